What follows belongs to an exercise in optimizing a design on an open flow for small area; a production flow would make more cautious choices. Only simulation tests tie the RTL to the original design; equivalence was not proved. Runs are listed by start time; runs that overlapped did not see each other's results, and the first one shown may already differ from the original design. Not every run is shown, and edits may drop behaviour that the tests do not exercise. No driver is modelled on the clock port, so clocking that relies on it looks cheaper here than on a real chip. Power is estimated from default activity; no workload was simulated.

`design/flow/constraint.sdc`:
```
create_clock -name core_clock -period 8.0 [get_ports {CLOCK_50}]
set_input_delay 1.6000 -clock core_clock [delete_from_list [all_inputs] [get_ports {CLOCK_50}]]
set_output_delay 1.6000 -clock core_clock [all_outputs]
set_load 0.01 [all_outputs]
```
`design/flow/design.v`:
```
module hex_decoder(hex_digit, segments);
    input [3:0] hex_digit;
    output reg [6:0] segments;
    always @(*)
        case (hex_digit)
            4'h0: segments = 7'b100_0000;
            4'h1: segments = 7'b111_1001;
            4'h2: segments = 7'b010_0100;
            4'h3: segments = 7'b011_0000;
            4'h4: segments = 7'b001_1001;
            4'h5: segments = 7'b001_0010;
            4'h6: segments = 7'b000_0010;
            4'h7: segments = 7'b111_1000;
            4'h8: segments = 7'b000_0000;
            4'h9: segments = 7'b001_1000;
            4'hA: segments = 7'b000_1000;
            4'hB: segments = 7'b000_0011;
            4'hC: segments = 7'b100_0110;
            4'hD: segments = 7'b010_0001;
            4'hE: segments = 7'b000_0110;
            4'hF: segments = 7'b000_1110;
            default: segments = 7'h7f;
        endcase
endmodule
module rate_divider_fast(rst, enable, clkin, tick, fast);
	parameter FAST_DIV = 1500000;
	parameter SLOW_DIV = 3000000;
	input rst;
	input [0:0] enable;
	input clkin;
	input fast;
	output tick;
	reg [0:0]clkout;
	reg [24:0] count;
	assign tick = enable & ~clkout & (fast ? (count >= FAST_DIV) : (count >= SLOW_DIV));
	always @(posedge clkin) begin
		if (rst) begin
			count <= 0;
			clkout <= 0;
		end
		else if (enable == 1'b1) begin
			if (fast) begin
				if (count < FAST_DIV)
					count <= count + 1;
				else begin
					count <= 0;
					clkout <= ~clkout;
				end
			end
			else begin
				if (count < SLOW_DIV)
					count <= count + 1;
				else begin
					count <= 0;
					clkout <= ~clkout;
				end
			end
		end
	end
endmodule
module rate_divider_slow(rst, enable, clkin, tick);
	parameter SECOND_DIV = 24999999;
	input rst;
	input [0:0] enable;
	input clkin;
	output tick;
	reg [0:0]clkout;
	reg [24:0] count;
	assign tick = enable & ~clkout & (count >= SECOND_DIV);
	always @(posedge clkin) begin
		if (rst) begin
			count <= 0;
			clkout <= 0;
		end
		else if (enable == 1'b1) begin
			if (count < SECOND_DIV)
				count <= count + 1;
			else begin
				count <= 0;
				clkout <= ~clkout;
			end
		end
	end
endmodule
module timeCount (rst, SW ,CLOCK_50, HEX0, HEX1, HEX2, HEX3, fast_slow);
	parameter SECOND_DIV = 24999999;
	input rst;
	input [0:0] SW;
	input CLOCK_50;
	output [6:0] HEX0, HEX1, HEX2, HEX3;
	output fast_slow;
	wire tick;
	reg [3:0] counter0, counter1, counter2, counter3;
	rate_divider_slow myDivider (rst, SW, CLOCK_50, tick);
	defparam myDivider.SECOND_DIV = SECOND_DIV;
	always @(posedge CLOCK_50) begin
		if (rst) begin
			counter0 <= 0;
			counter1 <= 0;
			counter2 <= 0;
			counter3 <= 0;
		end
		else if (tick) begin
		if (counter0 < 4'b1001)begin
			counter0 <= counter0 + 1;
		end
		else begin
			counter0 <= 0;
			counter1 <= counter1 + 1;
		end
		if (counter1 == 4'b1001) begin
			counter1 <= 0;
			counter2 <= counter2 + 1;
		end
		if (counter2 == 4'b1001) begin
			counter2 <= 0;
			counter3 <= counter3 + 1;
		end
		end
	end
	assign fast_slow = (counter1) % 2;
	hex_decoder myHEX0(counter0, HEX0);
	hex_decoder myHEX1(counter1, HEX1);
	hex_decoder myHEX2(counter2, HEX2);
	hex_decoder myHEX3(counter3, HEX3);
endmodule
module ps2_keyboard (
    input clk,                
    input rst,                
    input ps2_clk,            
    input ps2_data,           
    output reg w, a, s, d,    
    output reg up, left, down, right   
);
    reg [10:0] shift_reg;   
    reg [3:0] bit_count;    
    reg [7:0] last_key;
    reg key_released;       
    reg [2:0] ps2_clk_s;    
    reg [1:0] ps2_data_s;   
    wire ps2_fall = ps2_clk_s[2] & ~ps2_clk_s[1];
    always @(posedge clk) begin
        if (rst) begin
            ps2_clk_s <= 3'b111;
            ps2_data_s <= 2'b11;
        end else begin
            ps2_clk_s <= {ps2_clk_s[1:0], ps2_clk};
            ps2_data_s <= {ps2_data_s[0], ps2_data};
        end
    end
    always @(posedge clk) begin
        if (rst) begin
            shift_reg <= 0;
            bit_count <= 0;
            last_key <= 0;
        end else if (ps2_fall) begin
        if (bit_count < 11) begin
            shift_reg <= {ps2_data_s[1], shift_reg[10:1]};  
            bit_count <= bit_count + 1;
        end 
        if (bit_count == 10) begin
            last_key <= shift_reg[8:1];  
            bit_count <= 0;              
        end
        end
    end
    always @(posedge clk) begin
        if (rst) begin
            key_released <= 0;
            w <= 0; a <= 0; s <= 0; d <= 0;
            up <= 0; left <= 0; down <= 0; right <= 0;
        end else
        if (last_key == 8'b11110000) begin  
            key_released <= 1;
        end else if (key_released) begin
            case (last_key)
                8'b00011101: w <= 0;   
                8'b00011011: s <= 0;   
                8'b00011100: a <= 0;   
                8'b00100011: d <= 0;   
                8'b01110101: up <= 0;   
                8'b01110010: down <= 0;  
                8'b01101011: left <= 0;  
                8'b01110100: right <= 0;  
            endcase
            key_released <= 0;
        end else begin
            case (last_key)
                8'b00011101: w <= 1;    
                8'b00011011: s <= 1;    
                8'b00011100: a <= 1;    
                8'b00100011: d <= 1;    
                8'b01110101: up <= 1;   
                8'b01110010: down <= 1;  
                8'b01101011: left <= 1;  
                8'b01110100: right <= 1;  
            endcase
        end
    end
endmodule
module vga_address_translator(x, y, mem_address);
	parameter RESOLUTION = "320x240";
	input [((RESOLUTION == "320x240") ? (8) : (7)):0] x; 
	input [((RESOLUTION == "320x240") ? (7) : (6)):0] y;	
	output reg [((RESOLUTION == "320x240") ? (16) : (14)):0] mem_address;
	wire [16:0] res_320x240 = ({1'b0, y, 8'd0} + {1'b0, y, 6'd0} + {1'b0, x});
	wire [15:0] res_160x120 = ({1'b0, y, 7'd0} + {1'b0, y, 5'd0} + {1'b0, x});
	always @(*)
	begin
		if (RESOLUTION == "320x240")
			mem_address = res_320x240;
		else
			mem_address = res_160x120[14:0];
	end
endmodule
module vga_controller(	vga_clock, resetn, rst, pixel_colour, memory_address, 
		VGA_R, VGA_G, VGA_B,
		VGA_HS, VGA_VS, VGA_BLANK,
		VGA_SYNC);
	parameter BITS_PER_COLOUR_CHANNEL = 1;
	parameter MONOCHROME = "FALSE";
	parameter RESOLUTION = "320x240";
	parameter C_VERT_NUM_PIXELS  = 10'd480;
	parameter C_VERT_SYNC_START  = 10'd493;
	parameter C_VERT_SYNC_END    = 10'd494;  
	parameter C_VERT_TOTAL_COUNT = 10'd525;
	parameter C_HORZ_NUM_PIXELS  = 10'd640;
	parameter C_HORZ_SYNC_START  = 10'd659;
	parameter C_HORZ_SYNC_END    = 10'd754;  
	parameter C_HORZ_TOTAL_COUNT = 10'd800;	
	input vga_clock, resetn;
	input rst;  
	input [((MONOCHROME == "TRUE") ? (0) : (BITS_PER_COLOUR_CHANNEL*3-1)):0] pixel_colour;
	output [((RESOLUTION == "320x240") ? (16) : (14)):0] memory_address;
	output reg [9:0] VGA_R;
	output reg [9:0] VGA_G;
	output reg [9:0] VGA_B;
	output reg VGA_HS;
	output reg VGA_VS;
	output reg VGA_BLANK;
	output VGA_SYNC;
	reg VGA_HS1;
	reg VGA_VS1;
	reg VGA_BLANK1; 
	reg [9:0] xCounter, yCounter;
	wire xCounter_clear;
	wire yCounter_clear;
	wire vcc;
	reg [((RESOLUTION == "320x240") ? (8) : (7)):0] x; 
	reg [((RESOLUTION == "320x240") ? (7) : (6)):0] y;	
	assign vcc =1'b1;
	always @(posedge vga_clock)
	begin
		if (!resetn || rst)
			xCounter <= 10'd0;
		else if (xCounter_clear)
			xCounter <= 10'd0;
		else
		begin
			xCounter <= xCounter + 1'b1;
		end
	end
	assign xCounter_clear = (xCounter == (C_HORZ_TOTAL_COUNT-1));
	always @(posedge vga_clock)
	begin
		if (!resetn || rst)
			yCounter <= 10'd0;
		else if (xCounter_clear && yCounter_clear)
			yCounter <= 10'd0;
		else if (xCounter_clear)		 
			yCounter <= yCounter + 1'b1;
	end
	assign yCounter_clear = (yCounter == (C_VERT_TOTAL_COUNT-1)); 
	always @(*)
	begin
		if (RESOLUTION == "320x240")
		begin
			x = xCounter[9:1];
			y = yCounter[8:1];
		end
		else
		begin
			x = xCounter[9:2];
			y = yCounter[8:2];
		end
	end
	vga_address_translator controller_translator(
					.x(x), .y(y), .mem_address(memory_address) );
		defparam controller_translator.RESOLUTION = RESOLUTION;
	always @(posedge vga_clock)
	if (rst)
	begin
		VGA_HS1 <= 1'b1;
		VGA_VS1 <= 1'b1;
		VGA_BLANK1 <= 1'b0;
		VGA_HS <= 1'b1;
		VGA_VS <= 1'b1;
		VGA_BLANK <= 1'b0;
	end
	else
	begin
		VGA_HS1 <= ~((xCounter >= C_HORZ_SYNC_START) && (xCounter <= C_HORZ_SYNC_END));
		VGA_VS1 <= ~((yCounter >= C_VERT_SYNC_START) && (yCounter <= C_VERT_SYNC_END));
		VGA_BLANK1 <= ((xCounter < C_HORZ_NUM_PIXELS) && (yCounter < C_VERT_NUM_PIXELS));	
		VGA_HS <= VGA_HS1;
		VGA_VS <= VGA_VS1;
		VGA_BLANK <= VGA_BLANK1;	
	end
	assign VGA_SYNC = vcc;
	integer index;
	integer sub_index;
	always @(*)
	begin		
		VGA_R = 'b0;
		VGA_G = 'b0;
		VGA_B = 'b0;
		if (MONOCHROME == "FALSE")
		begin
			for (index = 10-BITS_PER_COLOUR_CHANNEL; index >= 0; index = index - BITS_PER_COLOUR_CHANNEL)
			begin
				for (sub_index = BITS_PER_COLOUR_CHANNEL - 1; sub_index >= 0; sub_index = sub_index - 1)
				begin
					VGA_R[sub_index+index] = pixel_colour[sub_index + BITS_PER_COLOUR_CHANNEL*2];
					VGA_G[sub_index+index] = pixel_colour[sub_index + BITS_PER_COLOUR_CHANNEL];
					VGA_B[sub_index+index] = pixel_colour[sub_index];
				end
			end	
		end
		else
		begin
			for (index = 0; index < 10; index = index + 1)
			begin
				VGA_R[index] = pixel_colour[0:0];
				VGA_G[index] = pixel_colour[0:0];
				VGA_B[index] = pixel_colour[0:0];
			end	
		end
	end
endmodule
module vga_adapter(
			resetn,
			clock,
			colour,
			x, y, plot,
			VGA_R,
			VGA_G,
			VGA_B,
			VGA_HS,
			VGA_VS,
			VGA_BLANK,
			VGA_SYNC,
			mem_we, mem_waddr, mem_wdata, mem_raddr, mem_rdata,
			rst);
	parameter BITS_PER_COLOUR_CHANNEL = 1;
	parameter MONOCHROME = "FALSE";
	parameter RESOLUTION = "320x240";
	parameter BACKGROUND_IMAGE = "background.mif";
	input resetn;
	input clock;
	input [((MONOCHROME == "TRUE") ? (0) : (BITS_PER_COLOUR_CHANNEL*3-1)):0] colour;
	input [((RESOLUTION == "320x240") ? (8) : (7)):0] x; 
	input [((RESOLUTION == "320x240") ? (7) : (6)):0] y;
	input plot;
	output [9:0] VGA_R;
	output [9:0] VGA_G;
	output [9:0] VGA_B;
	output VGA_HS;
	output VGA_VS;
	output VGA_BLANK;
	output VGA_SYNC;
	output mem_we;
	output [((RESOLUTION == "320x240") ? (16) : (14)):0] mem_waddr;
	output [((MONOCHROME == "TRUE") ? (0) : (BITS_PER_COLOUR_CHANNEL*3-1)):0] mem_wdata;
	output [((RESOLUTION == "320x240") ? (16) : (14)):0] mem_raddr;
	input [((MONOCHROME == "TRUE") ? (0) : (BITS_PER_COLOUR_CHANNEL*3-1)):0] mem_rdata;
	input rst;
	wire valid_160x120;
	wire valid_320x240;
	wire writeEn;
	wire [((MONOCHROME == "TRUE") ? (0) : (BITS_PER_COLOUR_CHANNEL*3-1)):0] to_ctrl_colour;
	wire [((RESOLUTION == "320x240") ? (16) : (14)):0] user_to_video_memory_addr;
	wire [((RESOLUTION == "320x240") ? (16) : (14)):0] controller_to_video_memory_addr;
	wire vcc, gnd;
	assign vcc = 1'b1;
	assign gnd = 1'b0;
	vga_address_translator user_input_translator(
					.x(x), .y(y), .mem_address(user_to_video_memory_addr) );
		defparam user_input_translator.RESOLUTION = RESOLUTION;
	assign valid_160x120 = (({1'b0, x} >= 0) & ({1'b0, x} < 160) & ({1'b0, y} >= 0) & ({1'b0, y} < 120)) & (RESOLUTION == "160x120");
	assign valid_320x240 = (({1'b0, x} >= 0) & ({1'b0, x} < 320) & ({1'b0, y} >= 0) & ({1'b0, y} < 240)) & (RESOLUTION == "320x240");
	assign writeEn = (plot) & (valid_160x120 | valid_320x240);
	assign mem_we = writeEn;
	assign mem_waddr = user_to_video_memory_addr;
	assign mem_wdata = colour;
	assign mem_raddr = controller_to_video_memory_addr;
	assign to_ctrl_colour = mem_rdata;
	vga_controller controller(
			.vga_clock(clock),
			.resetn(resetn),
			.rst(rst),
			.pixel_colour(to_ctrl_colour),
			.memory_address(controller_to_video_memory_addr), 
			.VGA_R(VGA_R),
			.VGA_G(VGA_G),
			.VGA_B(VGA_B),
			.VGA_HS(VGA_HS),
			.VGA_VS(VGA_VS),
			.VGA_BLANK(VGA_BLANK),
			.VGA_SYNC(VGA_SYNC)
		);
		defparam controller.BITS_PER_COLOUR_CHANNEL  = BITS_PER_COLOUR_CHANNEL ;
		defparam controller.MONOCHROME = MONOCHROME;
		defparam controller.RESOLUTION = RESOLUTION;
endmodule
module game (
    CLOCK_50,                            
    rst,                                 
    KEY,
    SW,
    VGA_HS,                              
    VGA_VS,                              
    VGA_BLANK_N,                         
    VGA_SYNC_N,                          
    VGA_R,                               
    VGA_G,                               
    VGA_B,                               
    ps2_clk,        
    ps2_data,       
    HEX0,
    HEX1,
    HEX2,
    HEX3,
    HEX4,
    HEX5,
    HEX6,
    HEX7,
    LEDR,
    fb_we,
    fb_waddr,
    fb_wdata,
    fb_raddr,
    fb_rdata
    );
    parameter FAST_DIV   = 15;         
    parameter SLOW_DIV   = 30;         
    parameter SECOND_DIV = 249;        
    input       CLOCK_50;
    input       rst;
    input       [17:0] SW;
    input       [3:0] KEY;
    input ps2_clk;        
    input ps2_data;       
    output [6:0] HEX0, HEX1, HEX2, HEX3, HEX4, HEX6, HEX5, HEX7;
    output [0:0] LEDR;
    output      VGA_HS;                  
    output      VGA_VS;                  
    output      VGA_BLANK_N;             
    output      VGA_SYNC_N;              
    output      [9:0] VGA_R;             
    output      [9:0] VGA_G;             
    output      [9:0] VGA_B;             
    output      fb_we;
    output      [14:0] fb_waddr;
    output      [2:0] fb_wdata;
    output      [14:0] fb_raddr;
    input       [2:0] fb_rdata;
    wire w, a, s, d, up, left, down, right;
    wire resetn;
    assign resetn = KEY[0];
    wire [7:0] t1x, t2x;
	reg [7:0] x;
	reg [6:0] y;
	reg [2:0] colour;
    wire [6:0] t1y, t2y;
    wire [1:0] xposoff1, yposoff1, xposoff2, yposoff2;
    reg [1:0] switch;
	reg writeEn;
    wire clk_out_fast;
    reg [24:0] counter;
	reg p1Dead, p2Dead;
	wire fast;
	reg [31:0] i, j;
    rate_divider_fast fast_clk(
        .rst(rst),
        .enable(SW[17]),
        .clkin(CLOCK_50),
        .fast(fast),
        .tick(clk_out_fast));
    defparam fast_clk.FAST_DIV = FAST_DIV;
    defparam fast_clk.SLOW_DIV = SLOW_DIV;
    ps2_keyboard teclado (
        .clk(CLOCK_50),
        .rst(rst),
        .ps2_clk(ps2_clk),
        .ps2_data(ps2_data),
        .w(w), .a(a), .s(s), .d(d),
        .up(up), .left(left), .down(down), .right(right)
    );
    vga_adapter VGA(
        .resetn(1'b1),
        .rst(rst),
        .clock(CLOCK_50),
        .colour(colour),
        .x(x),
        .y(y),
        .plot(writeEn),
        .VGA_R(VGA_R),
        .VGA_G(VGA_G),
        .VGA_B(VGA_B),
        .VGA_HS(VGA_HS),
        .VGA_VS(VGA_VS),
        .VGA_BLANK(VGA_BLANK_N),
        .VGA_SYNC(VGA_SYNC_N),
        .mem_we(fb_we),
        .mem_waddr(fb_waddr),
        .mem_wdata(fb_wdata),
        .mem_raddr(fb_raddr),
        .mem_rdata(fb_rdata));
    defparam VGA.RESOLUTION = "160x120";
    defparam VGA.MONOCHROME = "FALSE";
    defparam VGA.BITS_PER_COLOUR_CHANNEL = 1;
    wire reposition;
    wire p1_left, p1_right, p1_up, p1_down;
    wire p2_left, p2_right, p2_up, p2_down;
    assign p1_left  = a | SW[12];
    assign p1_down  = s | SW[11];
    assign p1_up    = w | SW[10];
    assign p1_right = d | SW[9];
    assign p2_left  = left  | SW[3];
    assign p2_down  = down  | SW[2];
    assign p2_up    = up    | SW[1];
    assign p2_right = right | SW[0];
    tron_datapath_1 d1(
        .clk(CLOCK_50),
        .rst(rst),
        .en(clk_out_fast),
        .coordsX(t1x),
        .coordsY(t1y),
        .xOffset(xposoff1),
        .yOffset(yposoff1),
        .resetn(reposition));
	assign reposition = ~KEY[0] || p1Dead || p2Dead;
    tron_datapath_2 d2(
        .clk(CLOCK_50),
        .rst(rst),
        .en(clk_out_fast),
        .coordsX(t2x),
        .coordsY(t2y),
        .xOffset(xposoff2),
		  .yOffset(yposoff2),
        .resetn(reposition));
     tron_control c1 (
        .clk(CLOCK_50),
        .rst(rst),
        .SW({p1_left, p1_down, p1_up, p1_right}),
        .resetn(KEY[3] || p1Dead || p2Dead),
        .xOffset(xposoff1),
        .yOffset(yposoff1)
    );
     tron_control c2 (
        .clk(CLOCK_50),
        .rst(rst),
        .SW({p2_left, p2_down, p2_up, p2_right}),
        .resetn(KEY[3] || p1Dead || p2Dead),
        .xOffset(xposoff2),
        .yOffset(yposoff2)
    );
    timeCount count(
       .rst(rst),
       .SW(SW[17]),
       .CLOCK_50(CLOCK_50),
       .HEX0(HEX0),
       .HEX1(HEX1),
       .HEX2(HEX2),
       .HEX3(HEX3),
		 .fast_slow(fast));
    defparam count.SECOND_DIV = SECOND_DIV;
    always @(posedge CLOCK_50) begin
	   if (rst) begin
		p1Dead <= 0;
		p2Dead <= 0;
		i <= 11;
		j <= 18;
		x <= 0;
		y <= 0;
		colour <= 0;
		writeEn <= 0;
		switch <= 0;
		counter <= 0;
	   end
	   else begin
		 if (reposition) begin
		    writeEn <= 1;
			colour <= 3'b000;
			if (i == 148 && j == 107) begin
				p1Dead <= 0;
				p2Dead <= 0;
			    i <= 11;
				j <= 18;
				writeEn <= 0;
			end
			else if (i < 148 && j == 107) begin
				i <= i + 1;
				j <= 18;
			end
			else if (j < 107) begin
				j <= j + 1;
			end
			x <= i[7:0];
			y <= j[6:0];
		 end
		 if (~reposition) begin
			if (switch == 2'b00) begin
				if((t1x == t2x && t1y ==t2y) || t1x == 8'd10 || t1x == 8'd149 || t1y == 7'd17 || t1y == 7'd108) begin
				    p1Dead <= 1;
				end
			    else begin
					x <= t1x;
					y <= t1y;
					colour <= 3'b001;
					writeEn <= 1;
					switch <= switch + 1;
				end
			end
			else if (switch == 2'b01) begin
				if((t1x == t2x && t1y ==t2y) || t2x == 8'd10 || t2x == 8'd149 || t2y == 7'd17 || t2y == 7'd108) begin
					p2Dead <= 1;
				end
				else begin
					x <= t2x;
					y <= t2y;
					colour <= 3'b100;
					writeEn <= 1;
					switch <= switch + 1;
				end
			end
		else
			writeEn <= 0;
			 if (fast) begin
			   if (counter < FAST_DIV - 1)
			    counter <= counter + 1;
				else begin
					counter <= 0;
					switch <= 0;
			end
			 end
			 else begin
		    if (counter < SLOW_DIV - 1)
			    counter <= counter + 1;
	        else begin
				counter <= 0;
				switch <= 0;
			end
			end
	  end
	  end
    end
	assign LEDR[0] = p1Dead || p2Dead;
	scoreKeep player1Score(CLOCK_50, rst, p2Dead, HEX6);
	scoreKeep player2Score(CLOCK_50, rst, p1Dead, HEX4);
	scoreKeep player1ScoreH(CLOCK_50, rst, ~KEY[2], HEX7);  
	scoreKeep player2ScoreH(CLOCK_50, rst, ~KEY[1], HEX5);  
endmodule
module scoreKeep(
		input clk,
		input rst,
		input givePoint,
		output [6:0] hex0,
		output [6:0] hex1);
	reg [3:0] ones, tens;
	reg givePoint_q;
	always@(posedge clk) begin
		if (rst) begin
			ones <= 0;
			tens <= 0;
			givePoint_q <= 0;
		end
		else begin
			givePoint_q <= givePoint;
			if (givePoint && !givePoint_q) begin
				if (ones < 9) begin
					ones <= ones + 1;
				end
				else begin
					ones <= 0;
					tens <= tens + 1;
				end
			end
		end
	end
	hex_decoder hex6(ones, hex0);
	hex_decoder hex7(tens, hex1);
endmodule
module tron_datapath_1(
    input clk,
    input rst,
    input en,
    input [1:0] xOffset,
    input  [1:0] yOffset,
    input resetn,
    output [7:0] coordsX,
    output [6:0] coordsY);
    reg [7:0] y_coordinate;
	reg [7:0] x_coordinate;
    always @(posedge clk) begin
		if (rst) begin
			x_coordinate <= 8'd25;
			y_coordinate <= 7'd100;
		end
		else if (en) begin
		if (resetn != 1) begin
		    if (xOffset == 2'b01)begin
				x_coordinate <= x_coordinate + 1'b1;
		     end
		    else if (xOffset == 2'b10) begin
			    x_coordinate <= x_coordinate - 1'b1;
		    end
		    if (yOffset == 2'b01)begin
			    y_coordinate <= y_coordinate + 1'b1;
		    end
		    else if (yOffset == 2'b10) begin
			    y_coordinate <= y_coordinate - 1'b1;
		    end
		end
	   else begin
		    x_coordinate <= 8'd25;
		    y_coordinate <= 7'd100;
	   end
		end
	end
	assign coordsY = y_coordinate[6:0];
    assign coordsX = x_coordinate;
endmodule
module tron_datapath_2(
    input clk,
    input rst,
    input en,
    output [7:0] coordsX,
	output [6:0] coordsY,
    input [1:0] xOffset,
    input  [1:0] yOffset,
    input resetn);
    reg [7:0] y_coordinate;
	reg [7:0] x_coordinate;
    always @(posedge clk) begin
		if (rst) begin
			x_coordinate <= 8'd135;
			y_coordinate <= 7'd100;
		end
		else if (en) begin
		if (resetn != 1) begin
		if (xOffset == 2'b01)begin
			x_coordinate <= x_coordinate + 1'b1;
		end
		else if (xOffset == 2'b10) begin
			x_coordinate <= x_coordinate - 1'b1;
		end
		if (yOffset == 2'b01)begin
			y_coordinate <= y_coordinate + 1'b1;
		end
		else if (yOffset == 2'b10) begin
			y_coordinate <= y_coordinate - 1'b1;
		end
		end
		else begin
			x_coordinate <= 8'd135;
			y_coordinate <= 7'd100;
		end
		end
	end
    assign coordsY = y_coordinate[6:0];
    assign coordsX = x_coordinate;
endmodule
module tron_control(
    input clk,
    input rst,
    input resetn,
	input [3:0] SW,
    output reg [1:0] xOffset,
    output reg [1:0] yOffset);
    reg [2:0] current_state, next_state;
    localparam  down = 2'b00,
                right = 2'b01,
                up = 2'b10,
                left = 2'b11;
    always@(posedge clk)
    begin: state_table
      if (rst)
        next_state <= 3'd0;
      else
      case (current_state)
        up: begin: turn_table_1
			       case (SW[3:0])
				         4'b0001: next_state <= right;
				         4'b1000: next_state <= left;
				         default: next_state <= up;
			       endcase
			end
		right: begin: turn_table_2
				    case (SW[3:0])
					     4'b0010: next_state <= up;
					     4'b0100: next_state <= down;
					     default: next_state <= right;
				     endcase
			 end
		down: begin: turn_table_3
				      case (SW[3:0])
					     4'b0001: next_state <= right;
					     4'b1000: next_state <= left;
					     default: next_state <= down;
			         endcase
            end
		left: begin: turn_table_4
				      case (SW[3:0])
					     4'b0100: next_state <= down;
					     4'b0010: next_state <= up;
					     default: next_state <= left;
				     endcase
            end
      default: next_state <= up;
      endcase
  end
  always@(*)
  begin: make_output
      case(current_state)
       up: begin
				        xOffset = 2'b00;
				        yOffset = 2'b01;
			        end
	   right: begin
				        xOffset = 2'b01;
				        yOffset = 2'b00;
		         end
       down: begin
                xOffset = 2'b00;
                yOffset = 2'b10;
		         end
       left: begin
				        yOffset = 2'b00;
				        xOffset = 2'b10;
			       end
      default: begin
			        	xOffset = 2'b00;
				        yOffset = 2'b00;
			         end
      endcase
    end
    always@(posedge clk)
    begin: state_FFs
        if (rst)
            current_state <= 3'd0;
        else if(!resetn)  
            current_state <= down;
		else
            current_state <= next_state;
    end
endmodule
```
`design/flow/config.mk`:
```
export PLATFORM = sky130hd
export DESIGN_NAME = game
export DESIGN_NICKNAME = game
export VERILOG_FILES = /design/flow/design.v
export SDC_FILE = /design/flow/constraint.sdc
export NUM_CORES = 4
export LEC_CHECK = 0
export CAP_MARGIN = 20
export CORE_MARGIN = 2
export CORE_UTILIZATION = 40
export PLACE_DENSITY = 0.6
export SLEW_MARGIN = 20
```
`design/flow/run.sh`:
```
#!/bin/bash
# synth_recipe.tcl (not shown) runs the flow's synth.tcl, then flattens the netlist and writes it again
# the make line also repeats each setting of config.mk as NAME=value (left out here)
make -C /OpenROAD-flow-scripts/flow DESIGN_CONFIG=/design/flow/config.mk WORK_HOME=/design/flow/orfs CLKGATE_MAP_FILE= SYNTH_SCRIPT=/design/flow/synth_recipe.tcl finish
```
==> results_dict.tcl, run 1 <==
set metrics [dict create \
    status "finished clean" \
    regToRegSetupSlack_ns 4.64 \
    drtPass1Iterations 5 \
    holdWs_ns 0.406 \
    viasPerCell 5.30 \
    htreeDepth 2 \
    drt-total-wl_um 40800 \
    rows 78 \
    start_kind "register" \
    cp_max_fo 8 \
    ys_ff_latch 356 \
    grt_pass1_wl_um 68400 \
    nets 2329 \
    hpwl_um 28700 \
    final_antenna_net_count 0 \
    regArea_sq_um 7130 \
    clockBufferDepth 3 \
    ys_seq_area_share_pct 38.7 \
    p_total_mw 3.94 \
    reg2reg_to "HEX3[3]$_DFF_P_" \
    initial_core_util_pct 40.5 \
    avgSynthCellArea_sq_um 8.72 \
    grt-ovfl-total 0 \
    netlist_area_sq_um 18400 \
    syn2layout_area_growth_pct 14.7 \
    slowest_stage "clkdlybuf4s50_1" \
    powerDensity_nw_per_um2 187 \
    die_y_um 218 \
    rsz0062_at_grt "no" \
    vias 14800 \
    yosys-top-cells-area "dfxtp_1, ha_1, nor2_1, xnor2_1, a21oi_1" \
    fin_crit_sh_pct 63.3 \
    synth.most_common_cell "dfxtp_1" \
    hp-start "teclado.ps2_clk_s[0]$_SDFF_PP1_" \
    startpoint "VGA.controller.yCounter[4]$_SDFFE_PP0P_" \
    fp.dieW_um 218 \
    track_usage_pct 17.0 \
    post_drt_wl_per_cell_um 14.6 \
    place_ws_ns 2.68 \
    endpoint "fb_raddr[13]" \
    reg_top3 "i (32), j (32)" \
    synth_fp_nets 2276 \
    synth_area_leader_cell "dfxtp_1" \
    worstRegToRegCells 11 \
    antenna_found_initial 0 \
    cts-root-buf "clkbuf_16" \
    final-hold-violation-count 0 \
    post_cts_buffers 0 \
    cts_resized 0 \
    final_util_pct 46.5 \
    grt_max_degree 60 \
    clk_latency_ns 0.56 \
    tightest_slew_ns 0.968 \
    slew_headroom_pct 34.9 \
    grt_pass1_vias 14200 \
    crit_type "reg -> out" \
    numClockSinks 356 \
    ios 154 \
    yosysUniqueCellTypes 91 \
    nFillCells 4345 \
    finalSetupTns_ns 0 \
    synth_warnings 12 \
    maxCapViolCount 0 \
    clk_pin_slew_ns 0.06 \
    critPathCaptureType "output port" \
    hold_path_class "reg -> reg" \
    fin_ws_ns 2.93 \
    leakagePower_nw 8.35 \
    drc 0 \
    setup_viol 0 \
    crit_chain "fa_1, ha_1, a21o_1, a21oi_1, o21bai_1, a21oi_1, o21ai_0, xor2_1, clkdlybuf4s50_1" \
    skew_ns 0.0241 \
    maxSlewViolCount 0 \
    synth_top_flop_cell "dfxtp_1" \
    synth_edf_count 0 \
    place_congestion 0.850 \
    dr.first_iter.drc_count 893 \
    dieArea_sq_um 47700 \
    postCtsHoldBufs 0 \
    max_stage_delay_ns 0.55 \
    irDropWorstVdd_mv 0.167 \
    yosys-top-cells-count "dfxtp_1, nor2_1, nand2_1" \
    ys_async_sr_fraction_pct 0 \
    cts_tree "done" \
    synth_top_area_share_pct 38.7 \
    num_antenna_cells 0 \
    cts_buffers 41 \
    port_buffers 110 \
    crit_required_ns 6.40 \
    multiInputGateArea_sq_um 10300 \
    core_sq_um 45400 \
    synthCells 2110 \
    r2r-start "count.myDivider.count[0]$_SDFFE_PP0P_" \
    worst_path_most_repeated_cell "a21oi_1" \
    drive_above_1_share_pct 5.47 \
    arrival_ns 3.47 \
    fin_crit_ns 5.07 \
    fmax_mhz 197 \
]
per-stage QoR:
stage | area, sq um | instances
6_report | 21100 | 2793
2_1_floorplan | 18400 | 2110
3_3_place_gp | 19700 | 2720
5_1_grt | 21100 | 2793
4_1_cts | 21100 | 2793
3_5_place_dp | 19700 | 2720
worst min path at each step:
| stage | endpoint | slack (ns) | cells past startpoint |
|---|---|---|---|
| 2_1_floorplan | VGA.controller.VGA_HS$_SDFF_PP1_ | 0.39 | 1 |
| 3_3_place_gp | VGA.controller.VGA_HS$_SDFF_PP1_ | 0.39 | 1 |
| 3_5_place_dp | VGA.controller.VGA_HS$_SDFF_PP1_ | 0.40 | 1 |
| 4_1_cts | VGA.controller.VGA_HS$_SDFF_PP1_ | 0.41 | 1 |
| 5_1_grt | teclado.ps2_data_s[1]$_SDFF_PP1_ | 0.42 | 1 |
| 6_report | teclado.ps2_clk_s[1]$_SDFF_PP1_ | 0.41 | 1 |
critical path: cells and delay by family (launching register included):
kind | cells | cell delay [ns]
compound gates | 5 | 0.88
fa+ha+maj | 2 | 0.84
buf+inv | 1 | 0.55
flops | 1 | 0.48
xor+xnor | 1 | 0.17
layer usage:
metal | vias to the layer above | wire [um] | GRT usage [%]
met5 | - | 0 | 0
met4 | 0 | 958 | 5.26
met3 | 67 | 1690 | 3.30
met2 | 269 | 19500 | 29.1
met1 | 6942 | 18600 | 21.7
li1 | 7513 | - | -
power by group:
part | internal, mW | total (mW) | leakage [nW] | switching (mW)
clock network | 1.14 | 1.88 | 0.667 | 0.736
registers | 1.80 | 1.82 | 2.88 | 0.0211
logic | 0.101 | 0.243 | 4.80 | 0.141
logic make-up (layout without fill, tap and decap cells):
group | Yosys count | count (layout) | synth area share, %
and+or+nand+nor | 811 | 811 | 22.3
AOI/OAI and AO/OA | 401 | 401 | 14.4
DFF | 356 | 356 | 38.7
buffers and inverters | 210 | 293 | 5.26
xor gates and xnor gates | 148 | 148 | 7.13
adders and majority gates | 137 | 137 | 9.64
muxes | 46 | 46 | 2.54
other | 1 | 1 | 0.0204
area by class of cell:
class / instances / share of cell area [%]
Multi-Input combinational cell: 1544 / 48.9
Sequential cell: 356 / 33.8
Clock buffer: 60 / 5.73
Timing Repair Buffer: 120 / 5.56
Tap cell: 600 / 3.56
Inverter: 100 / 1.78
Clock inverter: 13 / 0.705
cell usage in the layout (no fill, tap or decap), types with 7 or more instances in the layout:
master | Yosys | final
and3_1 | 46 | 46
nor3_1 | 38 | 38
clkbuf_8 | 0 | 7
ha_1 | 129 | 129
nor2b_1 | 26 | 26
o21a_1 | 11 | 11
or2_2 | 8 | 8
and2_1 | 36 | 36
mux2i_1 | 44 | 44
a21o_1 | 15 | 15
clkbuf_16 | 0 | 43
o31ai_1 | 7 | 7
xnor2_1 | 86 | 86
clkinv_2 | 0 | 7
nand2_1 | 134 | 134
nand4_1 | 38 | 38
inv_1 | 98 | 97
clkbuf_1 | 43 | 10
and4_1 | 8 | 8
o21bai_1 | 8 | 8
nor4bb_1 | 9 | 9
o22ai_1 | 17 | 17
a221oi_1 | 18 | 18
nor2_1 | 283 | 283
nand3_1 | 73 | 73
xor2_1 | 60 | 60
nor4_1 | 40 | 40
dfxtp_1 | 356 | 356
nand2b_1 | 21 | 21
o21ai_0 | 72 | 72
or3_1 | 9 | 9
fa_1 | 8 | 8
buf_4 | 44 | 11
a21oi_1 | 125 | 125
a211oi_1 | 16 | 16
clkdlybuf4s50_1 | 0 | 109
a31oi_1 | 30 | 30
==> run 2: changes to the inputs <==
==> design/flow/design.v (replaced) <==
module hex_decoder(hex_digit, segments);
    input [3:0] hex_digit;
    output reg [6:0] segments;
    always @(*)
        case (hex_digit)
            4'h0: segments = 7'b100_0000;
            4'h1: segments = 7'b111_1001;
            4'h2: segments = 7'b010_0100;
            4'h3: segments = 7'b011_0000;
            4'h4: segments = 7'b001_1001;
            4'h5: segments = 7'b001_0010;
            4'h6: segments = 7'b000_0010;
            4'h7: segments = 7'b111_1000;
            4'h8: segments = 7'b000_0000;
            4'h9: segments = 7'b001_1000;
            4'hA: segments = 7'b000_1000;
            4'hB: segments = 7'b000_0011;
            4'hC: segments = 7'b100_0110;
            4'hD: segments = 7'b010_0001;
            4'hE: segments = 7'b000_0110;
            default: segments = 7'b000_1110;
        endcase
endmodule
module bcd_decoder(d, seg);
    input [3:0] d;
    output [6:0] seg;
    wire A = d[3], B = d[2], C = d[1], D = d[0];
    wire a = A | C | (B & D) | (~B & ~D);
    wire b = ~B | (~C & ~D) | (C & D);
    wire c = B | ~C | D;
    wire dd = (~B & ~D) | (C & ~D) | (B & ~C & D) | (~B & C);
    wire e = (~B & ~D) | (C & ~D);
    wire f = A | (~C & ~D) | (B & ~C) | (B & ~D);
    wire g = A | (B & ~C) | (~B & C) | (C & ~D);
    assign seg = ~{g, f, e, dd, c, b, a};
endmodule
module game (
    CLOCK_50, rst, KEY, SW,
    VGA_HS, VGA_VS, VGA_BLANK_N, VGA_SYNC_N, VGA_R, VGA_G, VGA_B,
    ps2_clk, ps2_data,
    HEX0, HEX1, HEX2, HEX3, HEX4, HEX5, HEX6, HEX7,
    LEDR,
    fb_we, fb_waddr, fb_wdata, fb_raddr, fb_rdata
    );
    parameter FAST_DIV   = 15;
    parameter SLOW_DIV   = 30;
    parameter SECOND_DIV = 249;
    input       CLOCK_50;
    input       rst;
    input       [17:0] SW;
    input       [3:0] KEY;
    input       ps2_clk;
    input       ps2_data;
    output [6:0] HEX0, HEX1, HEX2, HEX3, HEX4, HEX6, HEX5, HEX7;
    output [0:0] LEDR;
    output      VGA_HS;
    output      VGA_VS;
    output      VGA_BLANK_N;
    output      VGA_SYNC_N;
    output      [9:0] VGA_R;
    output      [9:0] VGA_G;
    output      [9:0] VGA_B;
    output      fb_we;
    output      [14:0] fb_waddr;
    output      [2:0] fb_wdata;
    output      [14:0] fb_raddr;
    input       [2:0] fb_rdata;
    wire clk = CLOCK_50;
    wire run = SW[17];
    reg [2:0] ps2_clk_s;
    reg [1:0] ps2_data_s;       
    reg [7:0] kb_shift;         
    reg [3:0] bit_count;
    reg [3:0] last_key;         
    reg key_released;
    reg w, a, s, d, up, left, down, right;
    wire ps2_fall = ps2_clk_s[2] & ~ps2_clk_s[1];
    always @(posedge clk) begin
        ps2_data_s <= {ps2_data_s[0], ps2_data};
        if (ps2_fall && !bit_count[3])
            kb_shift <= {ps2_data_s[1], kb_shift[7:1]};
    end
    reg [3:0] key_class;
    always @(*) begin
        case (kb_shift)
            8'h1D: key_class = 4'd1;    
            8'h1B: key_class = 4'd2;    
            8'h1C: key_class = 4'd3;    
            8'h23: key_class = 4'd4;    
            8'h75: key_class = 4'd5;    
            8'h72: key_class = 4'd6;    
            8'h6B: key_class = 4'd7;    
            8'h74: key_class = 4'd8;    
            8'hF0: key_class = 4'd9;
            default: key_class = 4'd0;
        endcase
    end
    always @(posedge clk) begin
        if (rst) begin
            ps2_clk_s <= 3'b111;
            bit_count <= 0;
            last_key <= 0;
            key_released <= 0;
            w <= 0; a <= 0; s <= 0; d <= 0;
            up <= 0; left <= 0; down <= 0; right <= 0;
        end else begin
            ps2_clk_s <= {ps2_clk_s[1:0], ps2_clk};
            if (ps2_fall) begin
                if (bit_count == 4'd10) begin
                    last_key <= key_class;
                    bit_count <= 0;
                end else
                    bit_count <= bit_count + 1'b1;
            end
            key_released <= (last_key == 4'd9);
            if (last_key == 4'd1) w <= ~key_released;
            if (last_key == 4'd2) s <= ~key_released;
            if (last_key == 4'd3) a <= ~key_released;
            if (last_key == 4'd4) d <= ~key_released;
            if (last_key == 4'd5) up <= ~key_released;
            if (last_key == 4'd6) down <= ~key_released;
            if (last_key == 4'd7) left <= ~key_released;
            if (last_key == 4'd8) right <= ~key_released;
        end
    end
    reg [7:0] sec_count;
    reg sec_clkout;
    reg [3:0] counter0, counter1, counter2, counter3;
    wire sec_tick = run & ~sec_clkout & (sec_count == SECOND_DIV);
    always @(posedge clk) begin
        if (rst) begin
            sec_count <= 0;
            sec_clkout <= 0;
        end else if (run) begin
            if (sec_count == SECOND_DIV) begin
                sec_count <= 0;
                sec_clkout <= ~sec_clkout;
            end else
                sec_count <= sec_count + 1'b1;
        end
    end
    always @(posedge clk) begin
        if (rst) begin
            counter0 <= 0;
            counter1 <= 0;
            counter2 <= 0;
            counter3 <= 0;
        end else if (sec_tick) begin
            if (counter0 != 4'd9)
                counter0 <= counter0 + 1'b1;
            else begin
                counter0 <= 0;
                counter1 <= counter1 + 1'b1;
            end
            if (counter1 == 4'd9) begin
                counter1 <= 0;
                counter2 <= counter2 + 1'b1;
            end
            if (counter2 == 4'd9) begin
                counter2 <= 0;
                counter3 <= counter3 + 1'b1;
            end
        end
    end
    wire fast = counter1[0];
    bcd_decoder hx0(counter0, HEX0);
    bcd_decoder hx1(counter1, HEX1);
    bcd_decoder hx2(counter2, HEX2);
    hex_decoder hx3(counter3, HEX3);
    reg [4:0] mv_count;
    reg mv_clkout;
    wire mv_wrap = fast ? (mv_count >= FAST_DIV) : (mv_count >= SLOW_DIV);
    wire mv_tick = run & ~mv_clkout & mv_wrap;
    always @(posedge clk) begin
        if (rst) begin
            mv_count <= 0;
            mv_clkout <= 0;
        end else if (run) begin
            if (mv_wrap) begin
                mv_count <= 0;
                mv_clkout <= ~mv_clkout;
            end else
                mv_count <= mv_count + 1'b1;
        end
    end
    reg p1Dead, p2Dead;
    wire dead = p1Dead | p2Dead;
    wire reposition = ~KEY[0] | dead;
    wire dir_keep = KEY[3] | dead;
    wire [3:0] p1_sw = {a | SW[12], s | SW[11], w | SW[10], d | SW[9]};
    wire [3:0] p2_sw = {left | SW[3], down | SW[2], up | SW[1], right | SW[0]};
    function [1:0] turn;
        input [1:0] cs;
        input [3:0] sw;
        begin
            turn = cs;
            if (cs[0] == 1'b0) begin
                if (sw == 4'b0001) turn = 2'd1;
                else if (sw == 4'b1000) turn = 2'd3;
            end else begin
                if (sw == 4'b0010) turn = 2'd2;
                else if (sw == 4'b0100) turn = 2'd0;
            end
        end
    endfunction
    reg [1:0] cs1, ns1, cs2, ns2;
    always @(posedge clk) begin
        if (rst) begin
            cs1 <= 0; ns1 <= 0; cs2 <= 0; ns2 <= 0;
        end else begin
            ns1 <= turn(cs1, p1_sw);
            ns2 <= turn(cs2, p2_sw);
            cs1 <= dir_keep ? ns1 : 2'd0;
            cs2 <= dir_keep ? ns2 : 2'd0;
        end
    end
    reg [7:0] t1x, t2x;
    reg [6:0] t1y, t2y;
    always @(posedge clk) begin
        if (rst) begin
            t1x <= 8'd25;  t1y <= 7'd100;
            t2x <= 8'd135; t2y <= 7'd100;
        end else if (mv_tick) begin
            if (reposition) begin
                t1x <= 8'd25;  t1y <= 7'd100;
                t2x <= 8'd135; t2y <= 7'd100;
            end else begin
                if (cs1 == 2'd1) t1x <= t1x + 1'b1;
                if (cs1 == 2'd3) t1x <= t1x - 1'b1;
                if (cs1 == 2'd2) t1y <= t1y + 1'b1;
                if (cs1 == 2'd0) t1y <= t1y - 1'b1;
                if (cs2 == 2'd1) t2x <= t2x + 1'b1;
                if (cs2 == 2'd3) t2x <= t2x - 1'b1;
                if (cs2 == 2'd2) t2y <= t2y + 1'b1;
                if (cs2 == 2'd0) t2y <= t2y - 1'b1;
            end
        end
    end
    reg [7:0] i;
    reg [6:0] j;
    reg [7:0] x;            
    reg [6:0] y;            
    reg col_p1, col_p2;
    reg writeEn;
    reg [1:0] switch;
    reg [4:0] counter;
    wire heads = (t1x == t2x) && (t1y == t2y);
    wire die1 = heads || t1x == 8'd10 || t1x == 8'd149 || t1y == 7'd17 || t1y == 7'd108;
    wire die2 = heads || t2x == 8'd10 || t2x == 8'd149 || t2y == 7'd17 || t2y == 7'd108;
    wire clear_done = (i == 8'd148) && (j == 7'd107);
    wire cnt_wrap = fast ? (counter >= FAST_DIV - 1) : (counter >= SLOW_DIV - 1);
    always @(posedge clk) begin
        if (rst) begin
            p1Dead <= 0;
            p2Dead <= 0;
            i <= 8'd11;
            j <= 7'd18;
            writeEn <= 0;
            switch <= 0;
            counter <= 0;
        end else if (reposition) begin
            writeEn <= 1;
            if (j == 7'd107) begin
                if (i == 8'd148) begin
                    p1Dead <= 0;
                    p2Dead <= 0;
                    i <= 8'd11;
                    writeEn <= 0;
                end else
                    i <= i + 1'b1;
                j <= 7'd18;
            end else
                j <= j + 1'b1;
        end else begin
            if (switch == 2'd0) begin
                if (die1) p1Dead <= 1;
                else begin
                    writeEn <= 1;
                    switch <= 2'd1;
                end
            end else if (switch == 2'd1) begin
                if (die2) p2Dead <= 1;
                else begin
                    writeEn <= 1;
                    switch <= 2'd2;
                end
            end else
                writeEn <= 0;
            if (cnt_wrap) begin
                counter <= 0;
                switch <= 0;
            end else
                counter <= counter + 1'b1;
        end
    end
    always @(posedge clk) begin
        if (reposition) begin
            x <= i;
            y <= j;
            col_p1 <= 0;
            col_p2 <= 0;
        end else if (switch == 2'd0) begin
            if (!die1) begin
                x <= t1x;
                y <= t1y;
                col_p1 <= 1;
                col_p2 <= 0;
            end
        end else if (switch == 2'd1) begin
            if (!die2) begin
                x <= t2x;
                y <= t2y;
                col_p1 <= 0;
                col_p2 <= 1;
            end
        end
    end
    assign fb_we = writeEn & (x < 8'd160) & (y < 7'd120);
    assign fb_waddr = {({1'b0, y, 2'b00} + {3'b000, y} + {7'b0, x[7:5]}), x[4:0]};
    assign fb_wdata = {col_p2, 1'b0, col_p1};
    assign LEDR[0] = dead;
    reg repos_q;            
    reg key2_q, key1_q;
    reg [3:0] sc_p1, sc_p2, hn_p1, hn_p2;
    always @(posedge clk)
        repos_q <= reposition;
    always @(posedge clk) begin
        if (rst) begin
            key2_q <= 0; key1_q <= 0;
            sc_p1 <= 0; sc_p2 <= 0; hn_p1 <= 0; hn_p2 <= 0;
        end else begin
            key2_q <= ~KEY[2];
            key1_q <= ~KEY[1];
            if (p2Dead && !repos_q) sc_p1 <= (sc_p1 == 4'd9) ? 4'd0 : sc_p1 + 1'b1;
            if (p1Dead && !repos_q) sc_p2 <= (sc_p2 == 4'd9) ? 4'd0 : sc_p2 + 1'b1;
            if (~KEY[2] && !key2_q) hn_p1 <= (hn_p1 == 4'd9) ? 4'd0 : hn_p1 + 1'b1;
            if (~KEY[1] && !key1_q) hn_p2 <= (hn_p2 == 4'd9) ? 4'd0 : hn_p2 + 1'b1;
        end
    end
    bcd_decoder hx6(sc_p1, HEX6);
    bcd_decoder hx4(sc_p2, HEX4);
    bcd_decoder hx7(hn_p1, HEX7);
    bcd_decoder hx5(hn_p2, HEX5);
    reg [9:0] xCounter, yCounter;
    wire x_end = (xCounter == 10'd799);
    wire y_end = (yCounter == 10'd524);
    always @(posedge clk) begin
        if (rst) begin
            xCounter <= 0;
            yCounter <= 0;
        end else begin
            xCounter <= x_end ? 10'd0 : xCounter + 1'b1;
            if (x_end)
                yCounter <= y_end ? 10'd0 : yCounter + 1'b1;
        end
    end
    wire [7:0] sx = xCounter[9:2];
    wire [6:0] sy = yCounter[8:2];
    assign fb_raddr = {({1'b0, sy, 2'b00} + {3'b000, sy} + {7'b0, sx[7:5]}), sx[4:0]};
    wire x_lt2 = (xCounter < 10'd2);
    assign VGA_HS = ~((xCounter >= 10'd661) && (xCounter <= 10'd756));
    assign VGA_VS = ~(x_lt2 ? (yCounter == 10'd494 || yCounter == 10'd495)
                            : (yCounter == 10'd493 || yCounter == 10'd494));
    assign VGA_BLANK_N = (xCounter >= 10'd2) && (xCounter <= 10'd641) && (yCounter < 10'd480);
    assign VGA_SYNC_N = 1'b1;
    assign VGA_R = {10{fb_rdata[2]}};
    assign VGA_G = {10{fb_rdata[1]}};
    assign VGA_B = {10{fb_rdata[0]}};
endmodule
==> run 2 against run 1 <==
  * Still clean on timing, DRC and antenna
  * Setup slack worse by 0.067 ns
  * Cell count is 35% lower
  * Flip-flop and latch count is 169 lower
  * Global-route usage is 0.39 points lower
  * Design area is 37% lower
  * Register-to-register slack better by 0.10 ns
  * Routed wire length is 39% lower
  * Count of clock-buffer cells in the layout is 41 lower
  * Sequential share of layout area is 3.7 points lower
  * Utilization is 0.27 points lower
  * Die area is 36% lower
  * Critical path type unchanged
  * Largest cell class unchanged
==> results_dict.tcl, run 2 <==
set metrics [dict create \
    status "finished clean" \
    clockPowerShare_pct 40.1 \
    fin_ws_ns 2.87 \
    internal-power_mw 1.56 \
    ys_seq_area_share_pct 34.3 \
    dieArea_sq_um 30400 \
    maxSlewViolCount 0 \
    powerDensity_nw_per_um2 163 \
    cts-root-buf "clkbuf_16" \
    p_comb_share_pct 13.2 \
    crit_chain "inv_1, fa_1, inv_1, ha_1, a21o_1, a21oi_1, nor2b_1, o21a_1, o41a_1, xor2_1, clkdlybuf4s50_1" \
    critical_path_buf_inv_count 3 \
    finalSetupTns_ns 0 \
    final_util_pct 46.2 \
    clk_pin_slew_ns 0.08 \
    fin_crit_sh_pct 64.1 \
    multiInputGateArea_sq_um 6850 \
    arrival_ns 3.53 \
    drt-total-wl_um 24700 \
    cts_resized 0 \
    synth_warnings 2 \
    synth_area_leader_cell "dfxtp_1" \
    netlist_area_sq_um 11600 \
    port_buffers 109 \
    holdWs_ns 0.333 \
    final_antenna_net_count 0 \
    place_congestion 0.804 \
    hpwl_um 17800 \
    p_total_mw 2.15 \
    place_ws_ns 3.10 \
    final-hold-violation-count 0 \
    tightest_slew_ns 0.890 \
    worst_path_most_repeated_cell "inv_1" \
    ios 154 \
    nFillCells 2788 \
    fin_crit_ns 5.13 \
    crit_cells 11 \
    synth_fp_nets 1498 \
    max_stage_delay_ns 0.56 \
    clockBufferDepth 2 \
    fmax_mhz 195 \
    final_common_cell "nor2_1" \
    cts_buffers 17 \
    final_area_sq_um 13200 \
    cts_tree "done" \
    regToRegSetupSlack_ns 4.74 \
    nets 1527 \
    leakagePower_nw 5.17 \
    critPathCaptureType "output port" \
    drive_above_1_share_pct 4.40 \
    startpoint "xCounter[9]$_SDFF_PP0_" \
    postCtsHoldBufs 0 \
    syn2layout_area_growth_pct 14.1 \
    track_usage_pct 16.7 \
    r2r-start "cs1[0]$_SDFF_PP0_" \
    crit_type "reg -> out" \
    worstRegToRegCells 8 \
    viasPerCell 5.20 \
    ys_ff_latch 187 \
    ys_async_sr_fraction_pct 0 \
    dr.first_iter.drc_count 604 \
    post_drt_wl_per_cell_um 13.6 \
    setup_viol 0 \
    hold_path_class "reg -> reg" \
    core_sq_um 28600 \
    final_cell_mix "nor2_1, dfxtp_1, clkdlybuf4s50_1, a21oi_1, nand2_1" \
    drtPass1Iterations 5 \
    seq_power_share_pct 46.7 \
    synth.most_common_cell "nor2_1" \
    slowest_stage "clkdlybuf4s50_1" \
    start_kind "register" \
    fp.dieW_um 174 \
    endpoint "fb_raddr[13]" \
    synth_edf_count 23 \
    regArea_sq_um 3970 \
    grt-ovfl-total 0 \
    yosys-top-cells-area "dfxtp_1, ha_1, edfxtp_1, nor2_1, xnor2_1" \
    cp_max_fo 6 \
    clk_latency_ns 0.45 \
    drc 0 \
    switching_share_pct 27.6 \
    p_sw_uw 594 \
    avgSynthCellArea_sq_um 8.35 \
    vias 9445 \
    synth_top_flop_cell "dfxtp_1" \
    dpl.cell_count 1783 \
    num_antenna_cells 0 \
    reg2reg_to "t1x[7]$_SDFFE_PP0P_" \
    die_y_um 174 \
    grt_max_degree 69 \
    irDropWorstVdd_mv 0.0960 \
    yosys-top-cells-count "nor2_1, dfxtp_1, a21oi_1" \
    instances_no_fill 1815 \
    yosysUniqueCellTypes 78 \
    maxCapViolCount 0 \
    skew_ns 0.0130 \
    numClockSinks 187 \
    post_cts_buffers 0 \
    cp_top_family "compound AO/OA/AOI/OAI gates" \
    grt_pass1_vias 8629 \
    crit_required_ns 6.40 \
    reg_top3 "xCounter (10), yCounter (10)" \
    htreeDepth 4 \
    slew_headroom_pct 39.1 \
    antenna_found_initial 0 \
    rsz0062_at_grt "no" \
    initial_core_util_pct 40.5 \
    synthCells 1389 \
    postPlaceCellArea_sq_um 12600 \
    grt_pass1_wl_um 42300 \
    rows 62 \
    synth_top_area_share_pct 28.3 \
]
==> run 2: kinds of logic after synthesis <==
group	share of synthesized area [%]
adder cells (fa/ha/maj)	9.15
XOR/XNOR	8.08
multiplexers	2.11
buffers and inverters	6.70
AND/OR/NAND/NOR	23.6
AO/OA/AOI/OAI	16.0
flip-flops	34.3
other	0.0648
==> run 2: power by group through the flow <==
| stage | clock network (mW) | registers [mW] | logic, mW |
|---|---|---|---|
| final | 0.864 | 1.01 | 0.284 |
| after global routing | 0.932 | 1.01 | 0.320 |
| after CTS | 0.890 | 1.01 | 0.288 |
| after detailed placement | 0 | 1.03 | 0.287 |
| after global placement | 0 | 1.03 | 0.283 |
| after floorplan | 0 | 1.02 | 0.211 |
==> run 2: layer usage <==
| metal | track usage [%] | part of all wire [%] | vias to the layer above |
|---|---|---|---|
| met5 | 0 | 0 | - |
| met1 | 23.2 | 50 | 4382 |
| met2 | 26.5 | 46 | 137 |
| met3 | 2.91 | 3.3 | 27 |
| li1 | - | - | 4899 |
| met4 | 4.69 | 1.2 | 0 |
==> run 2: layout make-up <==
class                      instances  share of cell area, %
multi-input combinational       1040                   51.8
sequential                       187                   30.0
timing repair buffer             113                   8.45
tap                              384                   3.63
clock buffer                      19                   3.43
inverter                          59                   1.67
clock inverter                    13                   1.02
==> run 2: worst min path at each step <==
stage / startpoint / endpoint / cells past startpoint
after global placement: ps2_data_s[0]$_DFF_P_ / ps2_data_s[1]$_DFF_P_ / 0
after CTS: ps2_data_s[0]$_DFF_P_ / ps2_data_s[1]$_DFF_P_ / 0
after detailed placement: ps2_data_s[0]$_DFF_P_ / ps2_data_s[1]$_DFF_P_ / 0
after floorplan: ps2_data_s[0]$_DFF_P_ / ps2_data_s[1]$_DFF_P_ / 0
after global routing: ps2_data_s[0]$_DFF_P_ / ps2_data_s[1]$_DFF_P_ / 0
final: ps2_data_s[0]$_DFF_P_ / ps2_data_s[1]$_DFF_P_ / 0
==> run 3: changes to the inputs <==
==> design/flow/design.v (replaced) <==
module hex_decoder(hex_digit, segments);
    input [3:0] hex_digit;
    output [6:0] segments;
    wire [15:0] s0 = 16'b0010_1000_0001_0010;
    wire [15:0] s1 = 16'b1101_1000_0110_0000;
    wire [15:0] s2 = 16'b1101_0000_0000_0100;
    wire [15:0] s3 = 16'b1000_0110_1001_0010;
    wire [15:0] s4 = 16'b0000_0010_1011_1010;
    wire [15:0] s5 = 16'b0010_0000_1000_1110;
    wire [15:0] s6 = 16'b0001_0000_1000_0011;
    assign segments = {s6[hex_digit], s5[hex_digit], s4[hex_digit], s3[hex_digit],
                       s2[hex_digit], s1[hex_digit], s0[hex_digit]};
endmodule
module bcd_decoder(d, seg);
    input [3:0] d;
    output [6:0] seg;
    wire A = d[3], B = d[2], C = d[1], D = d[0];
    wire a = A | C | (B & D) | (~B & ~D);
    wire b = ~B | (~C & ~D) | (C & D);
    wire c = B | ~C | D;
    wire dd = (~B & ~D) | (C & ~D) | (B & ~C & D) | (~B & C);
    wire e = (~B & ~D) | (C & ~D);
    wire f = A | (~C & ~D) | (B & ~C) | (B & ~D);
    wire g = A | (B & ~C) | (~B & C) | (C & ~D);
    assign seg = ~{g, f, e, dd, c, b, a};
endmodule
module game (
    CLOCK_50, rst, KEY, SW,
    VGA_HS, VGA_VS, VGA_BLANK_N, VGA_SYNC_N, VGA_R, VGA_G, VGA_B,
    ps2_clk, ps2_data,
    HEX0, HEX1, HEX2, HEX3, HEX4, HEX5, HEX6, HEX7,
    LEDR,
    fb_we, fb_waddr, fb_wdata, fb_raddr, fb_rdata
    );
    parameter FAST_DIV   = 15;
    parameter SLOW_DIV   = 30;
    parameter SECOND_DIV = 249;
    input       CLOCK_50;
    input       rst;
    input       [17:0] SW;
    input       [3:0] KEY;
    input       ps2_clk;
    input       ps2_data;
    output [6:0] HEX0, HEX1, HEX2, HEX3, HEX4, HEX6, HEX5, HEX7;
    output [0:0] LEDR;
    output      VGA_HS;
    output      VGA_VS;
    output      VGA_BLANK_N;
    output      VGA_SYNC_N;
    output      [9:0] VGA_R;
    output      [9:0] VGA_G;
    output      [9:0] VGA_B;
    output      fb_we;
    output      [14:0] fb_waddr;
    output      [2:0] fb_wdata;
    output      [14:0] fb_raddr;
    input       [2:0] fb_rdata;
    wire w, a, s, d, up, left, down, right;
    wire [3:0] counter0, counter1, counter2, counter3;
    wire fast = counter1[0];
    wire mv_tick;
    wire p1Dead, p2Dead;
    wire dead = p1Dead | p2Dead;
    wire reposition = ~KEY[0] | dead;
    wire [7:0] t1x, t2x;
    wire [6:0] t1y, t2y;
    ps2_keyboard_min kbd (
        .clk(CLOCK_50), .rst(rst), .ps2_clk(ps2_clk), .ps2_data(ps2_data),
        .w(w), .a(a), .s(s), .d(d), .up(up), .left(left), .down(down), .right(right));
    game_timer timer (
        .clk(CLOCK_50), .rst(rst), .run(SW[17]),
        .counter0(counter0), .counter1(counter1), .counter2(counter2), .counter3(counter3));
    bcd_decoder hx0(counter0, HEX0);
    bcd_decoder hx1(counter1, HEX1);
    bcd_decoder hx2(counter2, HEX2);
    hex_decoder hx3(counter3, HEX3);
    move_divider mdiv (
        .clk(CLOCK_50), .rst(rst), .run(SW[17]), .fast(fast), .tick(mv_tick));
    player #(.X0(8'd25)) pl1 (
        .clk(CLOCK_50), .rst(rst), .tick(mv_tick), .reposition(reposition),
        .dir_keep(KEY[3] | dead),
        .keys({a | SW[12], s | SW[11], w | SW[10], d | SW[9]}),
        .x(t1x), .y(t1y));
    player #(.X0(8'd135)) pl2 (
        .clk(CLOCK_50), .rst(rst), .tick(mv_tick), .reposition(reposition),
        .dir_keep(KEY[3] | dead),
        .keys({left | SW[3], down | SW[2], up | SW[1], right | SW[0]}),
        .x(t2x), .y(t2y));
    draw_control drw (
        .clk(CLOCK_50), .rst(rst), .reposition(reposition), .fast(fast),
        .t1x(t1x), .t1y(t1y), .t2x(t2x), .t2y(t2y),
        .p1Dead(p1Dead), .p2Dead(p2Dead),
        .fb_we(fb_we), .fb_waddr(fb_waddr), .fb_wdata(fb_wdata));
    assign LEDR[0] = dead;
    scores sc (
        .clk(CLOCK_50), .rst(rst), .reposition(reposition),
        .p1Dead(p1Dead), .p2Dead(p2Dead), .KEY(KEY[2:1]),
        .HEX4(HEX4), .HEX5(HEX5), .HEX6(HEX6), .HEX7(HEX7));
    vga_scan vga (
        .clk(CLOCK_50), .rst(rst),
        .fb_raddr(fb_raddr), .VGA_HS(VGA_HS), .VGA_VS(VGA_VS), .VGA_BLANK_N(VGA_BLANK_N));
    assign VGA_SYNC_N = 1'b1;
    assign VGA_R = {10{fb_rdata[2]}};
    assign VGA_G = {10{fb_rdata[1]}};
    assign VGA_B = {10{fb_rdata[0]}};
endmodule
module ps2_keyboard_min (
    input clk, input rst, input ps2_clk, input ps2_data,
    output reg w, a, s, d, up, left, down, right);
    reg [2:0] ps2_clk_s;
    reg [1:0] ps2_data_s;       
    reg [7:0] kb_shift;         
    reg [3:0] bit_count;        
    reg [3:0] last_key;         
    reg key_released;
    wire ps2_fall = ps2_clk_s[2] & ~ps2_clk_s[1];
    always @(posedge clk) begin
        ps2_data_s <= {ps2_data_s[0], ps2_data};
        if (ps2_fall && !bit_count[3])
            kb_shift <= {ps2_data_s[1], kb_shift[7:1]};
    end
    reg [3:0] key_class;
    always @(*) begin
        case (kb_shift)
            8'h1D: key_class = 4'd1;    
            8'h1B: key_class = 4'd2;    
            8'h1C: key_class = 4'd3;    
            8'h23: key_class = 4'd4;    
            8'h75: key_class = 4'd5;    
            8'h72: key_class = 4'd6;    
            8'h6B: key_class = 4'd7;    
            8'h74: key_class = 4'd8;    
            8'hF0: key_class = 4'd9;    
            default: key_class = 4'd0;
        endcase
    end
    always @(posedge clk) begin
        if (rst) begin
            ps2_clk_s <= 3'b111;
            bit_count <= 0;
            last_key <= 0;
            key_released <= 0;
            w <= 0; a <= 0; s <= 0; d <= 0;
            up <= 0; left <= 0; down <= 0; right <= 0;
        end else begin
            ps2_clk_s <= {ps2_clk_s[1:0], ps2_clk};
            if (ps2_fall) begin
                if (bit_count[3] & bit_count[1]) begin    
                    last_key <= key_class;
                    bit_count <= 0;
                end else
                    bit_count <= bit_count + 1'b1;
            end
            key_released <= (last_key == 4'd9);
            if (last_key == 4'd1) w <= ~key_released;
            if (last_key == 4'd2) s <= ~key_released;
            if (last_key == 4'd3) a <= ~key_released;
            if (last_key == 4'd4) d <= ~key_released;
            if (last_key == 4'd5) up <= ~key_released;
            if (last_key == 4'd6) down <= ~key_released;
            if (last_key == 4'd7) left <= ~key_released;
            if (last_key == 4'd8) right <= ~key_released;
        end
    end
endmodule
module game_timer (
    input clk, input rst, input run,
    output reg [3:0] counter0, counter1, counter2, counter3);
    reg [7:0] sec_count;    
    reg sec_clkout;
    wire sec_end = &{sec_count[7:3], sec_count[0]};    
    wire sec_tick = run & ~sec_clkout & sec_end;
    always @(posedge clk) begin
        if (rst) begin
            sec_count <= 0;
            sec_clkout <= 0;
        end else if (run) begin
            if (sec_end) begin
                sec_count <= 0;
                sec_clkout <= ~sec_clkout;
            end else
                sec_count <= sec_count + 1'b1;
        end
    end
    always @(posedge clk) begin
        if (rst) begin
            counter0 <= 0;
            counter1 <= 0;
            counter2 <= 0;
            counter3 <= 0;
        end else if (sec_tick) begin
            if (!(counter0[3] & counter0[0]))
                counter0 <= counter0 + 1'b1;
            else begin
                counter0 <= 0;
                counter1 <= counter1 + 1'b1;
            end
            if (counter1[3] & counter1[0]) begin
                counter1 <= 0;
                counter2 <= counter2 + 1'b1;
            end
            if (counter2[3] & counter2[0]) begin
                counter2 <= 0;
                counter3 <= counter3 + 1'b1;
            end
        end
    end
endmodule
module move_divider (
    input clk, input rst, input run, input fast, output tick);
    reg [4:0] mv_count;     
    reg mv_clkout;
    wire ge15 = mv_count[4] | (&mv_count[3:0]);
    wire ge30 = &mv_count[4:1];
    wire mv_wrap = fast ? ge15 : ge30;
    assign tick = run & ~mv_clkout & mv_wrap;
    always @(posedge clk) begin
        if (rst) begin
            mv_count <= 0;
            mv_clkout <= 0;
        end else if (run) begin
            if (mv_wrap) begin
                mv_count <= 0;
                mv_clkout <= ~mv_clkout;
            end else
                mv_count <= mv_count + 1'b1;
        end
    end
endmodule
module player #(parameter [7:0] X0 = 8'd25) (
    input clk, input rst, input tick, input reposition, input dir_keep,
    input [3:0] keys,
    output reg [7:0] x, output reg [6:0] y);
    reg [1:0] cs, ns;
    reg [1:0] turn;
    always @(*) begin
        turn = cs;
        if (cs[0] == 1'b0) begin
            if (keys == 4'b0001) turn = 2'd1;
            else if (keys == 4'b1000) turn = 2'd3;
        end else begin
            if (keys == 4'b0010) turn = 2'd2;
            else if (keys == 4'b0100) turn = 2'd0;
        end
    end
    always @(posedge clk) begin
        if (rst) begin
            cs <= 0; ns <= 0;
        end else begin
            ns <= turn;
            cs <= dir_keep ? ns : 2'd0;
        end
    end
    wire xdn = cs[1];           
    wire ydn = ~cs[1];          
    wire [7:0] xc, xn;
    wire [6:0] yc, yn;
    assign xc[0] = 1'b1;
    assign yc[0] = 1'b1;
    genvar k;
    generate
        for (k = 1; k < 8; k = k + 1) begin : gx
            assign xc[k] = xc[k-1] & (x[k-1] ^ xdn);
        end
        for (k = 1; k < 7; k = k + 1) begin : gy
            assign yc[k] = yc[k-1] & (y[k-1] ^ ydn);
        end
    endgenerate
    assign xn = x ^ xc;
    assign yn = y ^ yc;
    always @(posedge clk) begin
        if (rst) begin
            x <= X0;
            y <= 7'd100;
        end else if (tick) begin
            if (reposition) begin
                x <= X0;
                y <= 7'd100;
            end else if (cs[0])
                x <= xn;
            else
                y <= yn;
        end
    end
endmodule
module draw_control (
    input clk, input rst, input reposition, input fast,
    input [7:0] t1x, input [6:0] t1y, input [7:0] t2x, input [6:0] t2y,
    output reg p1Dead, output reg p2Dead,
    output fb_we, output [14:0] fb_waddr, output [2:0] fb_wdata);
    reg [7:0] i;            
    reg [6:0] j;            
    reg [7:0] x;            
    reg [6:0] y;            
    reg col_p1, col_p2;
    reg writeEn;
    reg [1:0] switch;       
    reg [4:0] counter;      
    wire heads = (t1x == t2x) && (t1y == t2y);
    wire die1 = heads || t1x == 8'd10 || t1x == 8'd149 || t1y == 7'd17 || t1y == 7'd108;
    wire die2 = heads || t2x == 8'd10 || t2x == 8'd149 || t2y == 7'd17 || t2y == 7'd108;
    wire j_end = j[6] & j[5] & j[3] & j[1] & j[0];     
    wire i_end = i[7] & i[4] & i[2];                   
    wire ge14 = counter[4] | (&counter[3:1]);
    wire ge29 = counter[4] & counter[3] & counter[2] & counter[0];
    wire cnt_wrap = fast ? ge14 : ge29;
    always @(posedge clk) begin
        if (rst) begin
            p1Dead <= 0;
            p2Dead <= 0;
            i <= 8'd11;
            j <= 7'd18;
            writeEn <= 0;
            switch <= 0;
            counter <= 0;
        end else if (reposition) begin
            writeEn <= 1;
            if (j_end) begin
                if (i_end) begin
                    p1Dead <= 0;
                    p2Dead <= 0;
                    i <= 8'd11;
                    writeEn <= 0;
                end else
                    i <= i + 1'b1;
                j <= 7'd18;
            end else
                j <= j + 1'b1;
        end else begin
            if (switch == 2'd0) begin
                if (die1) p1Dead <= 1;
                else begin
                    writeEn <= 1;
                    switch <= 2'd1;
                end
            end else if (switch == 2'd1) begin
                if (die2) p2Dead <= 1;
                else begin
                    writeEn <= 1;
                    switch <= 2'd2;
                end
            end else
                writeEn <= 0;
            if (cnt_wrap) begin
                counter <= 0;
                switch <= 0;
            end else
                counter <= counter + 1'b1;
        end
    end
    always @(posedge clk) begin
        if (reposition) begin
            x <= i;
            y <= j;
            col_p1 <= 0;
            col_p2 <= 0;
        end else if (switch == 2'd0) begin
            if (!die1) begin
                x <= t1x;
                y <= t1y;
                col_p1 <= 1;
                col_p2 <= 0;
            end
        end else if (switch == 2'd1) begin
            if (!die2) begin
                x <= t2x;
                y <= t2y;
                col_p1 <= 0;
                col_p2 <= 1;
            end
        end
    end
    assign fb_we = writeEn & (x < 8'd160) & (y < 7'd120);
    assign fb_waddr = {({1'b0, y, 2'b00} + {3'b000, y} + {7'b0, x[7:5]}), x[4:0]};
    assign fb_wdata = {col_p2, 1'b0, col_p1};
endmodule
module scores (
    input clk, input rst, input reposition, input p1Dead, input p2Dead,
    input [2:1] KEY,
    output [6:0] HEX4, HEX5, HEX6, HEX7);
    reg repos_q;            
    reg key2_q, key1_q;
    reg [3:0] sc_p1, sc_p2, hn_p1, hn_p2;    
    always @(posedge clk)
        repos_q <= reposition;
    function [3:0] bcd_inc;
        input [3:0] v;
        bcd_inc = (v[3] & v[0]) ? 4'd0 : v + 1'b1;
    endfunction
    always @(posedge clk) begin
        if (rst) begin
            key2_q <= 0; key1_q <= 0;
            sc_p1 <= 0; sc_p2 <= 0; hn_p1 <= 0; hn_p2 <= 0;
        end else begin
            key2_q <= ~KEY[2];
            key1_q <= ~KEY[1];
            if (p2Dead && !repos_q) sc_p1 <= bcd_inc(sc_p1);
            if (p1Dead && !repos_q) sc_p2 <= bcd_inc(sc_p2);
            if (~KEY[2] && !key2_q) hn_p1 <= bcd_inc(hn_p1);
            if (~KEY[1] && !key1_q) hn_p2 <= bcd_inc(hn_p2);
        end
    end
    bcd_decoder hx6(sc_p1, HEX6);
    bcd_decoder hx4(sc_p2, HEX4);
    bcd_decoder hx7(hn_p1, HEX7);
    bcd_decoder hx5(hn_p2, HEX5);
endmodule
module vga_scan (
    input clk, input rst,
    output [14:0] fb_raddr, output VGA_HS, output VGA_VS, output VGA_BLANK_N);
    reg [9:0] xCounter;     
    reg [9:0] yCounter;     
    wire x_end = xCounter[9] & xCounter[8] & (&xCounter[4:0]);    
    wire y_end = yCounter[9] & yCounter[3] & yCounter[2];           
    always @(posedge clk) begin
        if (rst) begin
            xCounter <= 0;
            yCounter <= 0;
        end else begin
            xCounter <= x_end ? 10'd0 : xCounter + 1'b1;
            if (x_end)
                yCounter <= y_end ? 10'd0 : yCounter + 1'b1;
        end
    end
    wire [7:0] sx = xCounter[9:2];
    wire [6:0] sy = yCounter[8:2];
    assign fb_raddr = {({1'b0, sy, 2'b00} + {3'b000, sy} + {7'b0, sx[7:5]}), sx[4:0]};
    wire x_lt2 = ~|xCounter[9:1];
    assign VGA_HS = ~((xCounter >= 10'd661) && (xCounter <= 10'd756));
    assign VGA_VS = ~(x_lt2 ? (yCounter == 10'd494 || yCounter == 10'd495)
                            : (yCounter == 10'd493 || yCounter == 10'd494));
    assign VGA_BLANK_N = ~x_lt2 && (xCounter <= 10'd641) && (yCounter < 10'd480);
endmodule
==> run 3 against run 2 <==
  * Design area shrank 6.3%
  * Critical path type unchanged
  * Still clean
  * Setup slack better by 0.079 ns
  * Highest routed layer unchanged
  * Fmax rose by 1.6%
  * Synthesized cell count is 4.8% lower
==> results_dict.tcl, run 3 <==
set metrics [dict create \
    status "finished clean" \
    maxSlewViolCount 0 \
    vias 8753 \
    grt-ovfl-total 0 \
    clk_latency_ns 0.44 \
    final_antenna_net_count 0 \
    rsz0062_at_grt "no" \
    start_kind "register" \
    fmax_mhz 198 \
    synth_fp_nets 1421 \
    postCtsHoldBufs 0 \
    regArea_sq_um 3830 \
    antenna_found_initial 0 \
    rows 60 \
    crit_type "reg -> out" \
    fin_crit_ns 5.05 \
    drtPass1Iterations 5 \
    final_common_cell "nor2_1" \
    grt_max_degree 61 \
    p_total_mw 2.03 \
    yosys-top-cells-count "nor2_1, dfxtp_1, nand2_1" \
    setup_viol 0 \
    synth_edf_count 23 \
    ys_seq_area_share_pct 35.2 \
    arrival_ns 3.45 \
    cts_tree "done" \
    final-hold-violation-count 0 \
    synth_top_flop_cell "dfxtp_1" \
    synth_top_area_share_pct 28.9 \
    multiInputGateArea_sq_um 6230 \
    irDropWorstVdd_mv 0.117 \
    grt_pass1_vias 7982 \
    drive_above_1_share_pct 4.09 \
    ios 154 \
    drt-total-wl_um 22500 \
    numClockSinks 180 \
    fp.dieW_um 169 \
    crit_chain "inv_1, fa_1, inv_1, fa_1, a21o_1, a21oi_1, o21bai_1, a21oi_1, xnor2_1, clkdlybuf4s50_1" \
    critPathCaptureType "output port" \
    hp-start "kbd.ps2_data_s[0]$_DFF_P_" \
    htreeDepth 4 \
    max_stage_delay_ns 0.56 \
    ys_async_sr_fraction_pct 0 \
    cts-root-buf "clkbuf_16" \
    synth_warnings 8 \
    maxCapViolCount 0 \
    dieArea_sq_um 28500 \
    slowest_stage "clkdlybuf4s50_1" \
    crit_required_ns 6.40 \
    synth.most_common_cell "nor2_1" \
    post_drt_wl_per_cell_um 13.4 \
    hpwl_um 16100 \
    cts_resized 0 \
    post_cts_buffers 0 \
    skew_ns 0.0133 \
    synthCells 1322 \
    clockBufferDepth 2 \
    ys_ff_latch 180 \
    slew_headroom_pct 43.4 \
    avgSynthCellArea_sq_um 8.23 \
    yosysUniqueCellTypes 71 \
    die_y_um 169 \
    drc 0 \
    yosys-top-cells-area "dfxtp_1, ha_1, edfxtp_1, nor2_1, xnor2_1" \
    cp_max_fo 5 \
    startpoint "vga.yCounter[2]$_SDFFE_PP0P_" \
    netlist_area_sq_um 10900 \
    final_cell_mix "nor2_1, dfxtp_1, nand2_1, clkdlybuf4s50_1, o21ai_0" \
    fin_crit_sh_pct 63.2 \
    place_congestion 0.804 \
    dr.first_iter.drc_count 437 \
    regToRegSetupSlack_ns 5.41 \
    num_antenna_cells 0 \
    grt_pass1_wl_um 38800 \
    finalSetupTns_ns 0 \
    initial_core_util_pct 40.6 \
    nets 1430 \
    nFillCells 2583 \
    viasPerCell 5.19 \
    clk_pin_slew_ns 0.08 \
    leakagePower_nw 4.58 \
    reg_top3 "vga.xCounter (10), vga.yCounter (10)" \
    track_usage_pct 16.2 \
    syn2layout_area_growth_pct 13.9 \
    r2r-start "timer.counter1[0]$_SDFFE_PP0P_" \
    synth_area_leader_cell "dfxtp_1" \
    hold_path_class "reg -> reg" \
    tightest_slew_ns 0.849 \
    core_sq_um 26800 \
    powerDensity_nw_per_um2 164 \
    cts_buffers 17 \
    port_buffers 109 \
]
==> run 3: changes by cell type after synthesis, moves of 11 or more <==
cell / before / now
nand2_1: 86 / 124
a21oi_1: 103 / 66
clkbuf_1: 41 / 61
nand2b_1: 32 / 17
nor3_1: 35 / 50
inv_1: 57 / 43
nand3_1: 46 / 32
o21a_1: 16 / 2
xor2_1: 42 / 56
a22oi_1: 16 / 3
and2_1: 18 / 7
nor2_1: 169 / 158
==> run 3: path summary, 6_finish.rpt <==
path / endpoint / depth (start not counted)
setup reg to reg: pl2.y[1]$_SDFFE_PP0P_ / 6
hold / removal: kbd.ps2_data_s[1]$_DFF_P_ / 0
hold reg to reg: kbd.ps2_data_s[1]$_DFF_P_ / 0
setup / recovery: fb_raddr[12] / 10
==> run 3: routing by layer <==
layer	routed length, um	GRT usage [%]
met1	11000	21.9
met2	10500	26.7
met3	778	3.11
met4	209	4.16
met5	0	0
==> run 3: report_power, final <==
part	internal, mW	switching, mW	leakage [nW]
Clock	0.463	0.393	0.294
Sequential	0.936	0.0262	1.51
Combinational	0.107	0.102	2.77
==> run 3: cell families after synthesis <==
kind of cell    synth area share, %
compound gates                 13.0
other cells                  0.0690
mux                            2.02
fa+ha+maj                      8.32
buf+inv                        7.53
xor+xnor                       9.82
flops                          35.2
simple gates                   24.1
==> run 3: critical path, delay by kind of cell, from the launching register on <==
family	cells	cell delay, ns
DFF	1	0.41
xor gates and xnor gates	1	0.15
adders and majority gates	2	0.99
buffers and inverters	3	0.74
AOI/OAI and AO/OA	4	0.73
==> run 3: area by class of cell <==
type / instances / area share, %
repair buffers: 115 / 9.12
flip-flops and latches: 180 / 30.9
inverters: 44 / 1.33
well taps: 341 / 3.44
multi-input cells: 973 / 50.3
clock buffers: 18 / 3.63
clock inverters: 14 / 1.29
==> run 3: metrics by stage <==
step / worst slack (ns) / util, % / hold WS, ns / area, sq um / cells
after CTS: 2.91 / 46.3 / 0.343 / 12400 / 1685
after floorplan: 4.09 / - / 0.310 / 10900 / 1322
final: 2.95 / 46.3 / 0.336 / 12400 / 1685
after global placement: 3.42 / 44.0 / 0.311 / 11800 / 1653
after global routing: 2.72 / 46.3 / 0.345 / 12400 / 1685
after detailed placement: 3.40 / 44.0 / 0.316 / 11800 / 1653
==> run 4: changes to the inputs <==
==> design/flow/flow/run.sh (new file) <==
#!/bin/bash
# Standard synthesis, then the combinational logic between the registers is
# mapped again for area (registers untouched), then the standard layout with
# the smallest port buffers and a clock tree of small clock buffers without
# dummy loads. Each tool's output goes to a log file in this folder.
set -euo pipefail
HERE=$(pwd)
R=$HERE/orfs/results/sky130hd/game/base
LIB=$FLOW_HOME/platforms/sky130hd/lib/sky130_fd_sc_hd__tt_025C_1v80.lib

# 1. standard synthesis
bash standard.sh synth > synth.log 2>&1

# 2. area re-mapping of the combinational logic
cp $R/1_2_yosys.v $HERE/std_synth.v
DU=""
for c in $(sed -n '/^export DONT_USE_CELLS/,/^#/p' $FLOW_HOME/platforms/sky130hd/config.mk | grep -oE 'sky130_fd_sc_hd__[a-z0-9_]+'); do
  DU="$DU -dont_use $c"
done
SEQ=$(grep -oE '^\s*sky130_fd_sc_hd__[a-z0-9_]+' std_synth.v | sort -u | grep -E '__(e?dfx|dfr|dfs|dfb|sdf|dl|conb)' | tr '\n' ' ')
cat > remap.ys <<YS
read_liberty -ignore_miss_func $LIB
read_verilog $HERE/std_synth.v
hierarchy -top game
blackbox $SEQ
flatten
opt_clean
read_liberty -lib -overwrite $LIB
abc -liberty $LIB $DU -script $HERE/flow/remap.abc
opt_clean -purge
splitnets
opt_clean -purge
hilomap -singleton -hicell sky130_fd_sc_hd__conb_1 HI -locell sky130_fd_sc_hd__conb_1 LO
insbuf -buf sky130_fd_sc_hd__buf_1 A X
opt_clean -purge
check -assert
stat -liberty $LIB
write_verilog -noattr -nohex -nodec $HERE/remap.v
YS
yosys -s remap.ys > remap.log 2>&1
if grep -qE '^\s*assign\s+\S+\s*=.*>>' remap.v; then echo "unmapped logic left" >&2; exit 1; fi
cp remap.v $R/1_2_yosys.v
rm -f $R/1_synth.odb $R/1_synth.sdc

# 3. layout
export BUFFER_PORTS_ARGS="-buffer_cell sky130_fd_sc_hd__buf_1"
export CTS_ARGS="-sink_clustering_enable -repair_clock_nets -buf_list sky130_fd_sc_hd__clkbuf_8 -dont_use_dummy_load"
bash standard.sh > layout.log 2>&1
==> design/flow/flow/remap.abc (new file) <==
strash
&get -n
&deepsyn -T 60
&put
dch -f
amap
topo
==> design/flow/standard.sh (new file) <==
#!/bin/bash
# synth_recipe.tcl (not shown) runs the flow's synth.tcl, then flattens the netlist and writes it again
# the make line also repeats each setting of config.mk as NAME=value (left out here)
make -C /OpenROAD-flow-scripts/flow DESIGN_CONFIG=/design/flow/config.mk WORK_HOME=/design/flow/orfs CLKGATE_MAP_FILE= SYNTH_SCRIPT=/design/flow/synth_recipe.tcl "${@:-finish}"
--- a/design/flow/config.mk
+++ b/design/flow/config.mk
@@ -5,8 +5,9 @@
 export SDC_FILE = /design/flow/constraint.sdc
 export NUM_CORES = 4
 export LEC_CHECK = 0
+export ABC_AREA = 1
 export CAP_MARGIN = 20
 export CORE_MARGIN = 2
-export CORE_UTILIZATION = 40
+export CORE_UTILIZATION = 60
 export PLACE_DENSITY = 0.6
 export SLEW_MARGIN = 20
removed: design/flow/run.sh
==> run 4 against run 3 <==
  * Non-clock buffer count down 2
  * Cell count is 15% lower
  * Critical path type unchanged
  * Utilization increased by 18 points
  * Global-route usage increased by 8.1 points
  * Synthesized cell count decreased by 6.3%
  * Worst hold slack improved by 0.012 ns
  * Fmax fell by 1.2%
  * Area after synthesis fell by 18%
==> results_dict.tcl, run 4 <==
set metrics [dict create \
    port_buffers 109 \
    top_layer "met4" \
    wl_met1_um 8830 \
    setup_viol 0 \
    seq_power_share_pct 61.1 \
    p_sw_uw 390 \
    antenna_found_initial 0 \
    fp.dieW_um 126 \
    wl_met2_um 8780 \
    leakagePower_nw 3.18 \
    synth_warnings 8 \
    hpwl_um 14300 \
    tightest_slew_ns 0.833 \
    cts_resized 0 \
    fin_crit_ns 5.11 \
    post_cts_buffers 0 \
    netlist_area_sq_um 8880 \
    finalSetupTns_ns 0 \
    arrival_ns 3.51 \
    fmax_mhz 196 \
    die_y_um 126 \
    clockBufferDepth 2 \
    num_antenna_cells 0 \
    p_comb_share_pct 9.4 \
    vias 8089 \
    final-hold-violation-count 0 \
    powerDensity_nw_per_um2 168 \
    ios 154 \
    numClockSinks 180 \
    crit_required_ns 6.40 \
    holdPathStages 0 \
    cts-root-buf "clkbuf_8" \
    drc 0 \
    clockPowerShare_pct 29.5 \
    dieArea_sq_um 15800 \
    viasPerCell 5.64 \
    drive_above_1_share_pct 1.76 \
    synthCells 1239 \
    maxSlewViolCount 0 \
    worstRegToRegCells 11 \
    syn2layout_area_growth_pct 5.16 \
    cts_buffers 17 \
    final_antenna_net_count 0 \
    avgSynthCellArea_sq_um 7.17 \
    internal-power_mw 1.18 \
    postCtsHoldBufs 0 \
    skew_ns 0.0214 \
    clk_latency_ns 0.46 \
    critPathCaptureType "output port" \
    cp_max_fo 6 \
    slew_headroom_pct 44.0 \
    drt-total-wl_um 19100 \
    irDropWorstVdd_mv 0.127 \
    place_congestion 0.936 \
    reg_top3 "vga.xCounter (10), vga.yCounter (10)" \
    fin_crit_sh_pct 63.9 \
    nets 1281 \
    grt-ovfl-total 0 \
    grt_pass1_vias 7112 \
    clk_pin_slew_ns 0.09 \
    grt_pass1_wl_um 32200 \
    dr.first_iter.drc_count 513 \
    final_common_cell "nor2_1" \
    rows 44 \
    core_sq_um 14500 \
    final_cell_mix "nor2_1, clkinv_1, dfxtp_1, buf_1" \
    maxCapViolCount 0 \
    start_kind "register" \
    track_usage_pct 24.4 \
    initial_core_util_pct 61.3 \
    hold_path_class "reg -> reg" \
    wl_met3_um 1180 \
    final_util_pct 64.5 \
    post_drt_wl_per_cell_um 13.3 \
    synth_fp_nets 1268 \
    grt_max_degree 32 \
    status "finished clean" \
    drtPass1Iterations 8 \
    crit_type "reg -> out" \
    htreeDepth 4 \
    switching_share_pct 24.9 \
    rsz0062_at_grt "no" \
    cts_tree "done" \
]
## run 4: cell types whose count changed in the layout (fill, tap and decap cells not counted), sizes merged, moves of 50 or more
cell,change
xnor2,-65
ha,-66
clkdlybuf4s50,-108
nor2,+99
inv,-50
xor2,-56
clkinv,+153
buf,+105
## run 4: area by class of cell
cell class | count | area (sq um)
repair buffers | 113 | 440
inverters | 158 | 593
multi-input cells | 782 | 4010
clock buffers | 17 | 234
fillers | 1369 | 5140
flip-flops and latches | 180 | 3830
well taps | 184 | 230
## run 4: critical path, cell delays in order (launching register included)
cell	delay [ns]
dfxtp_1	0.42
clkinv_1	0.14
nor2_1	0.17
clkinv_1	0.10
nand2_1	0.07
nand2_1	0.08
o21ai_0	0.12
nand2_1	0.10
o21ai_0	0.08
a21oi_1	0.12
o22ai_1	0.20
a21oi_1	0.12
nand2_1	0.09
nand3_1	0.10
o221a_1	0.24
or2_0	0.23
nand2_1	0.09
clkinv_1	0.06
o21ai_0	0.22
nor2_1	0.06
nor2_1	0.09
nor2_1	0.04
buf_1	0.12
## run 4: power by group through the flow
stage	registers, mW	clock network [mW]	logic, mW
final	0.956	0.462	0.147
after floorplan	0.973	0	0.125
after global routing	0.960	0.512	0.166
after CTS	0.956	0.473	0.148
after global placement	0.976	0	0.145
after detailed placement	0.977	0	0.147
## run 4: metal layers
metal	up-vias	GRT usage, %
met5	-	0
met4	0	6.99
met3	34	6.03
met2	188	40.4
met1	3647	31.9
li1	4220	-
## run 4: final timing paths
kind	slack (ns)	start	to
max	2.89	vga.xCounter[7]$_SDFF_PP0_	fb_raddr[13]
min	0.35	kbd.ps2_data_s[0]$_DFF_P_	kbd.ps2_data_s[1]$_DFF_P_
max reg2reg	4.95	timer.counter1[0]$_SDFFE_PP0P_	pl1.y[6]$_SDFFE_PP1P_
min reg2reg	0.35	kbd.ps2_data_s[0]$_DFF_P_	kbd.ps2_data_s[1]$_DFF_P_
## run 4: per-stage QoR
| stage | area, sq um | hold WS, ns | setup slack, ns | cells | power, mW |
|---|---|---|---|---|---|
| floorplan | 8880 | 0.310 | 3.57 | 1239 | 1.10 |
| global placement | 9100 | 0.327 | 3.47 | 1417 | 1.12 |
| detailed placement | 9100 | 0.327 | 3.42 | 1417 | 1.12 |
| CTS | 9340 | 0.352 | 2.91 | 1434 | 1.58 |
| global route | 9340 | 0.364 | 2.27 | 1434 | 1.64 |
| finish | 9340 | 0.347 | 2.89 | 1434 | 1.57 |
==> run 5: changes to the inputs <==
--- a/design/flow/design.v
+++ b/design/flow/design.v
@@ -1,15 +1,14 @@
 module hex_decoder(hex_digit, segments);
     input [3:0] hex_digit;
     output [6:0] segments;
-    wire [15:0] s0 = 16'b0010_1000_0001_0010;
-    wire [15:0] s1 = 16'b1101_1000_0110_0000;
-    wire [15:0] s2 = 16'b1101_0000_0000_0100;
-    wire [15:0] s3 = 16'b1000_0110_1001_0010;
-    wire [15:0] s4 = 16'b0000_0010_1011_1010;
-    wire [15:0] s5 = 16'b0010_0000_1000_1110;
-    wire [15:0] s6 = 16'b0001_0000_1000_0011;
-    assign segments = {s6[hex_digit], s5[hex_digit], s4[hex_digit], s3[hex_digit],
-                       s2[hex_digit], s1[hex_digit], s0[hex_digit]};
+    wire [3:0] d = hex_digit;
+    assign segments[0] = ~((~d[0] & ~d[2]) | (d[1] & d[2]) | (~d[0] & d[3]) | (d[1] & ~d[3]) | (d[0] & d[2] & ~d[3]) | (~d[1] & ~d[2] & d[3]));
+    assign segments[1] = (~d[0] & d[1] & d[2]) | (d[0] & d[1] & d[3]) | (~d[0] & d[2] & d[3]) | (d[0] & ~d[1] & d[2] & ~d[3]);
+    assign segments[2] = (~d[0] & d[2] & d[3]) | (d[1] & d[2] & d[3]) | (~d[0] & d[1] & ~d[2] & ~d[3]);
+    assign segments[3] = (d[0] & ~d[1] & ~d[2]) | (d[0] & d[1] & d[2]) | (~d[0] & ~d[1] & d[2] & ~d[3]) | (~d[0] & d[1] & ~d[2] & d[3]);
+    assign segments[4] = (d[0] & ~d[1] & ~d[2]) | (d[0] & ~d[3]) | (~d[1] & d[2] & ~d[3]);
+    assign segments[5] = ~((~d[0] & ~d[1]) | (~d[0] & d[2]) | (d[1] & d[3]) | (~d[2] & d[3]) | (~d[1] & d[2] & ~d[3]));
+    assign segments[6] = (~d[1] & ~d[2] & ~d[3]) | (d[0] & d[1] & d[2] & ~d[3]) | (~d[0] & ~d[1] & d[2] & d[3]);
 endmodule
 module bcd_decoder(d, seg);
     input [3:0] d;
@@ -107,68 +106,61 @@
 module ps2_keyboard_min (
     input clk, input rst, input ps2_clk, input ps2_data,
     output reg w, a, s, d, up, left, down, right);
-    reg [2:0] ps2_clk_s;
+    reg [2:0] ps2_clk_s;        
     reg [1:0] ps2_data_s;       
     reg [7:0] kb_shift;         
     reg [3:0] bit_count;        
-    reg [3:0] last_key;         
-    reg key_released;
+    reg took1, took2;           
+    reg was_f0;                 
     wire ps2_fall = ps2_clk_s[2] & ~ps2_clk_s[1];
+    wire take = ps2_fall & bit_count[3] & bit_count[1];    
     always @(posedge clk) begin
         ps2_data_s <= {ps2_data_s[0], ps2_data};
+        ps2_clk_s[2] <= ps2_clk_s[1];
         if (ps2_fall && !bit_count[3])
             kb_shift <= {ps2_data_s[1], kb_shift[7:1]};
     end
-    reg [3:0] key_class;
-    always @(*) begin
-        case (kb_shift)
-            8'h1D: key_class = 4'd1;    
-            8'h1B: key_class = 4'd2;    
-            8'h1C: key_class = 4'd3;    
-            8'h23: key_class = 4'd4;    
-            8'h75: key_class = 4'd5;    
-            8'h72: key_class = 4'd6;    
-            8'h6B: key_class = 4'd7;    
-            8'h74: key_class = 4'd8;    
-            8'hF0: key_class = 4'd9;    
-            default: key_class = 4'd0;
-        endcase
-    end
+    wire upd = took1 | took2;
+    wire val = took2 | ~was_f0;
     always @(posedge clk) begin
         if (rst) begin
-            ps2_clk_s <= 3'b111;
+            ps2_clk_s[1:0] <= 2'b11;
             bit_count <= 0;
-            last_key <= 0;
-            key_released <= 0;
+            took1 <= 0;
+            took2 <= 0;
+            was_f0 <= 0;
             w <= 0; a <= 0; s <= 0; d <= 0;
             up <= 0; left <= 0; down <= 0; right <= 0;
         end else begin
-            ps2_clk_s <= {ps2_clk_s[1:0], ps2_clk};
+            ps2_clk_s[1:0] <= {ps2_clk_s[0], ps2_clk};
             if (ps2_fall) begin
-                if (bit_count[3] & bit_count[1]) begin    
-                    last_key <= key_class;
+                if (take)
                     bit_count <= 0;
-                end else
+                else
                     bit_count <= bit_count + 1'b1;
             end
-            key_released <= (last_key == 4'd9);
-            if (last_key == 4'd1) w <= ~key_released;
-            if (last_key == 4'd2) s <= ~key_released;
-            if (last_key == 4'd3) a <= ~key_released;
-            if (last_key == 4'd4) d <= ~key_released;
-            if (last_key == 4'd5) up <= ~key_released;
-            if (last_key == 4'd6) down <= ~key_released;
-            if (last_key == 4'd7) left <= ~key_released;
-            if (last_key == 4'd8) right <= ~key_released;
+            took1 <= take;
+            took2 <= took1;
+            if (took1) was_f0 <= (kb_shift == 8'hF0);
+            if (upd) begin
+                if (kb_shift == 8'h1D) w <= val;
+                if (kb_shift == 8'h1B) s <= val;
+                if (kb_shift == 8'h1C) a <= val;
+                if (kb_shift == 8'h23) d <= val;
+                if (kb_shift == 8'h75) up <= val;
+                if (kb_shift == 8'h72) down <= val;
+                if (kb_shift == 8'h6B) left <= val;
+                if (kb_shift == 8'h74) right <= val;
+            end
         end
     end
 endmodule
 module game_timer (
     input clk, input rst, input run,
     output reg [3:0] counter0, counter1, counter2, counter3);
-    reg [7:0] sec_count;    
+    reg [7:0] sec_count;
     reg sec_clkout;
-    wire sec_end = &{sec_count[7:3], sec_count[0]};    
+    wire sec_end = &{sec_count[7:4], ~sec_count[2:0]};
     wire sec_tick = run & ~sec_clkout & sec_end;
     always @(posedge clk) begin
         if (rst) begin
@@ -179,7 +171,7 @@
                 sec_count <= 0;
                 sec_clkout <= ~sec_clkout;
             end else
-                sec_count <= sec_count + 1'b1;
+                sec_count <= {sec_count[6:0], ~(sec_count[7] ^ sec_count[1] ^ sec_count[0])};
         end
     end
     always @(posedge clk) begin
@@ -251,23 +243,18 @@
             cs <= dir_keep ? ns : 2'd0;
         end
     end
-    wire xdn = cs[1];           
-    wire ydn = ~cs[1];          
-    wire [7:0] xc, xn;
-    wire [6:0] yc, yn;
-    assign xc[0] = 1'b1;
-    assign yc[0] = 1'b1;
+    wire horiz = cs[0];
+    wire dn = ~(cs[0] ^ cs[1]);         
+    wire [7:0] v = horiz ? x : {1'b0, y};
+    wire [7:0] c, vn;
+    assign c[0] = 1'b1;
     genvar k;
     generate
-        for (k = 1; k < 8; k = k + 1) begin : gx
-            assign xc[k] = xc[k-1] & (x[k-1] ^ xdn);
-        end
-        for (k = 1; k < 7; k = k + 1) begin : gy
-            assign yc[k] = yc[k-1] & (y[k-1] ^ ydn);
+        for (k = 1; k < 8; k = k + 1) begin : gc
+            assign c[k] = c[k-1] & (v[k-1] ^ dn);
         end
     endgenerate
-    assign xn = x ^ xc;
-    assign yn = y ^ yc;
+    assign vn = v ^ c;
     always @(posedge clk) begin
         if (rst) begin
             x <= X0;
@@ -276,10 +263,10 @@
             if (reposition) begin
                 x <= X0;
                 y <= 7'd100;
-            end else if (cs[0])
-                x <= xn;
+            end else if (horiz)
+                x <= vn;
             else
-                y <= yn;
+                y <= vn[6:0];
         end
     end
 endmodule
@@ -296,9 +283,10 @@
     reg writeEn;
     reg [1:0] switch;       
     reg [4:0] counter;      
+    wire [7:0] px = switch[0] ? t2x : t1x;
+    wire [6:0] py = switch[0] ? t2y : t1y;
     wire heads = (t1x == t2x) && (t1y == t2y);
-    wire die1 = heads || t1x == 8'd10 || t1x == 8'd149 || t1y == 7'd17 || t1y == 7'd108;
-    wire die2 = heads || t2x == 8'd10 || t2x == 8'd149 || t2y == 7'd17 || t2y == 7'd108;
+    wire die = heads || px == 8'd10 || px == 8'd149 || py == 7'd17 || py == 7'd108;
     wire j_end = j[6] & j[5] & j[3] & j[1] & j[0];     
     wire i_end = i[7] & i[4] & i[2];                   
     wire ge14 = counter[4] | (&counter[3:1]);
@@ -328,13 +316,13 @@
                 j <= j + 1'b1;
         end else begin
             if (switch == 2'd0) begin
-                if (die1) p1Dead <= 1;
+                if (die) p1Dead <= 1;
                 else begin
                     writeEn <= 1;
                     switch <= 2'd1;
                 end
             end else if (switch == 2'd1) begin
-                if (die2) p2Dead <= 1;
+                if (die) p2Dead <= 1;
                 else begin
                     writeEn <= 1;
                     switch <= 2'd2;
@@ -349,25 +337,21 @@
         end
     end
     always @(posedge clk) begin
-        if (reposition) begin
+        if (rst) begin
+            x <= 0;
+            y <= 0;
+            col_p1 <= 0;
+            col_p2 <= 0;
+        end else if (reposition) begin
             x <= i;
             y <= j;
             col_p1 <= 0;
             col_p2 <= 0;
-        end else if (switch == 2'd0) begin
-            if (!die1) begin
-                x <= t1x;
-                y <= t1y;
-                col_p1 <= 1;
-                col_p2 <= 0;
-            end
-        end else if (switch == 2'd1) begin
-            if (!die2) begin
-                x <= t2x;
-                y <= t2y;
-                col_p1 <= 0;
-                col_p2 <= 1;
-            end
+        end else if (!die) begin
+            x <= px;
+            y <= py;
+            col_p1 <= ~switch[0];
+            col_p2 <= switch[0];
         end
     end
     assign fb_we = writeEn & (x < 8'd160) & (y < 7'd120);
==> run 5 against run 4 <==
  * Critical path depth is 1 lower
  * Setup slack improved by 0.025 ns
  * Highest routed layer unchanged
  * First-iteration DRC count up 12%
  * Cell count shrank 2.9%
  * Still clean
  * Total power about the same
  * Clock power is 0.9% lower
==> results_dict.tcl, run 5 <==
set metrics [dict create \
    num_antenna_cells 0 \
    drt-total-wl_um 18900 \
    holdPathStages 0 \
    grt-ovfl-total 0 \
    post_drt_wl_per_cell_um 13.6 \
    r2r-start "pl1.y[0]$_SDFFE_PP0P_" \
    regToRegSetupSlack_ns 4.85 \
    final-hold-violation-count 0 \
    numClockSinks 178 \
    grt_pass1_wl_um 31200 \
    synth_warnings 8 \
    maxCapViolCount 0 \
    nets 1243 \
    synthCells 1202 \
    dpl.cell_count 1375 \
    final_cell_mix "nor2_1, dfxtp_1, clkinv_1, buf_1, nand2_1" \
    reg_top3 "vga.xCounter (10), vga.yCounter (10)" \
    instances_no_fill 1392 \
    initial_core_util_pct 61.8 \
    ios 154 \
    place_congestion 0.931 \
    setup_viol 0 \
    core_sq_um 13900 \
    viasPerCell 5.72 \
    critPathCaptureType "output port" \
    cts_resized 0 \
    hold_path_class "reg -> reg" \
    crit_chain "clkinv_1, nor2_1, clkinv_1, nand2_1, nand2_1, nor3_1, a21oi_1, nor2_1, a21oi_1, nand2_1, clkinv_1, o21ai_0, o32a_1, nor2_1, nor2_1, nor2_1, a21oi_1, nor2_1, nor2_1, nor2_1, buf_1" \
    tightest_slew_ns 0.953 \
    dieArea_sq_um 15300 \
    max_stage_delay_ns 0.35 \
    hp-start "kbd.ps2_data_s[0]$_DFF_P_" \
    fp.dieW_um 124 \
    crit_required_ns 6.40 \
    track_usage_pct 25.2 \
    maxSlewViolCount 0 \
    drtPass1Iterations 6 \
    grt_pass1_vias 6836 \
    vias 7960 \
    hpwl_um 14000 \
    antenna_found_initial 0 \
    rsz0062_at_grt "no" \
    port_buffers 109 \
    critical_path_buf_inv_count 4 \
    cp_max_fo 4 \
    leakagePower_nw 2.97 \
    status "finished clean" \
    cts-root-buf "clkbuf_8" \
    postCtsHoldBufs 0 \
    clk_pin_slew_ns 0.09 \
    dr.first_iter.drc_count 577 \
    netlist_area_sq_um 8620 \
    crit_type "reg -> out" \
    avgSynthCellArea_sq_um 7.17 \
    cts_buffers 17 \
    clockBufferDepth 2 \
    worstRegToRegCells 11 \
    grt_max_degree 38 \
    start_kind "register" \
    final_antenna_net_count 0 \
    die_y_um 124 \
    finalSetupTns_ns 0 \
    worst_path_most_repeated_cell "nor2_1" \
    fin_crit_ns 5.09 \
    skew_ns 0.0248 \
    irDropWorstVdd_mv 0.143 \
    drc 0 \
    final_common_cell "nor2_1" \
    arrival_ns 3.49 \
    place_ws_ns 3.41 \
    fmax_mhz 197 \
    syn2layout_area_growth_pct 5.17 \
    slew_headroom_pct 36.2 \
    clk_latency_ns 0.46 \
    drive_above_1_share_pct 1.73 \
    slowest_stage "dfxtp_1" \
    hold_end "kbd.ps2_data_s[1]$_DFF_P_" \
    fin_crit_sh_pct 63.6 \
    nFillCells 1310 \
    synth_fp_nets 1231 \
    post_cts_buffers 0 \
    fin_ws_ns 2.91 \
    rows 43 \
    htreeDepth 4 \
    cp_top_family "simple AND/OR/NAND/NOR gates" \
    reg2reg_to "drw.y[0]$_SDFFE_PP0P_" \
    cts_tree "done" \
    powerDensity_nw_per_um2 173 \
]
==> run 5: worst max-delay path by stage <==
stage	start	end	slack [ns]	cells after the start
after floorplan	drw.y[1]$_SDFFE_PP0P_	fb_waddr[13]	3.82	23
after global placement	drw.x[5]$_SDFFE_PP0P_	fb_waddr[13]	3.45	23
after detailed placement	drw.x[5]$_SDFFE_PP0P_	fb_waddr[13]	3.41	21
after CTS	drw.x[5]$_SDFFE_PP0P_	fb_waddr[13]	2.90	21
after global routing	drw.x[5]$_SDFFE_PP0P_	fb_waddr[13]	2.36	23
final	drw.x[5]$_SDFFE_PP0P_	fb_waddr[13]	2.91	21
==> run 5: per-stage QoR <==
| stage | hold WS [ns] | util [%] | cell area [sq um] | total power [mW] |
|---|---|---|---|---|
| floorplan | 0.310 | - | 8620 | 1.10 |
| global placement | 0.310 | 63.4 | 8830 | 1.13 |
| detailed placement | 0.315 | 63.4 | 8830 | 1.13 |
| CTS | 0.338 | 65.0 | 9060 | 1.58 |
| global route | 0.343 | 65.0 | 9060 | 1.64 |
| finish | 0.334 | 65.0 | 9060 | 1.57 |
==> run 5: cell type report <==
class                   count  area, sq um  area share [%]
inverters                 154          578            6.38
multi-input cells         751         3950            43.6
well taps                 180          225            2.49
repair buffers            112          433            4.78
clock buffers              17          234            2.58
flip-flops and latches    178         3640            40.2
==> run 5: power breakdown <==
group / total, mW / switching (mW) / leakage (nW) / internal (mW)
registers: 0.938 / 0.0215 / 1.46 / 0.916
logic: 0.172 / 0.114 / 1.39 / 0.0576
clock network: 0.458 / 0.270 / 0.122 / 0.188
==> run 5: metal layers <==
layer | global-route usage [%] | wire, um | vias to the layer above | part of all wire [%]
met3 | 5.59 | 1170 | 35 | 6.2
met4 | 8.52 | 335 | 0 | 1.8
met5 | 0 | 0 | - | 0
met2 | 40.0 | 8380 | 245 | 44
met1 | 34.0 | 9020 | 3546 | 48
li1 | - | - | 4134 | -
==> run 6: changes to the inputs <==
--- a/design/flow/flow/run.sh
+++ b/design/flow/flow/run.sh
@@ -1,8 +1,9 @@
 #!/bin/bash
 # Standard synthesis, then the combinational logic between the registers is
-# mapped again for area (registers untouched), then the standard layout with
-# the smallest port buffers and a clock tree of small clock buffers without
-# dummy loads. Each tool's output goes to a log file in this folder.
+# mapped again for area with ABC (registers untouched; several random seeds,
+# the smallest result kept), then the standard layout with the smallest port
+# buffers and a clock tree of clkbuf_8 without dummy loads.
+# Each tool's output goes to a log file in this folder.
 set -euo pipefail
 HERE=$(pwd)
 R=$HERE/orfs/results/sky130hd/game/base
@@ -18,7 +19,10 @@
   DU="$DU -dont_use $c"
 done
 SEQ=$(grep -oE '^\s*sky130_fd_sc_hd__[a-z0-9_]+' std_synth.v | sort -u | grep -E '__(e?dfx|dfr|dfs|dfb|sdf|dl|conb)' | tr '\n' ' ')
-cat > remap.ys <<YS
+remap() {
+  S=$1
+  sed "s/@SEED@/$S/" flow/remap.abc > remap_$S.abc
+  cat > remap_$S.ys <<YS
 read_liberty -ignore_miss_func $LIB
 read_verilog $HERE/std_synth.v
 hierarchy -top game
@@ -26,7 +30,7 @@
 flatten
 opt_clean
 read_liberty -lib -overwrite $LIB
-abc -liberty $LIB $DU -script $HERE/flow/remap.abc
+abc -liberty $LIB $DU -script $HERE/remap_$S.abc
 opt_clean -purge
 splitnets
 opt_clean -purge
@@ -34,11 +38,24 @@
 insbuf -buf sky130_fd_sc_hd__buf_1 A X
 opt_clean -purge
 check -assert
-stat -liberty $LIB
-write_verilog -noattr -nohex -nodec $HERE/remap.v
+tee -o $HERE/remap_$S.stat stat -liberty $LIB
+write_verilog -noattr -nohex -nodec $HERE/remap_$S.v
 YS
-yosys -s remap.ys > remap.log 2>&1
-if grep -qE '^\s*assign\s+\S+\s*=.*>>' remap.v; then echo "unmapped logic left" >&2; exit 1; fi
+  yosys -s remap_$S.ys > remap_$S.log 2>&1 || true
+}
+for S in 0 1 2 3; do remap $S & done; wait
+for S in 4 5 6 7; do remap $S & done; wait
+BEST=""; BESTA=""
+for S in 0 1 2 3 4 5 6 7; do
+  [[ -f remap_$S.v && -f remap_$S.stat ]] || continue
+  if grep -qE '^\s*assign\s+\S+\s*=.*>>' remap_$S.v; then continue; fi
+  A=$(grep -oE 'Chip area for module .\\game.: [0-9.]+' remap_$S.stat | awk '{print $NF}')
+  [[ -n "$A" ]] || continue
+  echo "seed $S area $A" >> remap_choice.log
+  if [[ -z "$BESTA" ]] || awk "BEGIN{exit !($A < $BESTA)}"; then BEST=$S; BESTA=$A; fi
+done
+echo "chosen seed $BEST area $BESTA" >> remap_choice.log
+cp remap_$BEST.v $HERE/remap.v
 cp remap.v $R/1_2_yosys.v
 rm -f $R/1_synth.odb $R/1_synth.sdc
 
==> design/flow/flow/remap.abc (replaced) <==
strash
&get -n
&deepsyn -T 60 -S @SEED@
&put
dch -f
amap
topo
==> run 6 against run 5 <==
  * Design area decreased by 0.21%
  * Cell count fell by 0.50%
  * Sequential power decreased by 1%
  * Highest routed layer unchanged
  * Non-clock buffer count up 1
  * Register-to-register slack got worse by 0.16 ns
  * Die area decreased by 0.30%
  * Clock skew increased by 0.0057 ns
  * Area after synthesis down 0.30%
  * Routed wire length is 0.99% lower
==> results_dict.tcl, run 6 <==
set metrics [dict create \
    status "finished clean" \
    avgSynthCellArea_sq_um 7.19 \
    cts_resized 0 \
    holdWs_ns 0.340 \
    rsz0062_at_grt "no" \
    grt_max_degree 38 \
    post_drt_wl_per_cell_um 13.5 \
    cp_max_fo 6 \
    final_antenna_net_count 0 \
    crit_chain "clkinv_1, nor2_1, a21oi_1, a22oi_1, o21ai_0, nor2_1, nor2_1, nor2_1, nor3_1, o32ai_1, nor2_1, clkinv_1, o21ai_0, nor2_1, a21oi_1, a221o_1, buf_1" \
    drt-total-wl_um 18700 \
    max_stage_delay_ns 0.38 \
    vias 7889 \
    antenna_found_initial 0 \
    reg_top3 "vga.xCounter (10), vga.yCounter (10)" \
    num_antenna_cells 0 \
    hp-start "kbd.ps2_data_s[0]$_DFF_P_" \
    fp.dieW_um 124 \
    start_kind "register" \
    clk_pin_slew_ns 0.10 \
    viasPerCell 5.70 \
    nets 1236 \
    hpwl_um 13900 \
    maxCapViolCount 0 \
    cts-root-buf "clkbuf_8" \
    postPlaceCellArea_sq_um 8810 \
    hold_path_class "reg -> reg" \
    core_sq_um 13900 \
    htreeDepth 4 \
    final_cell_mix "nor2_1, dfxtp_1, clkinv_1, buf_1, o21ai_0" \
    synth_warnings 8 \
    powerDensity_nw_per_um2 164 \
    worstRegToRegCells 16 \
    final_common_cell "nor2_1" \
    grt_pass1_wl_um 30500 \
    crit_required_ns 6.40 \
    dieArea_sq_um 15300 \
    synth_fp_nets 1223 \
    syn2layout_area_growth_pct 5.27 \
    dr.first_iter.drc_count 490 \
    netlist_area_sq_um 8590 \
    r2r-start "timer.counter1[0]$_SDFFE_PP0P_" \
    hold_end "kbd.ps2_data_s[1]$_DFF_P_" \
    holdPathStages 0 \
    arrival_ns 3.33 \
    port_buffers 109 \
    track_usage_pct 25.0 \
    place_congestion 0.884 \
    clk_latency_ns 0.46 \
    drtPass1Iterations 5 \
    fin_crit_ns 4.93 \
    fin_crit_sh_pct 61.7 \
    die_y_um 124 \
    reg2reg_to "pl1.y[6]$_SDFFE_PP1P_" \
    skew_ns 0.0306 \
    nFillCells 1304 \
    setup_viol 0 \
    final-hold-violation-count 0 \
    fmax_mhz 203 \
    slowest_stage "dfxtp_1" \
    cts_buffers 17 \
    dpl.cell_count 1368 \
    instances_no_fill 1385 \
    final_util_pct 64.9 \
    crit_type "reg -> out" \
    initial_core_util_pct 61.7 \
    grt_pass1_vias 6760 \
    drive_above_1_share_pct 1.83 \
    post_cts_buffers 0 \
    numClockSinks 178 \
    drc 0 \
    regToRegSetupSlack_ns 4.69 \
    finalSetupTns_ns 0 \
    critical_path_buf_inv_count 3 \
    worst_path_most_repeated_cell "nor2_1" \
    leakagePower_nw 3.01 \
    maxSlewViolCount 0 \
    critPathCaptureType "output port" \
    slew_headroom_pct 34.4 \
    ios 154 \
    rows 43 \
    grt-ovfl-total 0 \
    cts_tree "done" \
    clockBufferDepth 2 \
    irDropWorstVdd_mv 0.108 \
    synthCells 1194 \
    final_area_sq_um 9040 \
    cp_top_family "compound AO/OA/AOI/OAI gates" \
    tightest_slew_ns 0.980 \
    postCtsHoldBufs 0 \
]
[run 6: layer usage]
metal  global-route usage (%)  up-vias  share of wire [%]
li1                         -     4130                  -
met1                     33.0     3499                 47
met2                     40.5      224                 45
met3                     4.40       36                6.3
met4                     10.9        0                2.2
met5                        0        -                  0
[run 6: report_power, final]
group	internal, mW	total, mW	switching (mW)
clock network	0.188	0.459	0.271
logic	0.0349	0.104	0.0689
registers	0.910	0.925	0.0148
total	1.13	1.49	0.355
[run 6: final cells by class]
type,count,area (sq um),area share [%]
multi-input cells,748,3940,43.6
flip-flops and latches,178,3640,40.3
inverters,149,559,6.18
repair buffers,113,440,4.87
clock buffers,17,234,2.59
well taps,180,225,2.49
[run 6: worst reg2reg max path, stage by stage (launching register included)]
cell and delay (ns):
dfxtp_1 0.49, clkinv_1 0.23, nand2_1 0.11, a32oi_1 0.13
nor2_1 0.35, clkinv_1 0.16, nor2_1 0.16, clkinv_1 0.13
nor2_1 0.26, clkinv_1 0.16, nor4_1 0.29, o22a_1 0.22
o21ai_0 0.14, clkinv_1 0.08, o221ai_1 0.11, o21ai_0 0.10
o21ai_0 0.10
[run 6: how the worst max path moves through the flow]
stage | slack, ns | to | depth (start not counted) | start
global route | 2.59 | fb_raddr[12] | 17 | vga.xCounter[8]$_SDFF_PP0_
CTS | 3.05 | fb_raddr[12] | 17 | vga.xCounter[8]$_SDFF_PP0_
detailed placement | 3.37 | pl1.y[6]$_SDFFE_PP1P_ | 17 | SW[17]
global placement | 3.45 | pl1.y[6]$_SDFFE_PP1P_ | 17 | SW[17]
finish | 3.07 | fb_raddr[12] | 17 | vga.xCounter[8]$_SDFF_PP0_
floorplan | 3.81 | pl1.y[1]$_SDFFE_PP0P_ | 9 | SW[17]
[run 6: metrics by stage]
stage / power (mW) / setup WS, ns
floorplan: 1.03 / 3.81
global placement: 1.05 / 3.45
detailed placement: 1.05 / 3.37
CTS: 1.50 / 3.05
global route: 1.55 / 2.59
finish: 1.49 / 3.07
==> run 7: changes to the inputs <==
--- a/design/flow/flow/run.sh
+++ b/design/flow/flow/run.sh
@@ -2,7 +2,8 @@
 # Standard synthesis, then the combinational logic between the registers is
 # mapped again for area with ABC (registers untouched; several random seeds,
 # the smallest result kept), then the standard layout with the smallest port
-# buffers and a clock tree of clkbuf_8 without dummy loads.
+# buffers and a clock tree of clkbuf_8 without dummy loads (leaf buffers with
+# light loads then made clkbuf_4, see post_cts.tcl).
 # Each tool's output goes to a log file in this folder.
 set -euo pipefail
 HERE=$(pwd)
@@ -45,8 +46,10 @@
 }
 for S in 0 1 2 3; do remap $S & done; wait
 for S in 4 5 6 7; do remap $S & done; wait
+for S in 8 9 10 11; do remap $S & done; wait
+for S in 12 13 14 15; do remap $S & done; wait
 BEST=""; BESTA=""
-for S in 0 1 2 3 4 5 6 7; do
+for S in 0 1 2 3 4 5 6 7 8 9 10 11 12 13 14 15; do
   [[ -f remap_$S.v && -f remap_$S.stat ]] || continue
   if grep -qE '^\s*assign\s+\S+\s*=.*>>' remap_$S.v; then continue; fi
   A=$(grep -oE 'Chip area for module .\\game.: [0-9.]+' remap_$S.stat | awk '{print $NF}')
@@ -61,5 +64,6 @@
 
 # 3. layout
 export BUFFER_PORTS_ARGS="-buffer_cell sky130_fd_sc_hd__buf_1"
+export POST_CTS_TCL=$HERE/flow/post_cts.tcl
 export CTS_ARGS="-sink_clustering_enable -repair_clock_nets -buf_list sky130_fd_sc_hd__clkbuf_8 -dont_use_dummy_load"
 bash standard.sh > layout.log 2>&1
==> design/flow/flow/post_cts.tcl (new file) <==
proc leaf_worst_slew {inst} {
  set worst 0.0
  set out [get_pins -of_objects $inst -filter "direction==output"]
  foreach p [get_pins -of_objects [get_nets -of_objects $out] -filter "direction==input"] {
    foreach e {rise fall} {
      foreach a {min max} {
        set s [get_property $p slew_${a}_$e]
        if {[string is double -strict $s]} { set worst [expr {max($worst, $s)}] }
      }
    }
  }
  return $worst
}
estimate_parasitics -placement
set small [get_lib_cells */sky130_fd_sc_hd__clkbuf_4]
set big [get_lib_cells */sky130_fd_sc_hd__clkbuf_8]
set limit [expr {95e-12 / [sta::time_ui_sta 1.0]}]
set n 0
foreach inst [get_cells clkbuf_*] {
  if {[get_property $inst ref_name] ne "sky130_fd_sc_hd__clkbuf_8"} { continue }
  set out [get_pins -of_objects $inst -filter "direction==output"]
  set loads [get_pins -of_objects [get_nets -of_objects $out] -filter "direction==input"]
  set ffs 0
  foreach p $loads { if {[get_property $p is_clock]} { incr ffs } }
  if {$ffs == 0} { continue }
  replace_cell $inst $small
  estimate_parasitics -placement
  set w [leaf_worst_slew $inst]
  if {$w > $limit} {
    replace_cell $inst $big
    estimate_parasitics -placement
  } else {
    incr n
  }
}
puts "post_cts: $n clock buffers made clkbuf_4"
==> run 7 against run 6 <==
  * Utilization about the same
  * Design area about the same
  * Clock power down 3%
  * Sequential share of layout area about the same
  * Synthesized cell count grew 0.67%
  * Non-clock buffer count fell by 1
  * Fmax is 2.8% lower
  * Sequential power grew 1%
  * Routed wire length grew 1.2%
==> results_dict.tcl, run 7 <==
set metrics [dict create \
    status "finished clean" \
    hpwl_um 14000 \
    grt_pass1_wl_um 31200 \
    maxCapViolCount 0 \
    reg_top3 "vga.xCounter (10), vga.yCounter (10)" \
    die_y_um 124 \
    clk_pin_slew_ns 0.09 \
    drtPass1Iterations 5 \
    setup_viol 0 \
    hold_path_class "reg -> reg" \
    nFillCells 1314 \
    vias 7994 \
    holdPathStages 0 \
    leakagePower_nw 2.96 \
    final_cell_mix "nor2_1, dfxtp_1, clkinv_1, buf_1, nand2_1" \
    dpl.cell_count 1375 \
    finalSetupTns_ns 0 \
    core_sq_um 13900 \
    grt_max_degree 38 \
    fin_ws_ns 2.92 \
    post_drt_wl_per_cell_um 13.6 \
    critPathCaptureType "output port" \
    arrival_ns 3.48 \
    drt-total-wl_um 18900 \
    port_buffers 109 \
    skew_ns 0.0286 \
    start_kind "register" \
    slew_headroom_pct 36.4 \
    num_antenna_cells 0 \
    cts_tree "done" \
    antenna_found_initial 0 \
    grt-ovfl-total 0 \
    syn2layout_area_growth_pct 5.02 \
    regToRegSetupSlack_ns 4.90 \
    crit_required_ns 6.40 \
    powerDensity_nw_per_um2 172 \
    rows 43 \
    fp.dieW_um 124 \
    r2r-start "pl1.y[0]$_SDFFE_PP0P_" \
    fin_crit_ns 5.08 \
    startpoint "drw.x[5]$_SDFFE_PP0P_" \
    hold_end "kbd.ps2_data_s[1]$_DFF_P_" \
    reg2reg_to "drw.y[0]$_SDFFE_PP0P_" \
    irDropWorstVdd_mv 0.143 \
    viasPerCell 5.74 \
    place_congestion 0.931 \
    final-hold-violation-count 0 \
    drive_above_1_share_pct 1.73 \
    synthCells 1202 \
    ios 154 \
    hp-start "kbd.ps2_data_s[0]$_DFF_P_" \
    rsz0062_at_grt "no" \
    crit_type "reg -> out" \
    final_antenna_net_count 0 \
    worstRegToRegCells 11 \
    tightest_slew_ns 0.950 \
    place_ws_ns 3.41 \
    final_common_cell "nor2_1" \
    nets 1243 \
    postPlaceCellArea_sq_um 8830 \
    clk_latency_ns 0.46 \
    cp_max_fo 4 \
    fmax_mhz 197 \
    drc 0 \
    maxSlewViolCount 0 \
    avgSynthCellArea_sq_um 7.17 \
    numClockSinks 178 \
    instances_no_fill 1392 \
    initial_core_util_pct 61.8 \
    grt_pass1_vias 6835 \
    track_usage_pct 25.2 \
    dieArea_sq_um 15300 \
    netlist_area_sq_um 8620 \
    dr.first_iter.drc_count 544 \
    synth_fp_nets 1231 \
    fin_crit_sh_pct 63.5 \
    synth_warnings 8 \
    final_area_sq_um 9050 \
    final_util_pct 64.9 \
]
==> run 7: final cells by class <==
cell class | instances | area (sq um) | area share [%]
clock buffers | 17 | 221 | 2.45
inverters | 154 | 578 | 6.39
multi-input cells | 751 | 3950 | 43.6
flip-flops and latches | 178 | 3640 | 40.3
well taps | 180 | 225 | 2.49
repair buffers | 112 | 433 | 4.78
==> run 7: layer usage <==
metal	wire length (um)	track usage (%)	part of all wire, %	vias to the layer above
li1	-	-	-	4142
met1	8990	33.8	47	3560
met2	8440	40.0	45	253
met3	1210	5.86	6.4	39
met4	311	8.52	1.6	0
met5	0	0	0	-
==> run 7: worst max-delay path, cell delays in order (launching register included) <==
cell      delay (ns)
dfxtp_1         0.35
clkinv_1        0.14
nor2_1          0.17
clkinv_1        0.09
nand2_1         0.07
nand2_1         0.08
nor3_1          0.31
a21oi_1         0.11
nor2_1          0.16
a21oi_1         0.07
nand2_1         0.09
clkinv_1        0.11
o21ai_0         0.30
o32a_1          0.23
nor2_1          0.06
nor2_1          0.16
nor2_1          0.07
a21oi_1         0.15
nor2_1          0.06
nor2_1          0.08
nor2_1          0.05
buf_1           0.13
==> run 7: worst max-delay path by stage <==
stage                         to  slack, ns  cells after the start
floorplan           fb_waddr[13]       3.82                     23
global placement    fb_waddr[13]       3.45                     23
detailed placement  fb_waddr[13]       3.41                     21
global route        fb_waddr[13]       2.37                     23
finish              fb_waddr[13]       2.92                     21
==> run 7: stage by stage <==
step / hold slack [ns] / power (mW)
detailed placement: 0.315 / 1.13
global placement: 0.310 / 1.13
finish: 0.334 / 1.55
floorplan: 0.310 / 1.10
global route: 0.343 / 1.63
==> run 7: power by group <==
part | switching, mW | total, mW | leakage (nW) | internal (mW)
combinational | 0.114 | 0.172 | 1.39 | 0.0576
clock | 0.266 | 0.443 | 0.117 | 0.178
sequential | 0.0215 | 0.937 | 1.46 | 0.916
==> run 8: changes to the inputs <==
==> design/flow/flow/remap.abc (replaced) <==
strash
&get -n
&deepsyn -T 90 -S @SEED@
&put
dch -f
amap
topo
==> run 8 against run 7 <==
  * Area after synthesis down 0.23%
  * Critical path depth up 2
  * Total power down 2.6%
  * Highest routed layer unchanged
  * Register-to-register slack better by 0.03 ns
==> results_dict.tcl, run 8 <==
set metrics [dict create \
    critPathCaptureType "output port" \
    leakagePower_nw 3.03 \
    rsz0062_at_grt "no" \
    grt_pass1_vias 6837 \
    rows 43 \
    dr.first_iter.drc_count 549 \
    grt_pass1_wl_um 31500 \
    p_total_mw 1.51 \
    drc 0 \
    numClockSinks 178 \
    setup_viol 0 \
    drtPass1Iterations 5 \
    post_drt_wl_per_cell_um 13.9 \
    fin_crit_sh_pct 63.0 \
    drive_above_1_share_pct 1.91 \
    synthCells 1193 \
    netlist_area_sq_um 8600 \
    dpl.cell_count 1368 \
    viasPerCell 5.77 \
    start_kind "register" \
    maxCapViolCount 0 \
    final_antenna_net_count 0 \
    instances_no_fill 1385 \
    powerDensity_nw_per_um2 167 \
    irDropWorstVdd_mv 0.119 \
    postPlaceCellArea_sq_um 8820 \
    final_common_cell "nor2_1" \
    grt_max_degree 39 \
    grt-ovfl-total 0 \
    skew_ns 0.0275 \
    fmax_mhz 198 \
    hold_path_class "reg -> reg" \
    antenna_found_initial 0 \
    arrival_ns 3.44 \
    clk_latency_ns 0.46 \
    cp_max_fo 6 \
    ios 154 \
    fin_crit_ns 5.04 \
    vias 7995 \
    reg_top3 "vga.xCounter (10), vga.yCounter (10)" \
    place_congestion 0.914 \
    fp.dieW_um 124 \
    syn2layout_area_growth_pct 5.14 \
    final_util_pct 64.9 \
    slew_headroom_pct 33.8 \
    hpwl_um 14100 \
    drt-total-wl_um 19300 \
    tightest_slew_ns 0.990 \
    synth_fp_nets 1222 \
    status "finished clean" \
    final_cell_mix "nor2_1, dfxtp_1, clkinv_1, buf_1, o21ai_0" \
    core_sq_um 13900 \
    die_y_um 124 \
    crit_required_ns 6.40 \
    clk_pin_slew_ns 0.07 \
    track_usage_pct 25.7 \
    synth_warnings 8 \
    final_area_sq_um 9040 \
    nFillCells 1277 \
    dieArea_sq_um 15300 \
    num_antenna_cells 0 \
    port_buffers 109 \
    crit_type "reg -> out" \
    cts_tree "done" \
    initial_core_util_pct 61.7 \
    finalSetupTns_ns 0 \
    nets 1236 \
    maxSlewViolCount 0 \
    avgSynthCellArea_sq_um 7.21 \
    final-hold-violation-count 0 \
]
-- run 8: per-layer routing --
metal	GRT usage (%)	up-vias	routed length [um]
met3	4.90	32	1070
met5	0	-	0
li1	-	4146	-
met1	35.5	3609	9400
met2	40.4	208	8440
met4	8.95	0	353
-- run 8: metrics by stage --
stage | hold WS [ns] | worst slack (ns)
floorplan | 0.310 | 3.66
global placement | 0.314 | 3.51
detailed placement | 0.333 | 3.47
global route | 0.354 | 2.35
finish | 0.343 | 2.96
-- run 8: cell type report --
| type | count | area (sq um) | share of cell area [%] |
|---|---|---|---|
| multi-input cells | 751 | 3960 | 43.8 |
| flip-flops and latches | 178 | 3640 | 40.3 |
| inverters | 145 | 544 | 6.02 |
| repair buffers | 114 | 448 | 4.96 |
| well taps | 180 | 225 | 2.49 |
| clock buffers | 17 | 215 | 2.38 |
-- run 8: final timing paths --
kind,from,to,slack (ns),depth (start not counted)
max,vga.yCounter[3]$_SDFFE_PP0P_,fb_raddr[13],2.96,23
min reg2reg,kbd.ps2_data_s[0]$_DFF_P_,kbd.ps2_data_s[1]$_DFF_P_,0.34,0
max reg2reg,timer.counter1[0]$_SDFFE_PP0P_,pl2.x[7]$_SDFFE_PP1P_,4.93,13
min,kbd.ps2_data_s[0]$_DFF_P_,kbd.ps2_data_s[1]$_DFF_P_,0.34,0
-- run 8: worst max-delay path, stage by stage, from the launching register on --
cell and delay (ns):
dfxtp_1 0.42, clkinv_1 0.16, nor2_1 0.16, nor2_1 0.07
nand2_1 0.08, nand2_1 0.09, o21ai_0 0.11, nand2_1 0.09
o21ai_0 0.08, a21oi_1 0.10, nor2_1 0.15, a21oi_1 0.06
nor2_1 0.08, nor2_1 0.06, o22ai_1 0.21, nor2_1 0.10
a21oi_1 0.17, nand2_1 0.09, a21oi_1 0.18, o21ai_0 0.13
nand2_1 0.11, nor2_1 0.06, a21oi_1 0.10, buf_1 0.16
-- run 8: where the power goes --
part           internal, mW  switching (mW)
Combinational        0.0458          0.0908
Clock                 0.172           0.269
Sequential            0.915          0.0190
Total                  1.13           0.379
==> run 9: changes to the inputs <==
--- a/design/flow/flow/run.sh
+++ b/design/flow/flow/run.sh
@@ -1,7 +1,7 @@
 #!/bin/bash
 # Standard synthesis, then the combinational logic between the registers is
-# mapped again for area with ABC (registers untouched; several random seeds,
-# the smallest result kept), then the standard layout with the smallest port
+# mapped again for area with ABC (registers untouched; several time limits
+# and random seeds, the smallest result kept), then the standard layout with the smallest port
 # buffers and a clock tree of clkbuf_8 without dummy loads (leaf buffers with
 # light loads then made clkbuf_4, see post_cts.tcl).
 # Each tool's output goes to a log file in this folder.
@@ -22,7 +22,7 @@
 SEQ=$(grep -oE '^\s*sky130_fd_sc_hd__[a-z0-9_]+' std_synth.v | sort -u | grep -E '__(e?dfx|dfr|dfs|dfb|sdf|dl|conb)' | tr '\n' ' ')
 remap() {
   S=$1
-  sed "s/@SEED@/$S/" flow/remap.abc > remap_$S.abc
+  sed "s/@SEED@/${S#*_}/; s/@T@/${S%_*}/" flow/remap.abc > remap_$S.abc
   cat > remap_$S.ys <<YS
 read_liberty -ignore_miss_func $LIB
 read_verilog $HERE/std_synth.v
@@ -44,12 +44,15 @@
 YS
   yosys -s remap_$S.ys > remap_$S.log 2>&1 || true
 }
-for S in 0 1 2 3; do remap $S & done; wait
-for S in 4 5 6 7; do remap $S & done; wait
-for S in 8 9 10 11; do remap $S & done; wait
-for S in 12 13 14 15; do remap $S & done; wait
+# candidates T_SEED: ABC time limit T (s) and random seed SEED, four at a time
+CANDS=""
+for T in 40 60 80 100; do
+  for G in "0 1 2 3" "4 5 6 7"; do
+    for SD in $G; do remap ${T}_$SD & CANDS="$CANDS ${T}_$SD"; done; wait
+  done
+done
 BEST=""; BESTA=""
-for S in 0 1 2 3 4 5 6 7 8 9 10 11 12 13 14 15; do
+for S in $CANDS; do
   [[ -f remap_$S.v && -f remap_$S.stat ]] || continue
   if grep -qE '^\s*assign\s+\S+\s*=.*>>' remap_$S.v; then continue; fi
   A=$(grep -oE 'Chip area for module .\\game.: [0-9.]+' remap_$S.stat | awk '{print $NF}')
==> design/flow/flow/remap.abc (replaced) <==
strash
&get -n
&deepsyn -T @T@ -S @SEED@
&put
dch -f
amap
topo
==> run 9 against run 8 <==
  * Still clean on timing, DRC and antenna
  * Die area is 0.23% higher
  * Count of clock-buffer cells in the layout did not move
  * Area after synthesis up 0.23%
  * Non-clock buffer count fell by 2
  * Clock power is essentially flat
  * Utilization is 0.081 points higher
  * Register-to-register slack worse by 0.03 ns
  * Via count about the same
  * Combinational power increased by 26%
  * Sequential power about the same
  * Global-route usage down 0.48 points
  * Clock skew is 0.0011 ns higher
  * Critical path type unchanged
  * Critical endpoint is now fb_waddr[13]
  * Largest cell class unchanged
  * Largest power group unchanged
==> results_dict.tcl, run 9 <==
set metrics [dict create \
    status "finished clean" \
    post_drt_wl_per_cell_um 13.6 \
    die_y_um 124 \
    fin_ws_ns 2.92 \
    vias 7994 \
    critPathCaptureType "output port" \
    tightest_slew_ns 0.950 \
    drt-total-wl_um 18900 \
    crit_type "reg -> out" \
    irDropWorstVdd_mv 0.143 \
    p_total_mw 1.55 \
    drc 0 \
    slew_headroom_pct 36.4 \
    leakagePower_nw 2.96 \
    fin_crit_sh_pct 63.5 \
    drtPass1Iterations 5 \
    maxCapViolCount 0 \
    place_congestion 0.931 \
    synthCells 1202 \
    hold_path_class "reg -> reg" \
    synth_warnings 8 \
    reg_top3 "vga.xCounter (10), vga.yCounter (10)" \
    drive_above_1_share_pct 1.73 \
    netlist_area_sq_um 8620 \
    fin_crit_ns 5.08 \
    syn2layout_area_growth_pct 5.02 \
    synth_fp_nets 1231 \
    num_antenna_cells 0 \
    worstRegToRegCells 11 \
    clk_pin_slew_ns 0.09 \
    hpwl_um 14000 \
    antenna_found_initial 0 \
    internal-power_mw 1.15 \
    start_kind "register" \
    cts_tree "done" \
    final_antenna_net_count 0 \
    hold_end "kbd.ps2_data_s[1]$_DFF_P_" \
    regToRegSetupSlack_ns 4.90 \
    avgSynthCellArea_sq_um 7.17 \
    rows 43 \
    r2r-start "pl1.y[0]$_SDFFE_PP0P_" \
    p_comb_share_pct 11.1 \
    reg2reg_to "drw.y[0]$_SDFFE_PP0P_" \
    place_ws_ns 3.41 \
    final_common_cell "nor2_1" \
    cp_max_fo 4 \
    final-hold-violation-count 0 \
    fp.dieW_um 124 \
    numClockSinks 178 \
    holdWs_ns 0.334 \
    hp-start "kbd.ps2_data_s[0]$_DFF_P_" \
    dr.first_iter.drc_count 544 \
    initial_core_util_pct 61.8 \
    skew_ns 0.0286 \
    maxSlewViolCount 0 \
    ios 154 \
    p_sw_uw 402 \
    arrival_ns 3.48 \
    track_usage_pct 25.2 \
    dieArea_sq_um 15300 \
    powerDensity_nw_per_um2 172 \
    seq_power_share_pct 60.4 \
    nets 1243 \
    grt_pass1_vias 6835 \
    grt_pass1_wl_um 31200 \
    fmax_mhz 197 \
    clockPowerShare_pct 28.6 \
    grt_max_degree 38 \
    port_buffers 109 \
    setup_viol 0 \
    finalSetupTns_ns 0 \
    core_sq_um 13900 \
    holdPathStages 0 \
    viasPerCell 5.74 \
    clk_latency_ns 0.46 \
    switching_share_pct 25.9 \
    final_cell_mix "nor2_1, dfxtp_1, clkinv_1, buf_1, nand2_1" \
    crit_required_ns 6.40 \
    grt-ovfl-total 0 \
    rsz0062_at_grt "no" \
]
## run 9: worst max-delay path, stage by stage (launching register included)
cell      delay (ns)
dfxtp_1         0.35
clkinv_1        0.14
nor2_1          0.17
clkinv_1        0.09
nand2_1         0.07
nand2_1         0.08
nor3_1          0.31
a21oi_1         0.11
nor2_1          0.16
a21oi_1         0.07
nand2_1         0.09
clkinv_1        0.11
o21ai_0         0.30
o32a_1          0.23
nor2_1          0.06
nor2_1          0.16
nor2_1          0.07
a21oi_1         0.15
nor2_1          0.06
nor2_1          0.08
nor2_1          0.05
buf_1           0.13
## run 9: area by class of cell
class	instances	area (sq um)
Fill cell	1314	4880
Multi-Input combinational cell	751	3950
Sequential cell	178	3640
Inverter	154	578
Timing Repair Buffer	112	433
Tap cell	180	225
Clock buffer	17	221
## run 9: stage by stage
stage | utilization [%] | std cells | area [sq um]
2_1_floorplan | - | 1202 | 8620
3_3_place_gp | 63.4 | 1375 | 8830
3_5_place_dp | 63.4 | 1375 | 8830
5_1_grt | 64.9 | 1392 | 9050
6_report | 64.9 | 1392 | 9050
## run 9: power groups by stage
stage                     registers, mW  logic, mW  clock network [mW]
final                             0.937      0.172               0.443
after global routing              0.940      0.198               0.491
after detailed placement          0.958      0.172                   0
after global placement            0.957      0.170                   0
after floorplan                   0.952      0.149                   0
## run 9: worst max path at each step
stage,from,slack (ns),cells after the start,end
2_1_floorplan,drw.y[1]$_SDFFE_PP0P_,3.82,23,fb_waddr[13]
5_1_grt,drw.x[5]$_SDFFE_PP0P_,2.37,23,fb_waddr[13]
3_3_place_gp,drw.x[5]$_SDFFE_PP0P_,3.45,23,fb_waddr[13]
3_5_place_dp,drw.x[5]$_SDFFE_PP0P_,3.41,21,fb_waddr[13]
6_report,drw.x[5]$_SDFFE_PP0P_,2.92,21,fb_waddr[13]
## run 9: routing by layer
layer | vias to the layer above | global-route usage (%) | part of all wire, % | wire, um
met2 | 253 | 40.0 | 45 | 8440
met3 | 39 | 5.86 | 6.4 | 1210
met5 | - | 0 | 0 | 0
met4 | 0 | 8.52 | 1.6 | 311
met1 | 3560 | 33.8 | 47 | 8990
li1 | 4142 | - | - | -
==> run 10: changes to the inputs <==
--- a/design/flow/flow/run.sh
+++ b/design/flow/flow/run.sh
@@ -1,6 +1,6 @@
 #!/bin/bash
 # Standard synthesis, then the combinational logic between the registers is
-# mapped again for area with ABC (registers untouched; several time limits
+# mapped again for area with ABC (registers untouched; several cell orders
 # and random seeds, the smallest result kept), then the standard layout with the smallest port
 # buffers and a clock tree of clkbuf_8 without dummy loads (leaf buffers with
 # light loads then made clkbuf_4, see post_cts.tcl).
@@ -20,12 +20,16 @@
   DU="$DU -dont_use $c"
 done
 SEQ=$(grep -oE '^\s*sky130_fd_sc_hd__[a-z0-9_]+' std_synth.v | sort -u | grep -E '__(e?dfx|dfr|dfs|dfb|sdf|dl|conb)' | tr '\n' ' ')
+python3 flow/reorder.py std_synth.v std_synth_rev.v rev > reorder.log 2>&1
+python3 flow/reorder.py std_synth.v std_synth_7.v 7 >> reorder.log 2>&1
+cp std_synth.v std_synth_o.v
 remap() {
   S=$1
-  sed "s/@SEED@/${S#*_}/; s/@T@/${S%_*}/" flow/remap.abc > remap_$S.abc
+  ORD=${S%%_*}; TS=${S#*_}
+  sed "s/@SEED@/${TS#*_}/; s/@T@/${TS%_*}/" flow/remap.abc > remap_$S.abc
   cat > remap_$S.ys <<YS
 read_liberty -ignore_miss_func $LIB
-read_verilog $HERE/std_synth.v
+read_verilog $HERE/std_synth_$ORD.v
 hierarchy -top game
 blackbox $SEQ
 flatten
@@ -44,11 +48,12 @@
 YS
   yosys -s remap_$S.ys > remap_$S.log 2>&1 || true
 }
-# candidates T_SEED: ABC time limit T (s) and random seed SEED, four at a time
+# candidates ORDER_T_SEED: the netlist's cells in the original, reversed or a
+# shuffled order, ABC time limit T (s) and random seed SEED, four at a time
 CANDS=""
-for T in 40 60 80 100; do
+for ORD in o rev 7; do
   for G in "0 1 2 3" "4 5 6 7"; do
-    for SD in $G; do remap ${T}_$SD & CANDS="$CANDS ${T}_$SD"; done; wait
+    for SD in $G; do remap ${ORD}_60_$SD & CANDS="$CANDS ${ORD}_60_$SD"; done; wait
   done
 done
 BEST=""; BESTA=""
==> design/flow/flow/reorder.py (new file) <==
# reorder.py IN OUT MODE: writes the netlist IN with its cell instances in
# another order (MODE "rev": reversed, otherwise a number used as a random
# seed), so that ABC reads the same logic in a different order.
import re, random, sys
src = open(sys.argv[1]).read()
pat = re.compile(r'^\s*sky130_fd_sc_hd__\w+\s+\S+\s*\(.*?\);\n', re.S | re.M)
cells = pat.findall(src)
first = pat.search(src).start()
rest = pat.sub('', src)
if sys.argv[3] == 'rev':
    cells.reverse()
else:
    random.Random(int(sys.argv[3])).shuffle(cells)
out = rest[:first] + ''.join(cells) + rest[first:]
open(sys.argv[2], 'w').write(out)
==> run 10 against run 9 <==
  * Utilization about the same
  * Routed wire length down 1.2%
  * Fmax up 0.11%
  * Clock skew down 0.0034 ns
  * Register-to-register slack worse by 0.16 ns
  * Design area up 0.36%
  * Non-clock buffer count up 2
  * Largest power group unchanged
==> results_dict.tcl, run 10 <==
set metrics [dict create \
    status "finished clean" \
    vias 7927 \
    antenna_found_initial 0 \
    final_antenna_net_count 0 \
    die_y_um 124 \
    nFillCells 1355 \
    fin_crit_ns 5.07 \
    grt_max_degree 39 \
    start_kind "register" \
    drc 0 \
    max_stage_delay_ns 0.40 \
    drt-total-wl_um 18700 \
    grt_pass1_vias 6610 \
    nets 1271 \
    ios 154 \
    clk_latency_ns 0.47 \
    numClockSinks 178 \
    clk_pin_slew_ns 0.08 \
    initial_core_util_pct 61.7 \
    cp_max_fo 5 \
    cts_tree "done" \
    leakagePower_nw 3.07 \
    final_cell_mix "nor2_1, dfxtp_1, clkinv_1, buf_1, o21ai_0" \
    hpwl_um 14200 \
    crit_required_ns 6.40 \
    num_antenna_cells 0 \
    fmax_mhz 197 \
    port_buffers 109 \
    grt-ovfl-total 0 \
    fp.dieW_um 124 \
    p_total_mw 1.57 \
    viasPerCell 5.58 \
    maxCapViolCount 0 \
    crit_chain "clkinv_1, nor2_1, nand2_1, nand2_1, clkinv_1, o21ai_0, nand2_1, o21a_1, o21ai_0, nor2_1, nor3_1, o22ai_1, nor2_1, clkinv_1, o21ai_0, o21ai_0, o22ai_1, buf_1" \
    place_ws_ns 3.24 \
    powerDensity_nw_per_um2 173 \
    drive_above_1_share_pct 1.85 \
    final_common_cell "nor2_1" \
    final-hold-violation-count 0 \
    slowest_stage "dfxtp_1" \
    core_sq_um 14000 \
    drtPass1Iterations 7 \
    synthCells 1228 \
    dr.first_iter.drc_count 538 \
    netlist_area_sq_um 8630 \
    post_drt_wl_per_cell_um 13.2 \
    fin_crit_sh_pct 63.4 \
    synth_fp_nets 1257 \
    crit_type "reg -> out" \
    slew_headroom_pct 43.2 \
    avgSynthCellArea_sq_um 7.03 \
    grt_pass1_wl_um 30400 \
    critPathCaptureType "output port" \
    hold_path_class "reg -> reg" \
    tightest_slew_ns 0.843 \
    rsz0062_at_grt "no" \
    arrival_ns 3.47 \
    reg_top3 "vga.xCounter (10), vga.yCounter (10)" \
    synth_warnings 8 \
    instances_no_fill 1420 \
    place_congestion 0.891 \
    dpl.cell_count 1403 \
    fin_ws_ns 2.93 \
    dieArea_sq_um 15400 \
    maxSlewViolCount 0 \
    worst_path_most_repeated_cell "o21ai_0" \
    finalSetupTns_ns 0 \
    irDropWorstVdd_mv 0.150 \
    setup_viol 0 \
    skew_ns 0.0252 \
    track_usage_pct 24.8 \
    syn2layout_area_growth_pct 5.26 \
    rows 43 \
]
[run 10: worst max-delay path, delay by kind of cell, from the launching register on]
family                 cells  cell delay, ns
buffers and inverters      4            0.51
flip-flops                 1            0.40
AND/OR/NAND/NOR            7            1.13
AO/OA/AOI/OAI              7            0.98
[run 10: cell type report]
cell class	count	area (sq um)	area share (%)
Multi-Input combinational cell	774	3950	43.5
Sequential cell	178	3640	40.1
Inverter	157	589	6.49
Timing Repair Buffer	114	448	4.93
Clock buffer	17	228	2.51
Tap cell	180	225	2.48
[run 10: path summary, 6_finish.rpt]
kind                                 start                         to  slack [ns]  depth (start not counted)
min reg2reg      kbd.ps2_data_s[0]$_DFF_P_  kbd.ps2_data_s[1]$_DFF_P_        0.34                          0
max reg2reg  mdiv.mv_count[1]$_SDFFE_PP0P_      pl1.y[6]$_SDFFE_PP1P_        4.74                         17
min              kbd.ps2_data_s[0]$_DFF_P_  kbd.ps2_data_s[1]$_DFF_P_        0.34                          0
max           vga.yCounter[3]$_SDFFE_PP0P_               fb_raddr[12]        2.93                         18
[run 10: per-layer routing]
metal  track usage, %  vias to the layer above  wire length, um
li1                 -                     4196                -
met1             33.5                     3505             9120
met2             39.6                      188             8260
met3             4.85                       38              969
met4             8.85                        0              366
met5                0                        -                0
[run 10: metrics by stage]
step	instance area [sq um]	hold WS [ns]	util (%)
3_5_place_dp	8850	0.326	63.3
3_3_place_gp	8850	0.313	63.3
2_1_floorplan	8630	0.310	-
6_report	9080	0.338	64.9
5_1_grt	9080	0.349	64.9
[run 10: power breakdown]
group	total, mW	switching (mW)	internal [mW]	leakage, nW
Sequential	0.943	0.0220	0.921	1.45
Clock	0.453	0.270	0.182	0.120
Combinational	0.175	0.117	0.0580	1.50

## what the ideal ports hide
How much do the figures lean on ideal ports? The routed layouts below were timed once more, with nothing changed but the port constraints.
Step 1 assumes that a clkbuf_16 drives the clock port and a buf_2 every other input.
Step 2 times the ports against the registers' clock, not the clock port: input delays grow and output delays shrink by t, the midpoint of the rising clock arrivals with the driver on.
Slacks: no drivers / after step 1 / after step 2; pairs: no drivers / after step 1.
| run | t, ns | setup WS [ns] | worst setup path at the end | worst register clock-pin slew, ns |
|---|---|---|---|---|
| run 1 | 0.597 | 2.935 / 2.883 / 2.626 | input to register | 0.06 / 0.06 |
| run 2 | 0.489 | 2.868 / 2.820 / 3.089 | input to register | 0.08 / 0.08 |
| run 3 | 0.478 | 2.947 / 2.899 / 3.378 | register to output | 0.08 / 0.08 |
| run 4 | 0.485 | 2.886 / 2.848 / 3.333 | register to output | 0.09 / 0.09 |
| run 5 | 0.480 | 2.911 / 2.877 / 3.357 | register to output | 0.09 / 0.09 |
| run 6 | 0.485 | 3.067 / 3.027 / 3.323 | input to register | 0.10 / 0.10 |
| run 7 | 0.475 | 2.922 / 2.888 / 3.363 | register to output | 0.09 / 0.09 |
| run 8 | 0.484 | 2.958 / 2.920 / 3.404 | register to output | 0.09 / 0.09 |
| run 9 | 0.475 | 2.922 / 2.888 / 3.363 | register to output | 0.09 / 0.09 |
| run 10 | 0.494 | 2.928 / 2.893 / 3.166 | input to register | 0.09 / 0.09 |
After both steps setup and hold are still met in every run listed. The setup slack of run 1, which loses most, moves by -0.052 ns with the drivers and by -0.309 ns with both steps.
